Background: an optimization exercise with open tools, aiming at small area. Do not read the settings as production practice. Where RTL was checked, it was by simulation tests only, not by an equivalence proof against the original. The runs stand in the order in which they began. Some may have run side by side, so a run need not build on the results above it, and the first need not be the original design. Some runs may be left out. An edit can pass the tests and still lose a function that they never use. For run 3, only the layout was checked, not whether the RTL still works. The clock cells of runs 10 and 11 come from the design's own scripts or RTL, not from TritonCTS. The flow treats the clock pin as an ideal source. Dropping or thinning the clock tree relies on that and would not hold on a real chip. No activity file was given, so power comes from the tool's default toggle rates.

`design/flow/config.mk`:
```
export PLATFORM = sky130hd
export DESIGN_NAME = Fitbit
export DESIGN_NICKNAME = Fitbit
export VERILOG_FILES = /design/flow/design.v
export SDC_FILE = /design/flow/constraint.sdc
export NUM_CORES = 4
export LEC_CHECK = 0
export CAP_MARGIN = 20
export CORE_MARGIN = 2
export CORE_UTILIZATION = 40
export SLEW_MARGIN = 20
```
`design/flow/run.sh`:
```
#!/bin/bash
# synth_recipe.tcl (not shown) runs the flow's synth.tcl, then flattens the netlist and writes it again
# the make line also repeats each setting of config.mk as NAME=value (left out here)
make -C /OpenROAD-flow-scripts/flow DESIGN_CONFIG=/design/flow/config.mk WORK_HOME=/design/flow/orfs CLKGATE_MAP_FILE= SYNTH_SCRIPT=/design/flow/synth_recipe.tcl finish
```
`design/flow/design.v`:
```
`timescale 1ns / 1ps
module Seconds(pulseBase, reset, seconds, tick);
    input pulseBase, reset;
    output seconds;
    output tick;
    localparam [12:0] countSec = 13'd5000;
    reg [12:0] count;
    reg pulseIt;
    assign seconds = pulseIt;
    assign tick = (count == countSec) & ~pulseIt;
    always@(posedge pulseBase) begin
        if (reset) begin
            count <= 0;
            pulseIt <= 0;
        end
        else if (count == countSec) begin
            pulseIt <= ~pulseIt;
            count <= 1;
        end
        else count <= count + 1;
    end
endmodule
`timescale 1ns / 1ps
module Full_Pulse(start, select, pulseBase, reset, pulseOut);
    input start, pulseBase, reset;
    output pulseOut;
    input [1:0] select;
    reg [8:0] count, countComp, prevComp;
    reg [9:0] clock;
    reg pulseIt;
    wire sec, sec_tick;
    Seconds t1 (pulseBase, reset, sec, sec_tick);
    assign pulseOut = pulseIt;
    always@(posedge pulseBase) begin
        if (reset)
            clock <= 0;
        else if (sec_tick) begin
            if ((select == 2'b11) & start)
                clock <= clock + 1;
            else
                clock <= 0;
        end
    end
    always@(clock, select) begin
            if (select == 2'b00)
                countComp = 9'd156; 
            else begin
            if (select == 2'b01)
                countComp = 9'd78; 
            else begin
            if (select == 2'b10)
                countComp = 9'd39; 
            else begin
            if ((select == 2'b11) & (clock == 0))
                countComp = 9'd250; 
            else begin
            if ((select == 2'b11) & (clock == 1))
                countComp = 9'd152; 
            else begin
            if ((select == 2'b11) & ((clock == 2)|(clock == 8)))
                countComp = 9'd76; 
            else begin
            if ((select == 2'b11) & (clock == 3))
                countComp = 9'd185; 
            else begin
            if ((select == 2'b11) & (clock == 4))
                countComp = 9'd71; 
            else begin
            if ((select == 2'b11) & ((clock == 5)|(clock == 7)))
                countComp = 9'd167; 
            else begin
            if ((select == 2'b11) & (clock == 6))
                countComp = 9'd263; 
            else begin
            if ((select == 2'b11) & (8 < clock) & (clock < 74))
                countComp = 9'd72; 
            else begin
            if ((select == 2'b11) & (73 < clock) & (clock < 80))
                countComp = 9'd147; 
            else begin
            if ((select == 2'b11) & (79 < clock) & (clock < 145))
                countComp = 9'd40; 
            else begin
                countComp = 0;
            end end end end end end end end end end end end end
    end
    always@(posedge pulseBase) begin
        if (reset) begin
            count <= 0;
            prevComp <= 0;
            pulseIt <= 0;
        end
        else if(countComp != prevComp) begin
            count <= 2;
            prevComp <= countComp;
        end else begin
        if(start && (countComp != 0)) begin
            if ((count == countComp) ) begin
                pulseIt <= ~pulseIt;
                count <= 1;
            end
            else count <= count + 1;
        end
        end
    end
endmodule
`timescale 1ns / 1ps
module FitbitTracker(clk,pulse,reset,display,is_miles,SI);
input clk, pulse, reset;
output [15:0] display;  
output is_miles, SI;
reg second;
reg over60;
reg pulse_d;
reg [15:0] display_reg;
reg is_miles_reg;
reg SI_reg;
reg [12:0] second_divider;
reg display_change;
reg [1:0] display_mode;
reg [3:0] nine_seconds_counter;
reg [7:0] steps_per_sec;
reg [31:0] total_steps;
reg [15:0] high_activity_counter;
reg [15:0] displayed_high_activity_counter;
reg [15:0] distance_traveled;
reg [15:0] over32_highest_time;
wire sec_tick;
wire step;
assign display = display_reg;
assign is_miles = is_miles_reg;
assign SI = SI_reg;
assign sec_tick = (second_divider == 13'd5000) & ~second;
always @(posedge clk) 
begin
    if (reset) begin
        second <= 0;
        second_divider <= 0;
    end
    else if(second_divider == 13'd5000) begin 
        second <= ~second;
        second_divider <= 0;
    end
    else
    second_divider <= second_divider + 1;
end
always @(posedge clk) begin
    if (reset)
        pulse_d <= 0;
    else
        pulse_d <= pulse;
end
assign step = pulse & ~pulse_d;
always @(posedge clk) 
begin
    if(reset) 
        total_steps <= 0;
    else if (step)
        total_steps <= total_steps + 1;
end
always @(*) begin
    distance_traveled = total_steps[25:10];
end
always@(posedge clk) begin
    if (reset)
        steps_per_sec <= 0;
    else if (sec_tick)
        steps_per_sec <= {7'd0, step};
    else if (step)
        steps_per_sec <= steps_per_sec + 1;
end
always@(posedge clk) begin
    if (reset) begin
        nine_seconds_counter <= 0;
        over32_highest_time <= 0;
    end else if (sec_tick) begin
        if(nine_seconds_counter < 9) begin
            if(steps_per_sec > 8'd32)
                over32_highest_time <= over32_highest_time + 1;
            nine_seconds_counter <= nine_seconds_counter + 1;
        end
    end
end    
always @(posedge clk) 
begin
    if (reset) begin
        high_activity_counter <= 0;
        displayed_high_activity_counter <= 0;
        over60 <= 0;
    end
    else if (sec_tick) begin
        if(high_activity_counter < 60) begin
            if(steps_per_sec >= 64)
                high_activity_counter <= high_activity_counter + 1;
            else
                high_activity_counter <= 0;
        end
        else begin
            if(steps_per_sec >= 64) begin
                if(over60) 
                    displayed_high_activity_counter <= displayed_high_activity_counter + 1; 
                else
                displayed_high_activity_counter <= displayed_high_activity_counter + high_activity_counter;
                over60 <= 1;
            end
            else begin
                high_activity_counter <= 0;
                over60 <= 0;
            end
        end
    end
end
always @(posedge clk) begin
    if (reset) begin
        display_change <= 0;
        display_mode <= 0;
    end
    else if (sec_tick) begin
        if(display_change)
            display_mode <= display_mode + 1;
        display_change <= ~display_change;
    end
end
always @(*) 
begin
    case (display_mode)
        0: begin
            if(total_steps > 9999) begin
                display_reg = 9999;
                SI_reg = 1;
            end
            else begin
                display_reg = total_steps[15:0];
                SI_reg = 0;
            end
            is_miles_reg = 0;
        end
        1: begin
            display_reg = distance_traveled;
            is_miles_reg = 1;
            SI_reg = 0;
        end
        2: begin    
            display_reg = over32_highest_time;
            is_miles_reg = 0;
            SI_reg = 0;
        end
        default: begin
            display_reg = displayed_high_activity_counter;
            is_miles_reg = 0;
            SI_reg = 0;
        end
    endcase
end
endmodule
`timescale 1ns / 1ps
module bin2BCD(
    input [15:0] bin_value,
    input is_miles,
    output reg [15:0] BCD_value 
    );
    localparam [3:0] UNDERLINE = 4'd15;
    reg [15:0] temp;
    reg dec_flag;
    always @ (*) begin
        temp = bin_value;
        if(is_miles) begin
            dec_flag = temp[0];
            if(dec_flag) BCD_value[3:0] = 5;
            else BCD_value[3:0] = 0;
            temp = temp >> 1;
            BCD_value[7:4] = UNDERLINE;
            BCD_value[11:8] = temp % 10;
            temp = temp/10;
            BCD_value[15:12] = temp % 10; 
        end
        else begin
            dec_flag = 0;
            BCD_value [3:0] = temp % 10;
            temp = temp/10;
            BCD_value [7:4] = temp % 10;
            temp = temp/10;
            BCD_value [11:8] = temp % 10;
            temp = temp/10;
            BCD_value [15:12] = temp % 10;
        end
    end    
endmodule
`timescale 1ns / 1ps
module hexto7segment(
    input [3:0] x,
    output reg [6:0] r
    );
    always @ (*)
        case (x)
            4'b0000: r = 7'b0000001;
            4'b0001: r = 7'b1001111;
            4'b0010: r = 7'b0010010;
            4'b0011: r = 7'b0000110;
            4'b0100: r = 7'b1001100;
            4'b0101: r = 7'b0100100;
            4'b0110: r = 7'b0100000;
            4'b0111: r = 7'b0001111;
            4'b1000: r = 7'b0000000;
            4'b1001: r = 7'b0000100;
            4'd15: r = 7'b1110111;  
            default: r = 7'b1111111;
        endcase
endmodule
`timescale 1ns / 1ps
module SSEGClkDivider(
    input clk,
    input reset,
    output slow_clk,
    output tick
);
reg [4:0] COUNT;
assign slow_clk = COUNT[4];
assign tick = (COUNT == 5'b01111);
always @(posedge clk) begin
    if (reset)
        COUNT <= 0;
    else
        COUNT <= COUNT + 1;
end
endmodule
`timescale 1ns / 1ps
module StopwatchDisplay(
    input clk,
    input reset,
    input tick,
    input [27:0] sev_seg_data,
    output reg [3:0] an,
    output reg [6:0] sseg
    );
    reg [1:0] state;
    reg [1:0] next_state;
    always @ (*) begin
        case (state)
            2'b00: begin
                an = 4'b0111;
                sseg = sev_seg_data[27:21];
                next_state = 2'b01;
            end
            2'b01: begin
                an = 4'b1011;
                sseg = sev_seg_data[20:14];
                next_state = 2'b10;
            end
            2'b10: begin
                an = 4'b1101; 
                sseg = sev_seg_data[13:7];
                next_state = 2'b11;
            end
            default: begin
                an = 4'b1110; 
                sseg = sev_seg_data[6:0];
                next_state = 2'b00;
            end
        endcase
    end
    always @(posedge clk) begin
        if (reset)
            state <= 2'b00;
        else if (tick)
            state <= next_state;
    end
endmodule
`timescale 1ns / 1ps
module DisplayController(
    input clk,
    input reset,
    input [15:0] fitbit_data,
    input is_miles,
    output [3:0] an,
    output [6:0] sseg
);
wire [15:0] digits; 
wire [27:0] sev_seg_data;
wire slow_clk;
wire scan_tick;
SSEGClkDivider div1 (.clk(clk), .reset(reset), .slow_clk(slow_clk), .tick(scan_tick));
bin2BCD b1 (.bin_value(fitbit_data),.is_miles(is_miles),.BCD_value(digits));
hexto7segment left (.x(digits[15:12]),.r(sev_seg_data[27:21]));
hexto7segment mid_left (.x(digits[11:8]),.r(sev_seg_data[20:14]));
hexto7segment mid_right (.x(digits[7:4]),.r(sev_seg_data[13:7]));
hexto7segment right (.x(digits[3:0]),.r(sev_seg_data[6:0]));
StopwatchDisplay d1 (.clk(clk),.reset(reset),.tick(scan_tick),.sev_seg_data(sev_seg_data),.an(an),.sseg(sseg));
endmodule
`timescale 1ns / 1ps
module Fitbit(
    input CLK,
    input start,
    input reset,
    input [1:0] select,
    output [6:0] sseg,
    output [3:0] an,
    output SI,
    output dp
    );
assign dp = 1;
wire pulseOut;
wire [15:0] display;
wire is_miles;
Full_Pulse pulse (.start(start), .select(select),
    .pulseBase(CLK), .reset(reset), .pulseOut(pulseOut));
FitbitTracker fit (.clk(CLK), .pulse(pulseOut), .reset(reset),
    .display(display), .is_miles(is_miles),.SI(SI));
DisplayController dis (.clk(CLK), .reset(reset), .fitbit_data(display), 
    .is_miles(is_miles), .an(an), .sseg(sseg));
endmodule
```
`design/flow/constraint.sdc`:
```
create_clock -name core_clock -period 25.0 [get_ports {CLK}]
set_input_delay 5.0000 -clock core_clock [delete_from_list [all_inputs] [get_ports {CLK}]]
set_output_delay 5.0000 -clock core_clock [all_outputs]
set_load 0.01 [all_outputs]
```
==> impl_metrics.env, run 1 <==
export IMPL_ys_warn_count=7
export IMPL_synth_edf_count=0
export IMPL_clock_sinks=161
export IMPL_critPathMaxFanout=23
export IMPL_cts_setup_buffers=0
export IMPL_grt_pass1_vias=17503
export IMPL_vias=19069
export IMPL_num_io_pins=18
export IMPL_status="no timing/DRC/antenna violations"
export IMPL_skew_ns=0.009760
export IMPL_cts_max_level=4
export IMPL_antenna_found_initial=0
export IMPL_layout_nets=2602
export IMPL_cp_common_cell="ha_1"
export IMPL_drive_gt1_share_pct=6.653
export IMPL_grt_pass1_wl_mm=86.63
export IMPL_synth_avg_cell_area_um2=7.151
export IMPL_routabilityCongestion=0.9078
export IMPL_overflow=0
export IMPL_yosys_area_top_type="dfxtp_1"
export IMPL_grtUsageTotal_pct=21.41
export IMPL_drtIter0Drc=1557
export IMPL_yosys_top_cells_area="dfxtp_1 (17%), nor2_1 (6.3%), nand2_1 (5.8%)"
export IMPL_setup_violations=0
export IMPL_maxCapViolations=0
export IMPL_worstSetupPathType="flop to primary output"
export IMPL_path_clk_slew_ns=0.06
export IMPL_ys_flop_type="dfxtp_1"
export IMPL_drcViolationCount=0
export IMPL_cts_root_buf="clkbuf_16"
export IMPL_syn_area_um2=18430
export IMPL_wl_per_cell_um=16.72
export IMPL_num_rows=78
export IMPL_grt_max_degree=106
export IMPL_die_width_um=218.6
export IMPL_io_buffer_count=16
export IMPL_slowest_delay_ns=0.75
export IMPL_cp_slowest_cell="o21ai_2"
export IMPL_synth_top_cell_area_share_pct=17.49
export IMPL_finalMaxSlewViolations=0
export IMPL_die_area_um2=47800
export IMPL_worst_setup_path_start_kind="flop"
export IMPL_firstDrtPassIters=6
export IMPL_ant_nets=0
export IMPL_multiInputGateArea_um2=14450
export IMPL_max_slew_worst_pin_slew_ns=1.155
export IMPL_avgViaCountPerCell=6.102
export IMPL_cts_tree="done"
export IMPL_fillerInstances=4657
export IMPL_ff_latch_area_um2=3223
export IMPL_hp_class="flop to flop"
export IMPL_fin_crit_sh_pct=93.45
export IMPL_slew_limit_headroom_pct=22.65
export IMPL_worstPathRequired_ns=20.00
export IMPL_rsz0062_at_grt="false"
export IMPL_wl_mm=52.26
export IMPL_async_reset_ff_share_pct=0
export IMPL_hpwl_mm=39.72
export IMPL_synth_yosys_seq_area_share_pct=17.49
export IMPL_mappedNetlistNets=2666
export IMPL_synth_seq_cells=161
export IMPL_max_clock_path_buffers=2
export IMPL_postSynthCellCount=2577
export IMPL_fmax_ghz=0.04281
export IMPL_coreArea_um2=45380
export IMPL_hold_buffers=0
export IMPL_n_antenna_cell=0
export IMPL_clock_latency_ns=0.43
export IMPL_syn_to_final_growth_pct=6.355
export IMPL_initial_core_util_pct=40.61
export IMPL_arrival_ns=18.36
export IMPL_report_final_hold_viol_count=0
export IMPL_crit_path_end_kind="primary output"
export IMPL_period_needed_ns=23.36
export IMPL_dieHeight_um=218.6
export IMPL_yosys_cell_types_count=125
export IMPL_cts_made_buffers=17
export IMPL_fin_tns_setup_ns=0
-- logic make-up after synthesis --
family	after synthesis	synth area share, %
AOI/OAI and AO/OA	829	31.65
xor gates and xnor gates	178	8.643
adders and majority gates	94	6.294
buffers and inverters	195	4.332
DFF	161	17.49
muxes	41	2.322
other	1	0.02035
and+or+nand+nor	1078	29.25
-- final timing paths --
kind              cells past startpoint  slack, ns                                      end           startpoint
setup / recovery                     51       1.64                                  sseg[0]  fit.display_mode[0]
hold / removal                        1       0.45                        dis.div1.COUNT[0]    dis.div1.COUNT[0]
hold reg to reg                       1       0.45                        dis.div1.COUNT[0]    dis.div1.COUNT[0]
setup reg to reg                     20      20.79  fit.displayed_high_activity_counter[15]           fit.over60
-- routing by layer --
metal / vias up / GRT usage, % / wire length, um
met3: 78 / 1.726 / 2017
met2: 499 / 37.01 / 24930
li1: 9425 / - / -
met4: 0 / 6.395 / 1111
met1: 9067 / 28.24 / 24210
met5: - / 0 / 0
-- critical path, delay by kind of cell (launching register included) --
| kind | cells | cell delay (ns) |
|---|---|---|
| AO/OA/AOI/OAI | 22 | 7.93 |
| XOR/XNOR | 1 | 0.27 |
| adder cells (fa/ha/maj) | 6 | 2.16 |
| buffers and inverters | 4 | 0.82 |
| flip-flops | 1 | 0.36 |
| multiplexers | 2 | 0.75 |
| AND/OR/NAND/NOR | 16 | 5.56 |
-- registers in the layout (all words and copies together) (netlist names) --
register	cells
pulse.clock	10
fit.over60	1
fit.steps_per_sec	8
fit.nine_seconds_counter	4
pulse.t1.count	13
dis.d1.state	2
fit.high_activity_counter	16
fit.second_divider	13
fit.displayed_high_activity_counter	16
fit.display_mode	2
fit.display_change	1
fit.over32_highest_time	16
fit.pulse_d	1
fit.total_steps	32
pulse.t1.pulseIt	1
fit.second	1
dis.div1.COUNT	5
pulse.count	9
pulse.pulseIt	1
pulse.prevComp	9
-- cell usage in the layout (no fill, tap or decap), drive strengths merged, types with 15 or more instances in the layout --
master | netlist | routed
buf | 34 | 23
a21o | 23 | 23
xor2 | 82 | 82
a22oi | 22 | 22
a21oi | 189 | 189
o22ai | 18 | 18
nor2 | 312 | 312
a31oi | 39 | 39
o31ai | 21 | 21
dfxtp | 161 | 161
o211ai | 47 | 47
clkbuf | 87 | 19
nor3 | 72 | 72
o21a | 33 | 33
o31a | 20 | 20
clkdlybuf4s50 | 0 | 15
and3 | 40 | 40
nand4 | 39 | 39
or3 | 42 | 42
inv | 73 | 74
or2 | 22 | 22
o21ai | 181 | 181
a211oi | 40 | 40
nor2b | 33 | 33
o2111ai | 17 | 17
a221oi | 15 | 15
xnor2 | 96 | 96
and2 | 33 | 33
ha | 83 | 83
nand2 | 287 | 287
mux2i | 30 | 30
nand2b | 27 | 27
nand3 | 88 | 88
nor4 | 34 | 34
-- final cells by class --
type                       instances  area share [%]
sequential                       161           16.45
inverter                          74           1.417
multi-input combinational       2221           73.73
clock buffer                      19           2.311
tap                              600           3.830
clock inverter                    12          0.5682
timing repair buffer              38           1.698
-- synthesized netlist by cell type, types with 17 or more instances --
| master | n |
|---|---|
| o31a_1 | 20 |
| inv_1 | 72 |
| o2111ai_1 | 17 |
| xnor2_1 | 93 |
| a22oi_1 | 22 |
| o22ai_1 | 18 |
| nand3_1 | 85 |
| clkbuf_1 | 87 |
| o21a_1 | 32 |
| nand2_1 | 285 |
| o21ai_1 | 29 |
| nor3_1 | 65 |
| nor2_1 | 311 |
| o21ai_0 | 151 |
| o211ai_1 | 45 |
| o31ai_1 | 18 |
| ha_1 | 83 |
| mux2i_1 | 30 |
| or3_1 | 39 |
| nor4_1 | 23 |
| and2_1 | 33 |
| a21oi_1 | 188 |
| nor2b_1 | 33 |
| a31oi_1 | 36 |
| nand2b_1 | 26 |
| and3_1 | 40 |
| xor2_1 | 82 |
| nand4_1 | 37 |
| a21o_1 | 23 |
| dfxtp_1 | 161 |
| a211oi_1 | 32 |
-- repair_timing --
item	4_1_cts	5_1_grt
resized for setup	0	1
endpoints found under the hold margin	0	0
setup endpoints to repair	0	4
-- stage by stage --
step	hold WS [ns]	setup WS, ns	std cells	instance area, um2	util (%)
floorplan	0.4176	5.904	2577	18430	-
global placement	0.4329	2.672	3092	18980	41.83
detailed placement	0.4416	2.024	3092	18980	41.83
CTS	0.4513	1.441	3123	19550	43.08
global route	0.4902	0.2291	3125	19600	43.19
finish	0.4504	1.638	3125	19600	43.19
Power of run 1 is not shown: the default activity estimate is doubtful for this run.
==> run 2, diff against run 1 <==
==> design/flow/design.v (replaced) <==
`timescale 1ns / 1ps
module Fitbit(
    input CLK,
    input start,
    input reset,
    input [1:0] select,
    output [6:0] sseg,
    output [3:0] an,
    output SI,
    output dp
    );
assign dp = 1'b1;
reg [12:0] g_cnt;
reg        g_sec;
wire g_end  = (g_cnt[12] & g_cnt[9] & g_cnt[8] & g_cnt[7] & g_cnt[3]);  
wire g_tick = g_end & ~g_sec;
always @(posedge CLK) begin
    if (reset) begin
        g_cnt <= 13'd0;
        g_sec <= 1'b0;
    end else if (g_end) begin
        g_cnt <= 13'd1;
        g_sec <= ~g_sec;
    end else
        g_cnt <= g_cnt + 13'd1;
end
reg [9:0] hclk;
always @(posedge CLK) begin
    if (reset)
        hclk <= 10'd0;
    else if (g_tick) begin
        if ((select == 2'b11) & start)
            hclk <= hclk + 10'd1;
        else
            hclk <= 10'd0;
    end
end
reg [3:0] code;
always @(*) begin
    case (select)
        2'b00: code = 4'd1;
        2'b01: code = 4'd2;
        2'b10: code = 4'd3;
        default: begin
            if (hclk == 10'd0)                       code = 4'd4;
            else if (hclk == 10'd1)                  code = 4'd5;
            else if (hclk == 10'd2 || hclk == 10'd8) code = 4'd6;
            else if (hclk == 10'd3)                  code = 4'd7;
            else if (hclk == 10'd4)                  code = 4'd8;
            else if (hclk == 10'd5 || hclk == 10'd7) code = 4'd9;
            else if (hclk == 10'd6)                  code = 4'd10;
            else if (hclk < 10'd74)                  code = 4'd11;
            else if (hclk < 10'd80)                  code = 4'd12;
            else if (hclk < 10'd145)                 code = 4'd13;
            else                                     code = 4'd0;
        end
    endcase
end
reg [8:0] half;
always @(*) begin
    case (code)
        4'd1:  half = 9'd156;
        4'd2:  half = 9'd78;
        4'd3:  half = 9'd39;
        4'd4:  half = 9'd250;
        4'd5:  half = 9'd152;
        4'd6:  half = 9'd76;
        4'd7:  half = 9'd185;
        4'd8:  half = 9'd71;
        4'd9:  half = 9'd167;
        4'd10: half = 9'd263;
        4'd11: half = 9'd72;
        4'd12: half = 9'd147;
        4'd13: half = 9'd40;
        default: half = 9'bxxxxxxxxx;
    endcase
end
reg [3:0] prev_code;
reg [8:0] p_cnt;
reg       pulse;
reg       step;           
wire p_toggle = (code == prev_code) & start & (code != 4'd0) & (p_cnt == half);
always @(posedge CLK) begin
    if (reset)
        prev_code <= 4'd0;
    else
        prev_code <= code;
end
always @(posedge CLK) begin
    if (code != prev_code)
        p_cnt <= 9'd2;
    else if (start & (code != 4'd0)) begin
        if (p_toggle)
            p_cnt <= 9'd1;
        else
            p_cnt <= p_cnt + 9'd1;
    end
end
always @(posedge CLK) begin
    if (reset) begin
        pulse <= 1'b0;
        step  <= 1'b0;
    end else begin
        pulse <= pulse ^ (p_toggle & ~reset);
        step  <= p_toggle & ~pulse;
    end
end
reg [12:0] t_cnt;
reg        t_sec;
wire t_end  = (t_cnt[12] & t_cnt[9] & t_cnt[8] & t_cnt[7] & t_cnt[3]);  
wire tick   = t_end & ~t_sec;
always @(posedge CLK) begin
    if (reset) begin
        t_cnt <= 13'd0;
        t_sec <= 1'b0;
    end else if (t_end) begin
        t_cnt <= 13'd0;
        t_sec <= ~t_sec;
    end else
        t_cnt <= t_cnt + 13'd1;
end
reg [6:0] sps;
wire over32 = sps[6] | (sps[5] & (|sps[4:0]));
wire high   = sps[6];
always @(posedge CLK) begin
    if (reset)
        sps <= 7'd0;
    else if (tick)
        sps <= {6'd0, step};
    else if (step & ~sps[6])
        sps <= sps + 7'd1;
end
reg [3:0] nine;
reg [3:0] o32;
always @(posedge CLK) begin
    if (reset) begin
        nine <= 4'd0;
        o32  <= 4'd0;
    end else if (tick & ~(nine[3] & nine[0])) begin
        nine <= nine + 4'd1;
        if (over32)
            o32 <= o32 + 4'd1;
    end
end
reg [5:0] hac;
reg       over60;
wire hac60 = hac[5] & hac[4] & hac[3] & hac[2];
wire ha_add = tick & hac60 & high;
always @(posedge CLK) begin
    if (reset) begin
        hac    <= 6'd0;
        over60 <= 1'b0;
    end else if (tick) begin
        if (~high) begin
            hac    <= 6'd0;
            over60 <= 1'b0;
        end else if (~hac60)
            hac <= hac + 6'd1;
        else
            over60 <= 1'b1;
    end
end
reg [3:0] ha0, ha1, ha2, ha3;
wire add1  = ha_add & over60;
wire add60 = ha_add & ~over60;
wire c0 = add1 & (ha0 == 4'd9);
wire [4:0] t1 = {1'b0, ha1} + (add60 ? 5'd6 : {4'd0, c0});
wire c1 = (t1 > 5'd9);
wire c2 = c1 & (ha2 == 4'd9);
always @(posedge CLK) begin
    if (reset) begin
        ha0 <= 4'd0; ha1 <= 4'd0; ha2 <= 4'd0; ha3 <= 4'd0;
    end else begin
        if (add1) ha0 <= c0 ? 4'd0 : ha0 + 4'd1;
        ha1 <= c1 ? t1[3:0] - 4'd10 : t1[3:0];
        if (c1) ha2 <= c2 ? 4'd0 : ha2 + 4'd1;
        if (c2) ha3 <= (ha3 == 4'd9) ? 4'd0 : ha3 + 4'd1;
    end
end
reg [3:0] s0, s1, s2, s3;
reg       sat;
wire all9 = s0[3] & s0[0] & s1[3] & s1[0] & s2[3] & s2[0] & s3[3] & s3[0];
wire sinc = step & ~all9;
wire sc0 = sinc & s0[3] & s0[0];
wire sc1 = sc0 & s1[3] & s1[0];
wire sc2 = sc1 & s2[3] & s2[0];
always @(posedge CLK) begin
    if (reset) begin
        s0 <= 4'd0; s1 <= 4'd0; s2 <= 4'd0; s3 <= 4'd0;
        sat <= 1'b0;
    end else begin
        if (step & all9) sat <= 1'b1;
        if (sinc) s0 <= sc0 ? 4'd0 : s0 + 4'd1;
        if (sc0)  s1 <= sc1 ? 4'd0 : s1 + 4'd1;
        if (sc1)  s2 <= sc2 ? 4'd0 : s2 + 4'd1;
        if (sc2)  s3 <= s3 + 4'd1;
    end
end
reg [10:0] pre;
reg [3:0]  m0, m1;
wire minc = step & (&pre);
wire mc0  = minc & m0[3] & m0[0];
always @(posedge CLK) begin
    if (reset) begin
        pre <= 11'd0;
        m0  <= 4'd0;
        m1  <= 4'd0;
    end else begin
        if (step) pre <= pre + 11'd1;
        if (minc) m0 <= mc0 ? 4'd0 : m0 + 4'd1;
        if (mc0)  m1 <= (m1[3] & m1[0]) ? 4'd0 : m1 + 4'd1;
    end
end
reg [2:0] rot;
always @(posedge CLK) begin
    if (reset)
        rot <= 3'd0;
    else if (tick)
        rot <= rot + 3'd1;
end
wire [1:0] mode = rot[2:1];
assign SI = (mode == 2'd0) & sat;
reg [6:0] scan;
always @(posedge CLK) begin
    if (reset)
        scan <= 7'd16;
    else
        scan <= scan + 7'd1;
end
wire [1:0] dig = scan[6:5];
assign an = ~(4'b1000 >> dig);
reg [3:0] d;
always @(*) begin
    case (mode)
        2'd0: case (dig)
                2'd0: d = s3;
                2'd1: d = s2;
                2'd2: d = s1;
                default: d = s0;
              endcase
        2'd1: case (dig)
                2'd0: d = m1;
                2'd1: d = m0;
                2'd2: d = 4'd15;
                default: d = pre[10] ? 4'd5 : 4'd0;
              endcase
        2'd2: d = (dig == 2'd3) ? o32 : 4'd0;
        default: case (dig)
                2'd0: d = ha3;
                2'd1: d = ha2;
                2'd2: d = ha1;
                default: d = ha0;
              endcase
    endcase
end
reg [6:0] seg;
always @(*) begin
    case (d)
        4'd0: seg = 7'b0000001;
        4'd1: seg = 7'b1001111;
        4'd2: seg = 7'b0010010;
        4'd3: seg = 7'b0000110;
        4'd4: seg = 7'b1001100;
        4'd5: seg = 7'b0100100;
        4'd6: seg = 7'b0100000;
        4'd7: seg = 7'b0001111;
        4'd8: seg = 7'b0000000;
        4'd9: seg = 7'b0000100;
        4'd15: seg = 7'b1110111;
        default: seg = 7'bxxxxxxx;
    endcase
end
assign sseg = seg;
endmodule
==> run 2 against run 1 <==
Against the previous run: still clean on timing, DRC and antenna; hold slack got worse by 0.0091 ns; synthesized cell count fell by 67%; die area fell by 59%; critical endpoint is now p_cnt[4]; register-to-register slack improved by 0.04 ns; critical path type is now input pin to flop; cell area fell by 57%; sequential share of layout area rose by 16 points; first-iteration DRC count fell by 84%; routed wire length fell by 73%; worst setup slack improved by 15 ns; area after synthesis fell by 60%.
==> impl_metrics.env, run 2 <==
export IMPL_status="no timing/DRC/antenna violations"
export IMPL_routabilityCongestion=0.8852
export IMPL_clock_latency_ns=0.42
export IMPL_holdWs_ns=0.4413
export IMPL_fin_ws_ns=16.17
export IMPL_cts_made_buffers=17
export IMPL_cts_resized=0
export IMPL_grt_pass1_wl_mm=25.07
export IMPL_crit_path_end_kind="flop"
export IMPL_async_reset_ff_share_pct=0
export IMPL_dr_wl_met3_um=449
export IMPL_critPathMaxFanout=11
export IMPL_rr_worst_depth=15
export IMPL_grt_max_degree=73
export IMPL_power_frac_seq_pct=43.8
export IMPL_num_io_pins=18
export IMPL_top_regs="g_cnt x13, t_cnt x13, pre x11"
export IMPL_report_final_hold_viol_count=0
export IMPL_arrival_ns=9.12
export IMPL_grtUsageTotal_pct=15.22
export IMPL_yosys_cell_types_count=73
export IMPL_reg2reg_slack_ns=20.83
export IMPL_skew_ns=0.007946
export IMPL_drtIter0Drc=248
export IMPL_syn_to_final_growth_pct=12.89
export IMPL_io_buffer_count=16
export IMPL_layout_nets=914
export IMPL_power_density_nw_per_um2=60.67
export IMPL_fmax_ghz=0.1133
export IMPL_cts_max_level=4
export IMPL_final_cell_mix="dfxtp_1 (137), nor2_1 (130), nand2_1 (75), xor2_1 (48), ha_1 (46)"
export IMPL_slew_limit_headroom_pct=36.66
export IMPL_initial_core_util_pct=41.00
export IMPL_antenna_found_initial=0
export IMPL_vias=5690
export IMPL_synth_yosys_seq_area_share_pct=36.99
export IMPL_fillerInstances=1736
export IMPL_wl_mm=14.16
export IMPL_switching_share_pct=21.25
export IMPL_routed_top_layer="met4"
export IMPL_dieHeight_um=140.2
export IMPL_wl_per_cell_um=12.82
export IMPL_pre_cts_slack_ns=15.76
export IMPL_wl_met1_mm=7.327
export IMPL_overflow=0
export IMPL_mappedNetlistNets=909
export IMPL_worstSetupPathType="input pin to flop"
export IMPL_hold_buffers=0
export IMPL_setup_violations=0
export IMPL_syn_area_um2=7415
export IMPL_synth_top_cell_area_share_pct=36.99
export IMPL_ant_nets=0
export IMPL_max_clock_path_buffers=2
export IMPL_hpwl_mm=9.888
export IMPL_yosys_top_cells_area="dfxtp_1 (37%), ha_1 (7.8%), nor2_1 (6.6%)"
export IMPL_drcViolationCount=0
export IMPL_maxCapViolations=0
export IMPL_p_int_w=0.0003999
export IMPL_finalMaxSlewViolations=0
export IMPL_fin_crit_sh_pct=35.30
export IMPL_yosysMostFrequentCell="dfxtp_1"
export IMPL_num_rows=49
export IMPL_switchingPower_w=0.0001079
export IMPL_fin_tns_setup_ns=0
export IMPL_clkPwrFrac_pct=52.0
export IMPL_synth_edf_count=0
export IMPL_ys_top_cells_by_count="dfxtp_1 (137), nor2_1 (130), nand2_1 (75), xor2_1 (48), ha_1 (46)"
export IMPL_firstDrtPassIters=20
export IMPL_hold_path_cell_count=1
export IMPL_worstPathRequired_ns=25.29
export IMPL_cts_setup_buffers=0
export IMPL_synth_seq_cells=137
export IMPL_utilization_pct=46.28
export IMPL_cts_root_buf="clkbuf_16"
export IMPL_drive_gt1_share_pct=7.200
export IMPL_worst_setup_path_start_kind="input pin"
export IMPL_clock_sinks=137
export IMPL_postSynthCellCount=857
export IMPL_leakagePower_nw=3.218
export IMPL_cts_tree="done"
export IMPL_ys_flop_type="dfxtp_1"
export IMPL_grt_pass1_vias=5408
export IMPL_path_clk_slew_ns=0.06
export IMPL_avgViaCountPerCell=5.154
export IMPL_synth_avg_cell_area_um2=8.652
export IMPL_ir_worst_vdd_v=0.00005123
export IMPL_die_width_um=140.2
export IMPL_rsz0062_at_grt="false"
export IMPL_final_common_cell="dfxtp_1"
export IMPL_ys_warn_count=1
export IMPL_p_total_w=0.0005079
export IMPL_period_needed_ns=8.826
export IMPL_coreArea_um2=18090
export IMPL_yosys_area_top_type="dfxtp_1"
export IMPL_combPwrFrac_pct=4.2
export IMPL_max_slew_worst_pin_slew_ns=0.9466
export IMPL_hp_class="flop to flop"
export IMPL_n_antenna_cell=0
export IMPL_die_area_um2=19640
export IMPL_wl_met2_mm=6.112
run 2: worst max-delay path, stage by stage:
cell	delay [ns]
clkdlybuf4s50_1	0.50
ha_1	0.41
nor3b_2	0.28
o211ai_2	0.21
o31ai_2	0.50
inv_1	0.17
ha_1	0.34
nand3b_1	0.08
o32ai_1	0.42
a311oi_1	0.13
a211oi_1	0.24
nand4_1	0.20
o31ai_2	0.53
nor2_1	0.10
run 2: cells by family after synthesis:
| logic type | share of synthesized area [%] |
|---|---|
| compound gates | 12.12 |
| xor+xnor | 10.75 |
| fa+ha+maj | 8.032 |
| buf+inv | 3.172 |
| flops | 36.99 |
| mux | 4.590 |
| other cells | 0.05058 |
| simple gates | 24.30 |
run 2: metal layers:
| layer | GRT usage, % | up-vias |
|---|---|---|
| li1 | - | 2997 |
| met1 | 20.98 | 2594 |
| met2 | 23.14 | 74 |
| met3 | 3.897 | 25 |
| met4 | 5.369 | 0 |
| met5 | 0 | - |
run 2: power groups by stage:
stage	clock network, W	registers, W	logic (W)
6_report	0.000264	0.000222	0.0000214
3_5_place_dp	0	0.000227	0.0000212
3_3_place_gp	0	0.000227	0.0000215
5_1_grt	0.000282	0.000223	0.0000240
4_1_cts	0.000271	0.000222	0.0000214
2_1_floorplan	0	0.000227	0.0000166
run 2: cell type report:
type | instances | area, um2 | area share (%)
inverter | 26 | 97.59 | 1.166
multi-input combinational | 661 | 4437 | 53.00
sequential | 137 | 2743 | 32.77
clock inverter | 12 | 172.7 | 2.063
timing repair buffer | 19 | 177.7 | 2.123
tap | 229 | 286.5 | 3.423
clock buffer | 20 | 456.7 | 5.456
run 2: per-stage QoR:
stage / cell area [um2] / std cells
2_1_floorplan: 7415 / 857
3_3_place_gp: 7741 / 1072
3_5_place_dp: 7741 / 1072
4_1_cts: 8371 / 1104
5_1_grt: 8371 / 1104
6_report: 8371 / 1104
run 2: worst paths after layout:
check                   to       from
setup reg to reg    ha3[1]   t_cnt[8]
hold / removal     scan[0]    scan[0]
setup / recovery  p_cnt[4]  select[1]
hold reg to reg    scan[0]    scan[0]
==> run 3, diff against run 2 <==
--- a/design/flow/design.v
+++ b/design/flow/design.v
@@ -11,2 +11,49 @@
     );
+function [15:0] inc;
+    input [15:0] x;
+    integer i;
+    reg c;
+    begin
+        c = 1'b1;
+        for (i = 0; i < 16; i = i + 1) begin
+            inc[i] = x[i] ^ c;
+            c = c & x[i];
+        end
+    end
+endfunction
+function lt10;
+    input [9:0] x;
+    input [9:0] k;
+    integer i;
+    reg r, e;
+    begin
+        r = 1'b0;
+        e = 1'b1;
+        for (i = 9; i >= 0; i = i - 1) begin
+            r = r | (e & ~x[i] & k[i]);
+            e = e & ~(x[i] ^ k[i]);
+        end
+        lt10 = r;
+    end
+endfunction
+function [3:0] dinc;
+    input [3:0] d;
+    begin
+        dinc[0] = ~d[0];
+        dinc[1] = (d[1] ^ d[0]) & ~d[3];
+        dinc[2] = d[2] ^ (d[1] & d[0]);
+        dinc[3] = (d[3] & ~d[0]) | (d[2] & d[1] & d[0]);
+    end
+endfunction
+function [3:0] dadd6;
+    input [3:0] d;
+    reg lo;
+    begin
+        lo = ~d[3] & ~d[2];
+        dadd6[0] = d[0];
+        dadd6[1] = lo ? ~d[1] : (d[1] & ~d[3]);
+        dadd6[2] = lo ? ~d[1] : d[3];
+        dadd6[3] = lo & d[1];
+    end
+endfunction
 assign dp = 1'b1;
@@ -14,3 +61,4 @@
 reg        g_sec;
-wire g_end  = (g_cnt[12] & g_cnt[9] & g_cnt[8] & g_cnt[7] & g_cnt[3]);  
+wire [15:0] g_inc = inc({3'd0, g_cnt});
+wire g_end  = g_cnt[12] & g_cnt[9] & g_cnt[8] & g_cnt[7] & g_cnt[3];  
 wire g_tick = g_end & ~g_sec;
@@ -24,5 +72,6 @@
     end else
-        g_cnt <= g_cnt + 13'd1;
+        g_cnt <= g_inc[12:0];
 end
 reg [9:0] hclk;
+wire [15:0] h_inc = inc({6'd0, hclk});
 always @(posedge CLK) begin
@@ -32,3 +81,3 @@
         if ((select == 2'b11) & start)
-            hclk <= hclk + 10'd1;
+            hclk <= h_inc[9:0];
         else
@@ -51,5 +100,5 @@
             else if (hclk == 10'd6)                  code = 4'd10;
-            else if (hclk < 10'd74)                  code = 4'd11;
-            else if (hclk < 10'd80)                  code = 4'd12;
-            else if (hclk < 10'd145)                 code = 4'd13;
+            else if (lt10(hclk, 10'd74))             code = 4'd11;
+            else if (lt10(hclk, 10'd80))             code = 4'd12;
+            else if (lt10(hclk, 10'd145))            code = 4'd13;
             else                                     code = 4'd0;
@@ -81,3 +130,6 @@
 reg       step;           
-wire p_toggle = (code == prev_code) & start & (code != 4'd0) & (p_cnt == half);
+wire same     = (code == prev_code);
+wire p_run    = start & (code != 4'd0);
+wire p_toggle = same & p_run & (p_cnt == half);
+wire [15:0] p_inc = inc({7'd0, p_cnt});
 always @(posedge CLK) begin
@@ -89,5 +141,5 @@
 always @(posedge CLK) begin
-    if (code != prev_code)
+    if (~same)
         p_cnt <= 9'd2;
-    else if (start & (code != 4'd0)) begin
+    else if (p_run) begin
         if (p_toggle)
@@ -95,3 +147,3 @@
         else
-            p_cnt <= p_cnt + 9'd1;
+            p_cnt <= p_inc[8:0];
     end
@@ -103,3 +155,3 @@
     end else begin
-        pulse <= pulse ^ (p_toggle & ~reset);
+        pulse <= pulse ^ p_toggle;
         step  <= p_toggle & ~pulse;
@@ -109,3 +161,4 @@
 reg        t_sec;
-wire t_end  = (t_cnt[12] & t_cnt[9] & t_cnt[8] & t_cnt[7] & t_cnt[3]);  
+wire [15:0] t_inc = inc({3'd0, t_cnt});
+wire t_end  = t_cnt[12] & t_cnt[9] & t_cnt[8] & t_cnt[7] & t_cnt[3];  
 wire tick   = t_end & ~t_sec;
@@ -119,5 +172,6 @@
     end else
-        t_cnt <= t_cnt + 13'd1;
+        t_cnt <= t_inc[12:0];
 end
 reg [6:0] sps;
+wire [15:0] sps_inc = inc({9'd0, sps});
 wire over32 = sps[6] | (sps[5] & (|sps[4:0]));
@@ -130,3 +184,3 @@
     else if (step & ~sps[6])
-        sps <= sps + 7'd1;
+        sps <= sps_inc[6:0];
 end
@@ -139,5 +193,5 @@
     end else if (tick & ~(nine[3] & nine[0])) begin
-        nine <= nine + 4'd1;
+        nine <= dinc(nine);
         if (over32)
-            o32 <= o32 + 4'd1;
+            o32 <= dinc(o32);
     end
@@ -145,17 +199,14 @@
 reg [5:0] hac;
-reg       over60;
-wire hac60 = hac[5] & hac[4] & hac[3] & hac[2];
+wire [15:0] hac_inc = inc({10'd0, hac});
+wire hac60  = hac[5] & hac[4] & hac[3] & hac[2];
+wire over60 = hac[0];
 wire ha_add = tick & hac60 & high;
 always @(posedge CLK) begin
-    if (reset) begin
-        hac    <= 6'd0;
-        over60 <= 1'b0;
-    end else if (tick) begin
-        if (~high) begin
-            hac    <= 6'd0;
-            over60 <= 1'b0;
-        end else if (~hac60)
-            hac <= hac + 6'd1;
-        else
-            over60 <= 1'b1;
+    if (reset)
+        hac <= 6'd0;
+    else if (tick) begin
+        if (~high)
+            hac <= 6'd0;
+        else if (~(hac60 & hac[0]))
+            hac <= hac_inc[5:0];
     end
@@ -165,6 +216,5 @@
 wire add60 = ha_add & ~over60;
-wire c0 = add1 & (ha0 == 4'd9);
-wire [4:0] t1 = {1'b0, ha1} + (add60 ? 5'd6 : {4'd0, c0});
-wire c1 = (t1 > 5'd9);
-wire c2 = c1 & (ha2 == 4'd9);
+wire c0 = add1 & ha0[3] & ha0[0];
+wire c1 = (add60 & (ha1[3] | ha1[2])) | (c0 & ha1[3] & ha1[0]);
+wire c2 = c1 & ha2[3] & ha2[0];
 always @(posedge CLK) begin
@@ -173,6 +223,7 @@
     end else begin
-        if (add1) ha0 <= c0 ? 4'd0 : ha0 + 4'd1;
-        ha1 <= c1 ? t1[3:0] - 4'd10 : t1[3:0];
-        if (c1) ha2 <= c2 ? 4'd0 : ha2 + 4'd1;
-        if (c2) ha3 <= (ha3 == 4'd9) ? 4'd0 : ha3 + 4'd1;
+        if (add1)  ha0 <= dinc(ha0);
+        if (add60) ha1 <= dadd6(ha1);
+        else if (c0) ha1 <= dinc(ha1);
+        if (c1) ha2 <= dinc(ha2);
+        if (c2) ha3 <= dinc(ha3);
     end
@@ -180,3 +231,3 @@
 reg [3:0] s0, s1, s2, s3;
-reg       sat;
+wire sat  = s0[3] & s0[1];
 wire all9 = s0[3] & s0[0] & s1[3] & s1[0] & s2[3] & s2[0] & s3[3] & s3[0];
@@ -189,9 +240,8 @@
         s0 <= 4'd0; s1 <= 4'd0; s2 <= 4'd0; s3 <= 4'd0;
-        sat <= 1'b0;
     end else begin
-        if (step & all9) sat <= 1'b1;
-        if (sinc) s0 <= sc0 ? 4'd0 : s0 + 4'd1;
-        if (sc0)  s1 <= sc1 ? 4'd0 : s1 + 4'd1;
-        if (sc1)  s2 <= sc2 ? 4'd0 : s2 + 4'd1;
-        if (sc2)  s3 <= s3 + 4'd1;
+        if (step & all9) s0 <= 4'b1011;
+        else if (sinc) s0 <= dinc(s0);
+        if (sc0)  s1 <= dinc(s1);
+        if (sc1)  s2 <= dinc(s2);
+        if (sc2)  s3 <= dinc(s3);
     end
@@ -200,2 +250,3 @@
 reg [3:0]  m0, m1;
+wire [15:0] pre_inc = inc({5'd0, pre});
 wire minc = step & (&pre);
@@ -208,5 +259,5 @@
     end else begin
-        if (step) pre <= pre + 11'd1;
-        if (minc) m0 <= mc0 ? 4'd0 : m0 + 4'd1;
-        if (mc0)  m1 <= (m1[3] & m1[0]) ? 4'd0 : m1 + 4'd1;
+        if (step) pre <= pre_inc[10:0];
+        if (minc) m0 <= dinc(m0);
+        if (mc0)  m1 <= dinc(m1);
     end
@@ -214,2 +265,3 @@
 reg [2:0] rot;
+wire [15:0] rot_inc = inc({13'd0, rot});
 always @(posedge CLK) begin
@@ -218,3 +270,3 @@
     else if (tick)
-        rot <= rot + 3'd1;
+        rot <= rot_inc[2:0];
 end
@@ -223,2 +275,3 @@
 reg [6:0] scan;
+wire [15:0] scan_inc = inc({9'd0, scan});
 always @(posedge CLK) begin
@@ -227,6 +280,6 @@
     else
-        scan <= scan + 7'd1;
+        scan <= scan_inc[6:0];
 end
 wire [1:0] dig = scan[6:5];
-assign an = ~(4'b1000 >> dig);
+assign an = {~(dig == 2'd0), ~(dig == 2'd1), ~(dig == 2'd2), ~(dig == 2'd3)};
 reg [3:0] d;
@@ -244,3 +297,3 @@
                 2'd2: d = 4'd15;
-                default: d = pre[10] ? 4'd5 : 4'd0;
+                default: d = {1'b0, pre[10], 1'b0, pre[10]};
               endcase
@@ -268,2 +321,3 @@
         4'd9: seg = 7'b0000100;
+        4'd11: seg = 7'b0000100;
         4'd15: seg = 7'b1110111;
==> design/flow/flow/run.sh (new file) <==
#!/bin/bash
# Own layout flow: the standard synthesis, then an area-oriented re-mapping of
# its combinational logic (the registers, their names and cells are kept as
# the standard synthesis made them), then the standard ORFS layout steps with
# a small clock tree and small port buffers.
set -euo pipefail
W=$(pwd)
F=$W/flow
R=$W/orfs/results/$FLOW_PLATFORM/Fitbit/base
LIB=$FLOW_HOME/platforms/sky130hd/lib/sky130_fd_sc_hd__tt_025C_1v80.lib

bash standard.sh synth > $W/log_1_standard_synth.txt 2>&1

cp $R/1_2_yosys.v $W/standard_synth.v
LIB=$LIB IN=$W/standard_synth.v OUT=$W/resynth.v ABC=$F/area.abc \
  yosys -c $F/resynth.tcl > $W/log_2_resynth.txt 2>&1
cp $W/resynth.v $R/1_2_yosys.v
rm -f $R/1_synth.odb $R/1_synth.sdc

CTS="-sink_clustering_enable -repair_clock_nets -buf_list sky130_fd_sc_hd__clkbuf_4 -root_buf sky130_fd_sc_hd__clkbuf_8 -sink_clustering_size 16 -sink_clustering_max_diameter 60 -dont_use_dummy_load"
bash standard.sh finish \
  "CTS_ARGS=$CTS" \
  "BUFFER_PORTS_ARGS=-buffer_cell sky130_fd_sc_hd__buf_1" \
  > $W/log_3_standard_finish.txt 2>&1
test -f $W/out/final.def
==> design/flow/flow/area.abc (new file) <==
strash
balance -l
 resub -K 6 -l
 rewrite -l
 resub -K 6 -N 2 -l
 refactor -l
 resub -K 8 -l
 balance -l
 resub -K 8 -N 2 -l
 rewrite -l
 resub -K 10 -l
 rewrite -z -l
 resub -K 10 -N 2 -l
 balance -l
 resub -K 12 -l
 refactor -z -l
 resub -K 12 -N 2 -l
 rewrite -z -l
 balance -l
dch -f
map -a
strash
balance -l
 resub -K 6 -l
 rewrite -l
 resub -K 6 -N 2 -l
 refactor -l
 resub -K 8 -l
 balance -l
 resub -K 8 -N 2 -l
 rewrite -l
 resub -K 10 -l
 rewrite -z -l
 resub -K 10 -N 2 -l
 balance -l
 resub -K 12 -l
 refactor -z -l
 resub -K 12 -N 2 -l
 rewrite -z -l
 balance -l
dch -f
map -a
==> design/flow/flow/resynth.tcl (new file) <==
# Re-map the combinational logic of the standard synthesis for area.
# Flip-flops and tie cells stay as they are (same instances, names, cells).
yosys read_liberty -ignore_miss_func $::env(LIB)
yosys read_verilog $::env(IN)
yosys hierarchy -top Fitbit
yosys setattr -mod -set keep_hierarchy 1 sky130_fd_sc_hd__dfxtp_1 sky130_fd_sc_hd__conb_1
yosys flatten
yosys opt_clean
yosys abc -liberty $::env(LIB) -script $::env(ABC) -dont_use *lpflow* -dont_use *probe*
yosys opt_clean -purge
yosys hilomap -singleton -hicell sky130_fd_sc_hd__conb_1 HI -locell sky130_fd_sc_hd__conb_1 LO
yosys opt_clean -purge
yosys stat -liberty $::env(LIB)
yosys select Fitbit
yosys write_verilog -selected -noattr -nohex -nodec $::env(OUT)
==> design/flow/standard.sh (new file) <==
#!/bin/bash
# synth_recipe.tcl (not shown) runs the flow's synth.tcl, then flattens the netlist and writes it again
# the make line also repeats each setting of config.mk as NAME=value (left out here)
make -C /OpenROAD-flow-scripts/flow DESIGN_CONFIG=/design/flow/config.mk WORK_HOME=/design/flow/orfs CLKGATE_MAP_FILE= SYNTH_SCRIPT=/design/flow/synth_recipe.tcl "${@:-finish}"
removed: design/flow/run.sh
==> run 3 against run 2 <==
Against the previous run: still clean on timing, DRC and antenna; core utilization fell by 2.5 points; routed wire length fell by 6.9%; count of clock-buffer cells in the layout fell by 3; register-to-register slack improved by 0.02 ns; critical path type is now flop to primary output.
==> impl_metrics.env, run 3 <==
export IMPL_wl_mm=13.18
export IMPL_max_clock_path_buffers=2
export IMPL_maxCapViolations=0
export IMPL_final_cell_mix="nor2_1 (199), clkinv_1 (162), dfxtp_1 (135), o21ai_0 (105), nand2_1 (102)"
export IMPL_coreArea_um2=15200
export IMPL_hp_class="flop to flop"
export IMPL_antenna_found_initial=0
export IMPL_slew_limit_headroom_pct=55.20
export IMPL_grt_pass1_vias=5164
export IMPL_dieHeight_um=128.6
export IMPL_arrival_ns=3.67
export IMPL_min_from="scan[0]"
export IMPL_place_inst=1111
export IMPL_synth_avg_cell_area_um2=6.862
export IMPL_n_antenna_cell=0
export IMPL_hpwl_mm=9.563
export IMPL_grtUsageTotal_pct=17.13
export IMPL_path_clk_slew_ns=0.10
export IMPL_overflow=0
export IMPL_die_area_um2=16540
export IMPL_critPathMaxFanout=8
export IMPL_busiest_layer="met2"
export IMPL_p_int_w=0.0002551
export IMPL_switchingPower_w=0.00007740
export IMPL_fin_crit_sh_pct=34.68
export IMPL_rr_worst_depth=20
export IMPL_syn_to_final_growth_pct=7.173
export IMPL_ys_warn_count=1
export IMPL_num_io_pins=18
export IMPL_switching_share_pct=23.28
export IMPL_finalMaxSlewViolations=0
export IMPL_final_common_cell="nor2_1"
export IMPL_routabilityCongestion=0.9584
export IMPL_clock_sinks=135
export IMPL_utilization_pct=43.78
export IMPL_cts_tree="done"
export IMPL_initial_core_util_pct=40.85
export IMPL_skew_ns=0.04015
export IMPL_grt_pass1_wl_mm=23.16
export IMPL_mappedNetlistNets=910
export IMPL_worstSetupPathType="flop to primary output"
export IMPL_setup_violations=0
export IMPL_num_rows=45
export IMPL_top_regs="g_cnt x13, t_cnt x13, pre x11"
export IMPL_cts_root_buf="clkbuf_8"
export IMPL_layout_nets=947
export IMPL_period_needed_ns=8.671
export IMPL_drtIter0Drc=351
export IMPL_die_width_um=128.6
export IMPL_pre_cts_slack_ns=16.26
export IMPL_leakagePower_nw=2.283
export IMPL_clock_latency_ns=0.42
export IMPL_io_buffer_count=16
export IMPL_crit_path_end_kind="primary output"
export IMPL_r2r_end="p_cnt[3]"
export IMPL_cts_resized=0
export IMPL_grt_max_degree=50
export IMPL_grt_use_met3_pct=5.281
export IMPL_ant_nets=0
export IMPL_hold_buffers=0
export IMPL_finish_instance_area_um2=6655
export IMPL_hold_path_end="scan[0]"
export IMPL_power_frac_seq_pct=65.6
export IMPL_report_final_hold_viol_count=0
export IMPL_fin_tns_setup_ns=0
export IMPL_ir_worst_vdd_v=0.00002599
export IMPL_timing_rr_start="hclk[8]"
export IMPL_power_density_nw_per_um2=49.96
export IMPL_rsz0062_at_grt="false"
export IMPL_vias=5715
export IMPL_hold_path_cell_count=1
export IMPL_worst_setup_path_start_kind="flop"
export IMPL_max_slew_worst_pin_slew_ns=0.6650
export IMPL_reg2reg_slack_ns=20.85
export IMPL_firstDrtPassIters=5
export IMPL_cts_max_level=4
export IMPL_wl_per_cell_um=11.69
export IMPL_status="no timing/DRC/antenna violations"
export IMPL_cts_setup_buffers=0
export IMPL_drcViolationCount=0
export IMPL_avgViaCountPerCell=5.066
export IMPL_cts_made_buffers=17
export IMPL_clkPwrFrac_pct=29.4
export IMPL_syn_area_um2=6210
export IMPL_fin_cells=1128
export IMPL_postSynthCellCount=905
export IMPL_placed_area_um2=6521
export IMPL_grtUsageMet2_pct=27.38
export IMPL_grtUsageMet1_pct=21.76
export IMPL_drive_gt1_share_pct=2.660
export IMPL_combPwrFrac_pct=5.0
export IMPL_worstPathRequired_ns=20.00
export IMPL_fmax_ghz=0.1153
export IMPL_cp_startpoint="scan[6]"
export IMPL_fin_ws_ns=16.33
==> run 3: changes by cell type in the layout (fill, tap and decap cells not counted), sizes merged, moves of 16 or more <==
cell / previous run / this run
ha: 46 / 0
o21ai: 21 / 105
and3: 25 / 0
a21oi: 38 / 63
clkinv: 6 / 162
nor2: 130 / 199
inv: 26 / 0
nand2: 75 / 102
nand3: 35 / 19
xnor2: 43 / 0
nand4: 20 / 4
xor2: 48 / 5
mux2i: 16 / 0
==> run 3: cell type report <==
type | count | area, um2
Clock buffer | 17 | 133.9
Fill cell | 1612 | 8547
Inverter | 162 | 608.1
Multi-Input combinational cell | 608 | 2899
Sequential cell | 135 | 2703
Tap cell | 188 | 235.2
Timing Repair Buffer | 18 | 76.32
==> run 3: through the flow <==
| stage | power, W | hold slack (ns) |
|---|---|---|
| after global routing | 0.0003506 | 0.4693 |
| after detailed placement | 0.0002394 | 0.4237 |
| after global placement | 0.0002395 | 0.4207 |
| after floorplan | 0.0002341 | 0.4044 |
| after CTS | 0.0003385 | 0.4389 |
| final | 0.0003325 | 0.4362 |
==> run 3: worst max-delay path by stage <==
| stage | end | slack, ns |
|---|---|---|
| finish | sseg[6] | 16.33 |
| global route | sseg[6] | 15.79 |
| CTS | sseg[6] | 16.32 |
| detailed placement | p_cnt[6] | 16.26 |
| global placement | p_cnt[6] | 16.38 |
| floorplan | p_cnt[2] | 16.99 |
==> run 3: power groups by stage <==
stage	sequential, W	combinational, W	clock (W)
6_report	0.000218	0.0000165	0.0000979
5_1_grt	0.000218	0.0000187	0.000113
4_1_cts	0.000218	0.0000164	0.000104
3_5_place_dp	0.000223	0.0000164	0
3_3_place_gp	0.000223	0.0000164	0
2_1_floorplan	0.000223	0.0000114	0
==> run 3: critical path: stages (launching register included) <==
cell and delay, ns:
dfxtp_1 0.40, clkinv_1 0.17, nor2_1 0.45, clkinv_1 0.37, nor2_1 0.17, clkinv_1 0.09
o221ai_1 0.10, o22ai_1 0.10, a211oi_1 0.32, nand2_1 0.16, a2111oi_0 0.61, nand2_1 0.10
nand2_1 0.08, buf_1 0.14
==> run 3: per-layer routing <==
layer	wire length [um]	share of wire, %	vias up
li1	-	-	3090
met1	6476	49	2470
met2	5798	44	129
met3	641	4.9	26
met4	266	2.0	0
met5	0	0	-
==> run 4, diff against run 3 <==
--- a/design/flow/design.v
+++ b/design/flow/design.v
@@ -59,6 +59,13 @@
 assign dp = 1'b1;
+function [12:0] lfsr;
+    input [12:0] q;
+    lfsr = {q[11:0], ~(q[12] ^ q[11] ^ q[1] ^ q[0])};
+endfunction
+function lfsr_end;
+    input [12:0] q;
+    lfsr_end = ~q[10] & ~q[9] & ~q[8] & ~q[7] & q[6] & q[4] & ~q[3] & q[2] & ~q[1] & ~q[0];
+endfunction
 reg [12:0] g_cnt;
 reg        g_sec;
-wire [15:0] g_inc = inc({3'd0, g_cnt});
-wire g_end  = g_cnt[12] & g_cnt[9] & g_cnt[8] & g_cnt[7] & g_cnt[3];  
+wire g_end  = lfsr_end(g_cnt);
 wire g_tick = g_end & ~g_sec;
@@ -69,6 +76,6 @@
     end else if (g_end) begin
-        g_cnt <= 13'd1;
+        g_cnt <= 13'd1;           
         g_sec <= ~g_sec;
     end else
-        g_cnt <= g_inc[12:0];
+        g_cnt <= lfsr(g_cnt);
 end
@@ -161,4 +168,3 @@
 reg        t_sec;
-wire [15:0] t_inc = inc({3'd0, t_cnt});
-wire t_end  = t_cnt[12] & t_cnt[9] & t_cnt[8] & t_cnt[7] & t_cnt[3];  
+wire t_end  = lfsr_end(t_cnt);
 wire tick   = t_end & ~t_sec;
@@ -172,3 +178,3 @@
     end else
-        t_cnt <= t_inc[12:0];
+        t_cnt <= lfsr(t_cnt);
 end
--- a/design/flow/flow/run.sh
+++ b/design/flow/flow/run.sh
@@ -19,3 +19,3 @@
 
-CTS="-sink_clustering_enable -repair_clock_nets -buf_list sky130_fd_sc_hd__clkbuf_4 -root_buf sky130_fd_sc_hd__clkbuf_8 -sink_clustering_size 16 -sink_clustering_max_diameter 60 -dont_use_dummy_load"
+CTS="-sink_clustering_enable -repair_clock_nets -dont_use_dummy_load $(cat $F/cts_args.txt)"
 bash standard.sh finish \
--- a/design/flow/flow/area.abc
+++ b/design/flow/flow/area.abc
@@ -19,5 +19,6 @@
  balance -l
-dch -f
-map -a
-strash
+
+&get -n
+&deepsyn -J 100 -T 400 -v
+&put
 balance -l
@@ -40,3 +41,6 @@
  balance -l
-dch -f
-map -a
+
+&get -n
+&dch -f
+&nf -R 1000
+&put
==> design/flow/flow/cts_args.txt (new file) <==
-buf_list sky130_fd_sc_hd__clkbuf_8 -root_buf sky130_fd_sc_hd__clkbuf_8 -sink_clustering_size 30 -sink_clustering_max_diameter 100
==> run 4 against run 3 <==
Against the previous run: still clean; core utilization rose by 0.85 points; hold slack worse by 0.011 ns; count of clock-buffer cells in the layout stayed put; critical path type unchanged; largest power group unchanged.
==> impl_metrics.env, run 4 <==
export IMPL_firstDrtPassIters=4
export IMPL_fin_tns_setup_ns=0
export IMPL_grt_pass1_wl_mm=20.15
export IMPL_overflow=0
export IMPL_max_slew_worst_pin_slew_ns=0.7471
export IMPL_clkPwrFrac_pct=35.8
export IMPL_p_total_w=0.0003623
export IMPL_postSynthCellCount=660
export IMPL_drive_gt1_share_pct=2.878
export IMPL_fmax_ghz=0.1192
export IMPL_final_cell_mix="dfxtp_1 (135), nor2_1 (90), a21oi_1 (68), nor3_1 (46), nand2_1 (37)"
export IMPL_syn_to_final_growth_pct=9.503
export IMPL_wl_per_cell_um=13.31
export IMPL_critPathMaxFanout=10
export IMPL_drtIter0Drc=234
export IMPL_die_area_um2=15050
export IMPL_hpwl_mm=8.285
export IMPL_switching_share_pct=22.12
export IMPL_combPwrFrac_pct=3.7
export IMPL_status="no timing/DRC/antenna violations"
export IMPL_io_buffer_count=16
export IMPL_power_frac_seq_pct=60.5
export IMPL_finalMaxSlewViolations=0
export IMPL_fin_ws_ns=16.61
export IMPL_antenna_found_initial=0
export IMPL_worstPathRequired_ns=20.00
export IMPL_wl_mm=11.65
export IMPL_slew_limit_headroom_pct=49.66
export IMPL_ys_warn_count=1
export IMPL_n_antenna_cell=0
export IMPL_worst_setup_path_start_kind="flop"
export IMPL_cts_tree="done"
export IMPL_clock_latency_ns=0.43
export IMPL_crit_path_end_kind="primary output"
export IMPL_arrival_ns=3.39
export IMPL_drcViolationCount=0
export IMPL_num_io_pins=18
export IMPL_max_clock_path_buffers=2
export IMPL_report_final_hold_viol_count=0
export IMPL_path_clk_slew_ns=0.06
export IMPL_avgViaCountPerCell=5.459
export IMPL_cts_root_buf="clkbuf_8"
export IMPL_cts_made_buffers=17
export IMPL_coreArea_um2=13830
export IMPL_hold_buffers=0
export IMPL_switchingPower_w=0.00008015
export IMPL_grt_max_degree=60
export IMPL_skew_ns=0.01783
export IMPL_vias=4777
export IMPL_utilization_pct=44.63
export IMPL_hp_class="flop to flop"
export IMPL_maxCapViolations=0
export IMPL_syn_area_um2=5635
export IMPL_ir_worst_vdd_v=0.00003148
export IMPL_num_rows=43
export IMPL_fin_crit_sh_pct=33.56
export IMPL_period_needed_ns=8.389
export IMPL_layout_nets=702
export IMPL_leakagePower_nw=2.305
export IMPL_top_regs="g_cnt x13, t_cnt x13, pre x11"
export IMPL_synth_avg_cell_area_um2=8.538
export IMPL_routabilityCongestion=0.8460
export IMPL_clock_sinks=135
export IMPL_die_width_um=122.7
export IMPL_p_int_w=0.0002821
export IMPL_final_common_cell="dfxtp_1"
export IMPL_rsz0062_at_grt="false"
export IMPL_grtUsageTotal_pct=16.73
export IMPL_power_density_nw_per_um2=58.71
export IMPL_grt_pass1_vias=4482
export IMPL_worstSetupPathType="flop to primary output"
export IMPL_cts_resized=0
export IMPL_fin_cells=875
export IMPL_ant_nets=0
export IMPL_initial_core_util_pct=40.76
export IMPL_cts_max_level=4
export IMPL_pre_cts_slack_ns=16.85
export IMPL_setup_violations=0
export IMPL_place_inst=858
export IMPL_dieHeight_um=122.7
export IMPL_cts_setup_buffers=0
export IMPL_mappedNetlistNets=665
## run 4: cell types whose count changed in the layout (fill, tap and decap cells not counted), moves of 18 or more
cell / change
nor2_1: -109
and3_1: +30
nand2_1: -65
clkinv_1: -154
o21ai_0: -74
o21a_1: +22
nor3_1: +18
nor2b_1: +28
and2_0: +32
## run 4: power groups by stage
stage	sequential, W	combinational [W]	clock (W)
CTS	0.000219	0.0000135	0.000134
floorplan	0.000224	0.00000898	0
global route	0.000220	0.0000153	0.000143
detailed placement	0.000224	0.0000135	0
finish	0.000219	0.0000134	0.000130
global placement	0.000224	0.0000129	0
## run 4: worst paths after layout
| kind | startpoint | endpoint | slack (ns) | depth (start not counted) |
|---|---|---|---|---|
| hold reg to reg | t_cnt[12] | t_cnt[0] | 0.42 | 1 |
| hold / removal | t_cnt[12] | t_cnt[0] | 0.42 | 1 |
| setup / recovery | scan[5] | sseg[5] | 16.61 | 14 |
| setup reg to reg | t_cnt[3] | ha3[2] | 20.74 | 15 |
## run 4: worst max-delay path, stage by stage (launching register included)
cell	delay (ns)
dfxtp_1	0.49
clkinv_1	0.17
nor2_1	0.28
clkinv_1	0.33
o22ai_1	0.25
nor3_1	0.08
a211oi_1	0.22
o21ai_0	0.23
nor2b_1	0.24
o22ai_1	0.13
a21oi_1	0.21
nor2_1	0.06
nor2_1	0.11
nor2_1	0.05
buf_1	0.12
## run 4: final cells by class
class	count	area [um2]
clock buffer	17	234.0
fill	1352	7656
inverter	8	30.03
multi-input combinational	517	2903
sequential	135	2703
tap	180	225.2
timing repair buffer	18	76.32
## run 4: metrics by stage
stage          hold WS (ns)  instance area (um2)
2_1_floorplan        0.4000                 5635
3_3_place_gp         0.4105                 5937
3_5_place_dp         0.4130                 5937
4_1_cts              0.4280                 6171
5_1_grt              0.4592                 6171
6_report             0.4249                 6171
## run 4: metal layers
metal,track usage (%),wire length (um),vias to the layer above
li1,-,-,2452
met1,19.74,5425,2243
met2,28.94,5681,70
met3,5.297,409,12
met4,4.957,128,0
met5,0,0,-
==> run 5, diff against run 4 <==
==> design/flow/flow/cts_args.txt (replaced) <==
-buf_list sky130_fd_sc_hd__clkbuf_4 -root_buf sky130_fd_sc_hd__clkbuf_8 -sink_clustering_size 16 -sink_clustering_max_diameter 60
==> run 5 against run 4 <==
Against the previous run: still clean on timing, DRC and antenna; sequential share of layout area increased by 0.72 points; global-route usage about the same; hold slack improved by 0.0040 ns; fmax about the same; cell area decreased by 1.6%; combinational power about the same; non-clock buffer count unchanged; power decreased by 8.8%; core utilization decreased by 0.72 points; register-to-register slack got worse by 0.03 ns; highest routed layer unchanged.
==> impl_metrics.env, run 5 <==
export IMPL_worst_setup_path_start_kind="flop"
export IMPL_antenna_found_initial=0
export IMPL_cts_setup_buffers=0
export IMPL_hold_path_cell_count=1
export IMPL_finalMaxSlewViolations=0
export IMPL_grt_pass1_vias=4473
export IMPL_die_width_um=122.7
export IMPL_utilization_pct=43.91
export IMPL_grt_max_degree=60
export IMPL_drtIter0Drc=264
export IMPL_ys_warn_count=1
export IMPL_max_slew_worst_pin_slew_ns=0.7272
export IMPL_power_frac_seq_pct=66.3
export IMPL_io_buffer_count=16
export IMPL_cts_resized=0
export IMPL_coreArea_um2=13830
export IMPL_final_common_cell="dfxtp_1"
export IMPL_drive_gt1_share_pct=2.878
export IMPL_skew_ns=0.02689
export IMPL_mappedNetlistNets=665
export IMPL_layout_nets=702
export IMPL_setup_violations=0
export IMPL_switchingPower_w=0.00007475
export IMPL_clkPwrFrac_pct=29.6
export IMPL_ir_worst_vdd_v=0.00003166
export IMPL_rsz0062_at_grt="false"
export IMPL_worstSetupPathType="flop to primary output"
export IMPL_num_rows=43
export IMPL_combPwrFrac_pct=4.1
export IMPL_dieHeight_um=122.7
export IMPL_vias=4798
export IMPL_wl_mm=11.66
export IMPL_fin_cells=875
export IMPL_ant_nets=0
export IMPL_arrival_ns=3.39
export IMPL_hold_buffers=0
export IMPL_worstPathRequired_ns=20.00
export IMPL_die_area_um2=15050
export IMPL_crit_path_end_kind="primary output"
export IMPL_p_int_w=0.0002555
export IMPL_maxCapViolations=0
export IMPL_period_needed_ns=8.391
export IMPL_max_clock_path_buffers=2
export IMPL_n_antenna_cell=0
export IMPL_fillerInstances=1367
export IMPL_grtUsageTotal_pct=16.77
export IMPL_hpwl_mm=8.285
export IMPL_clock_latency_ns=0.41
export IMPL_slew_limit_headroom_pct=51.01
export IMPL_overflow=0
export IMPL_fin_crit_sh_pct=33.56
export IMPL_switching_share_pct=22.63
export IMPL_syn_area_um2=5635
export IMPL_routabilityCongestion=0.8460
export IMPL_syn_to_final_growth_pct=7.726
export IMPL_top_regs="g_cnt x13, t_cnt x13, pre x11"
export IMPL_r2r_end="ha3[2]"
export IMPL_min_from="t_cnt[12]"
export IMPL_power_density_nw_per_um2=54.40
export IMPL_timing_rr_start="t_cnt[3]"
export IMPL_cts_root_buf="clkbuf_8"
export IMPL_initial_core_util_pct=40.76
export IMPL_cts_made_buffers=17
export IMPL_report_final_hold_viol_count=0
export IMPL_drcViolationCount=0
export IMPL_synth_avg_cell_area_um2=8.538
export IMPL_hold_path_end="t_cnt[0]"
export IMPL_postSynthCellCount=660
export IMPL_status="no timing/DRC/antenna violations"
export IMPL_fmax_ghz=0.1192
export IMPL_firstDrtPassIters=4
export IMPL_wl_per_cell_um=13.33
export IMPL_grt_pass1_wl_mm=20.13
export IMPL_final_cell_mix="dfxtp_1 (135), nor2_1 (90), a21oi_1 (68), nor3_1 (46), nand2_1 (37)"
export IMPL_rr_worst_depth=15
export IMPL_place_inst=858
export IMPL_clock_sinks=135
export IMPL_fin_tns_setup_ns=0
export IMPL_cts_max_level=4
export IMPL_avgViaCountPerCell=5.483
export IMPL_path_clk_slew_ns=0.09
export IMPL_reg2reg_slack_ns=20.71
export IMPL_hp_class="flop to flop"
export IMPL_critPathMaxFanout=10
export IMPL_cts_tree="done"
export IMPL_num_io_pins=18
export IMPL_leakagePower_nw=2.264
[run 5: through the flow]
stage,setup WS [ns],cell area (um2),total power [W],hold WS [ns]
2_1_floorplan,17.40,5635,0.0002325,0.4000
3_3_place_gp,17.05,5937,0.0002369,0.4105
3_5_place_dp,16.85,5937,0.0002375,0.4130
4_1_cts,16.64,6071,0.0003357,0.4329
5_1_grt,16.14,6071,0.0003472,0.4605
6_report,16.61,6071,0.0003303,0.4289
[run 5: cell type report]
class                   count  area [um2]  share of cell area (%)
clock buffers              17       133.9                   2.205
multi-input cells         517        2903                   47.82
repair buffers             18       76.32                   1.257
well taps                 180       225.2                   3.710
flip-flops and latches    135        2703                   44.52
inverters                   8       30.03                  0.4946
[run 5: worst max-delay path by stage]
| stage | start | endpoint | slack [ns] | cells after the start |
|---|---|---|---|---|
| finish | scan[5] | sseg[5] | 16.61 | 14 |
| global route | scan[5] | sseg[3] | 16.14 | 13 |
| CTS | scan[5] | sseg[5] | 16.64 | 14 |
| detailed placement | select[0] | step | 16.85 | 14 |
| global placement | select[0] | step | 17.05 | 14 |
| floorplan | scan[5] | sseg[5] | 17.40 | 13 |
[run 5: layer usage]
metal | global-route usage [%] | vias to the layer above | part of all wire (%)
met5 | 0 | - | 0
met1 | 19.77 | 2247 | 45
li1 | - | 2457 | -
met4 | 5.316 | 0 | 0.93
met2 | 28.80 | 82 | 49
met3 | 5.437 | 12 | 4.3
[run 5: power groups by stage]
stage,clock network (W),registers (W),logic (W)
final,0.0000978,0.000219,0.0000134
after CTS,0.000103,0.000219,0.0000135
after global routing,0.000112,0.000220,0.0000153
after floorplan,0,0.000224,0.00000898
after detailed placement,0,0.000224,0.0000135
after global placement,0,0.000224,0.0000129
[run 5: worst max-delay path, stage by stage (launching register included)]
cell,delay (ns)
dfxtp_1,0.50
clkinv_1,0.17
nor2_1,0.28
clkinv_1,0.32
o22ai_1,0.25
nor3_1,0.07
a211oi_1,0.23
o21ai_0,0.23
nor2b_1,0.24
o22ai_1,0.13
a21oi_1,0.21
nor2_1,0.06
nor2_1,0.11
nor2_1,0.05
buf_1,0.12
==> run 6, diff against run 5 <==
--- a/design/flow/design.v
+++ b/design/flow/design.v
@@ -139,3 +139,3 @@
 wire p_run    = start & (code != 4'd0);
-wire p_toggle = same & p_run & (p_cnt == half);
+wire p_toggle = same & p_run & (&(p_cnt | ~half));
 wire [15:0] p_inc = inc({7'd0, p_cnt});
@@ -143,6 +143,7 @@
     if (reset)
-        prev_code <= 4'd0;
+        prev_code[3] <= 1'b1;
     else
-        prev_code <= code;
+        prev_code[3] <= code[3];
 end
+always @(posedge CLK) prev_code[2:0] <= code[2:0];
 always @(posedge CLK) begin
@@ -316,16 +317,13 @@
 always @(*) begin
-    case (d)
-        4'd0: seg = 7'b0000001;
-        4'd1: seg = 7'b1001111;
-        4'd2: seg = 7'b0010010;
-        4'd3: seg = 7'b0000110;
-        4'd4: seg = 7'b1001100;
-        4'd5: seg = 7'b0100100;
-        4'd6: seg = 7'b0100000;
-        4'd7: seg = 7'b0001111;
-        4'd8: seg = 7'b0000000;
-        4'd9: seg = 7'b0000100;
-        4'd11: seg = 7'b0000100;
-        4'd15: seg = 7'b1110111;
-        default: seg = 7'bxxxxxxx;
+    if (d[3])
+        seg = d[2] ? 7'b1110111 : (d[0] ? 7'b0000100 : 7'b0000000);
+    else case (d[2:0])
+        3'd0: seg = 7'b0000001;
+        3'd1: seg = 7'b1001111;
+        3'd2: seg = 7'b0010010;
+        3'd3: seg = 7'b0000110;
+        3'd4: seg = 7'b1001100;
+        3'd5: seg = 7'b0100100;
+        3'd6: seg = 7'b0100000;
+        default: seg = 7'b0001111;
     endcase
==> run 6 against run 5 <==
Against the previous run: routed wire length down 4.3%; cell area down 3.5%; first-iteration DRC count down 14%; count of clock-buffer cells in the layout unchanged; area after synthesis down 3.6%; critical path depth down 4; synthesized cell count down 4.4%; global-route usage down 0.48 points; core utilization up 0.32 points; clock power down 0.5%; sequential power about the same; critical endpoint is now sseg[3]; highest routed layer unchanged.
==> impl_metrics.env, run 6 <==
export IMPL_status="no timing/DRC/antenna violations"
export IMPL_hpwl_mm=7.728
export IMPL_worstSetupPathType="flop to primary output"
export IMPL_rr_worst_depth=15
export IMPL_finalMaxSlewViolations=0
export IMPL_final_common_cell="dfxtp_1"
export IMPL_dieHeight_um=120.5
export IMPL_clock_sinks=135
export IMPL_fillerInstances=1322
export IMPL_drcViolationCount=0
export IMPL_num_io_pins=18
export IMPL_hold_path_cell_count=1
export IMPL_grt_pass1_wl_mm=19.30
export IMPL_path_buf_inv=1
export IMPL_postSynthCellCount=631
export IMPL_path_clk_slew_ns=0.08
export IMPL_firstDrtPassIters=5
export IMPL_critPathMaxFanout=12
export IMPL_grt_pass1_vias=4268
export IMPL_arrival_ns=3.19
export IMPL_max_clock_path_buffers=2
export IMPL_wl_per_cell_um=13.27
export IMPL_synth_avg_cell_area_um2=8.610
export IMPL_initial_core_util_pct=41.02
export IMPL_worstPathCellList="or2_0, o22ai_1, nor2_1, a2111oi_1, and2_0, nor2_1, nor2_1, nand2_1, o21ai_0, buf_1"
export IMPL_cts_max_level=4
export IMPL_avgViaCountPerCell=5.422
export IMPL_ys_warn_count=1
export IMPL_wl_mm=11.16
export IMPL_hold_buffers=0
export IMPL_ir_worst_vdd_v=0.00003721
export IMPL_place_inst=824
export IMPL_worstPathRequired_ns=20.00
export IMPL_max_slew_worst_pin_slew_ns=0.8118
export IMPL_clock_latency_ns=0.42
export IMPL_die_area_um2=14530
export IMPL_fin_crit_sh_pct=32.76
export IMPL_drive_gt1_share_pct=2.857
export IMPL_period_needed_ns=8.191
export IMPL_fin_tns_setup_ns=0
export IMPL_leakagePower_nw=2.113
export IMPL_skew_ns=0.03856
export IMPL_holdWs_ns=0.4307
export IMPL_die_width_um=120.5
export IMPL_ant_nets=0
export IMPL_grtUsageTotal_pct=16.30
export IMPL_coreArea_um2=13240
export IMPL_cts_resized=0
export IMPL_cts_tree="done"
export IMPL_cp_num_cells=10
export IMPL_maxCapViolations=0
export IMPL_antenna_found_initial=0
export IMPL_cp_common_cell="nor2_1"
export IMPL_mappedNetlistNets=636
export IMPL_crit_path_end_kind="primary output"
export IMPL_setup_violations=0
export IMPL_cts_setup_buffers=0
export IMPL_layout_nets=672
export IMPL_slew_limit_headroom_pct=45.74
export IMPL_cp_slowest_cell="a2111oi_1"
export IMPL_utilization_pct=44.23
export IMPL_grt_max_degree=79
export IMPL_worst_setup_path_start_kind="flop"
export IMPL_report_final_hold_viol_count=0
export IMPL_final_cell_mix="dfxtp_1 (135), nor2_1 (81), a21oi_1 (74), nor3_1 (49), and3_1 (39)"
export IMPL_io_buffer_count=16
export IMPL_cts_made_buffers=17
export IMPL_power_density_nw_per_um2=55.74
export IMPL_fmax_ghz=0.1221
export IMPL_cts_root_buf="clkbuf_8"
export IMPL_syn_to_final_growth_pct=7.808
export IMPL_overflow=0
export IMPL_routabilityCongestion=0.8914
export IMPL_drtIter0Drc=226
export IMPL_num_rows=42
export IMPL_n_antenna_cell=0
export IMPL_slowest_delay_ns=0.75
export IMPL_syn_area_um2=5433
export IMPL_top_regs="g_cnt x13, t_cnt x13, pre x11"
export IMPL_fin_cells=841
export IMPL_rsz0062_at_grt="false"
export IMPL_vias=4560
export IMPL_critical_path_top_delay_family="simple AND/OR/NAND/NOR gates"
export IMPL_hp_class="flop to flop"
export IMPL_p_total_w=0.0003265
[run 6: where the power goes]
group | switching, W | internal, W
Clock | 0.0000639 | 0.0000334
Sequential | 0.00000145 | 0.000217
Combinational | 0.00000696 | 0.00000376
Total | 0.0000723 | 0.000254
[run 6: area by class of cell]
cell class	count	area, um2	area share, %
Clock buffer	17	133.9	2.286
Inverter	13	48.80	0.8332
Tap cell	176	220.2	3.760
Timing Repair Buffer	17	68.82	1.175
Multi-Input combinational cell	483	2683	45.80
Sequential cell	135	2703	46.14
[run 6: worst register-to-register path: stages, from the launching register on]
cell and delay [ns]:
dfxtp_1 0.48, o21a_1 0.21, o211ai_1 0.10, a21oi_1 0.27
or2_0 0.19, nor2b_1 0.21, clkinv_1 0.08, o21ai_0 0.61
or2_0 0.19, a31oi_1 0.08, o31ai_1 0.26, o2111ai_1 0.20
nor2b_1 0.30, xnor2_1 0.16, nor2_1 0.06, and2_0 0.18
[run 6: layer usage]
layer	part of all wire (%)	routed length (um)	global-route usage (%)	up-vias
li1	-	-	-	2357
met1	49	5443	20.44	2131
met2	46	5188	26.52	64
met3	3.8	429	5.189	8
met4	0.90	101	5.451	0
met5	0	0	0	-
[run 6: worst paths after layout]
| path | startpoint | to | slack, ns |
|---|---|---|---|
| setup / recovery | scan[5] | sseg[3] | 16.81 |
| hold / removal | t_cnt[5] | t_cnt[6] | 0.43 |
| setup reg to reg | hclk[2] | step | 21.32 |
| hold reg to reg | t_cnt[5] | t_cnt[6] | 0.43 |
[run 6: through the flow]
stage,setup slack (ns),instance area (um2)
6_report,16.81,5857
5_1_grt,16.50,5857
4_1_cts,16.61,5856
3_5_place_dp,17.08,5722
3_3_place_gp,17.29,5722
2_1_floorplan,17.61,5433
==> run 7, diff against run 6 <==
--- a/design/flow/flow/area.abc
+++ b/design/flow/flow/area.abc
@@ -21,3 +21,3 @@
 &get -n
-&deepsyn -J 100 -T 400 -v
+&deepsyn -J 100 -T 500
 &put
@@ -46 +46,4 @@
 &put
+mfs3 -ar
+mfs3 -a
+mfs3 -ar
--- a/design/flow/config.mk
+++ b/design/flow/config.mk
@@ -9,3 +9,3 @@
 export CORE_MARGIN = 2
-export CORE_UTILIZATION = 40
+export CORE_UTILIZATION = 55
 export SLEW_MARGIN = 20
==> run 7 against run 6 <==
Against the previous run: cell area down 2.0%; highest routed layer unchanged; power decreased by 0.58%; routed wire length is 4.6% lower; hold slack better by 0.010 ns; clock power fell by 0.9%; global-route usage rose by 5.4 points; die area down 27%; first-iteration DRC count decreased by 12%; sequential cell count unchanged; fmax fell by 1.5%.
==> impl_metrics.env, run 7 <==
export IMPL_rr_worst_depth=12
export IMPL_final_cell_mix="dfxtp_1 (135), nor2_1 (83), a21oi_1 (80), nor3_1 (49), o21ai_0 (38)"
export IMPL_layout_nets=666
export IMPL_ir_worst_vdd_v=0.00004361
export IMPL_cts_resized=0
export IMPL_fmax_ghz=0.1203
export IMPL_wl_mm=10.65
export IMPL_max_clock_path_buffers=2
export IMPL_grt_pass1_wl_mm=18.01
export IMPL_fin_crit_sh_pct=33.25
export IMPL_worst_setup_path_start_kind="flop"
export IMPL_period_needed_ns=8.314
export IMPL_crit_path_end_kind="primary output"
export IMPL_routabilityCongestion=0.8830
export IMPL_drive_gt1_share_pct=3.035
export IMPL_ant_nets=0
export IMPL_vias=4464
export IMPL_n_antenna_cell=0
export IMPL_maxCapViolations=0
export IMPL_wl_per_cell_um=13.45
export IMPL_postSynthCellCount=624
export IMPL_initial_core_util_pct=55.63
export IMPL_finalMaxSlewViolations=0
export IMPL_mappedNetlistNets=629
export IMPL_path_clk_slew_ns=0.11
export IMPL_cts_setup_buffers=0
export IMPL_worstSetupPathType="flop to primary output"
export IMPL_dieHeight_um=102.7
export IMPL_skew_ns=0.03655
export IMPL_final_common_cell="dfxtp_1"
export IMPL_clock_latency_ns=0.42
export IMPL_ys_warn_count=1
export IMPL_drcViolationCount=0
export IMPL_synth_avg_cell_area_um2=8.594
export IMPL_antenna_found_initial=0
export IMPL_syn_area_um2=5363
export IMPL_max_slew_worst_pin_slew_ns=1.065
export IMPL_grtUsageTotal_pct=21.66
export IMPL_cts_root_buf="clkbuf_8"
export IMPL_place_inst=775
export IMPL_arrival_ns=3.31
export IMPL_leakagePower_nw=2.060
export IMPL_cts_tree="done"
export IMPL_fin_tns_setup_ns=0
export IMPL_setup_violations=0
export IMPL_cts_made_buffers=17
export IMPL_report_final_hold_viol_count=0
export IMPL_firstDrtPassIters=4
export IMPL_grtUsageMet2_pct=34.59
export IMPL_overflow=0
export IMPL_grt_max_degree=52
export IMPL_syn_to_final_growth_pct=7.023
export IMPL_power_density_nw_per_um2=56.55
export IMPL_rsz0062_at_grt="false"
export IMPL_drtIter0Drc=199
export IMPL_critPathMaxFanout=12
export IMPL_io_buffer_count=16
export IMPL_hold_buffers=0
export IMPL_die_width_um=102.7
export IMPL_slew_limit_headroom_pct=27.18
export IMPL_coreArea_um2=9639
export IMPL_utilization_pct=59.54
export IMPL_hp_class="flop to flop"
export IMPL_num_rows=36
export IMPL_hold_path_cell_count=1
export IMPL_status="no timing/DRC/antenna violations"
export IMPL_cts_max_level=4
export IMPL_worstPathRequired_ns=20.00
export IMPL_hpwl_mm=7.412
export IMPL_die_area_um2=10560
export IMPL_grt_use_met3_pct=7.254
export IMPL_avgViaCountPerCell=5.636
export IMPL_grt_pass1_vias=3998
export IMPL_grtUsageMet1_pct=27.87
export IMPL_top_regs="g_cnt x13, t_cnt x13, pre x11"
export IMPL_fin_cells=792
export IMPL_busiest_layer="met2"
export IMPL_num_io_pins=18
export IMPL_clock_sinks=135
==> run 7: stage by stage <==
stage / worst slack, ns / total power [W] / instance area [um2] / hold slack, ns
after floorplan: 17.61 / 0.0002289 / 5363 / 0.3999
after global placement: 17.30 / 0.0002329 / 5605 / 0.4061
after detailed placement: 17.15 / 0.0002332 / 5605 / 0.4211
after CTS: 16.69 / 0.0003291 / 5739 / 0.4406
after global routing: 16.45 / 0.0003399 / 5739 / 0.4649
final: 16.69 / 0.0003246 / 5739 / 0.4407
==> run 7: final timing paths <==
| path | slack [ns] | endpoint | start |
|---|---|---|---|
| min reg2reg | 0.44 | t_cnt[0] | t_cnt[12] |
| min | 0.44 | t_cnt[0] | t_cnt[12] |
| max reg2reg | 21.10 | ha3[2] | t_cnt[3] |
| max | 16.69 | sseg[3] | scan[5] |
==> run 7: layout make-up <==
cell class,instances,area (um2)
well taps,133,166.4
repair buffers,18,76.32
flip-flops and latches,135,2703
clock buffers,17,133.9
fillers,879,3900
inverters,11,41.29
multi-input cells,478,2619
==> run 7: per-layer routing <==
layer / vias to the layer above / routed length, um / part of all wire (%)
met4: 0 / 138 / 1.3
met5: - / 0 / 0
met3: 15 / 341 / 3.2
li1: 2333 / - / -
met1: 2052 / 5229 / 49
met2: 64 / 4942 / 46
==> run 7: worst max-delay path, stage by stage, from the launching register on <==
cell and delay, ns:
dfxtp_1 0.38, or2_0 0.48, o22ai_1 0.26, nor2_1 0.07, a2111oi_0 0.91, and2_0 0.29
nor2_1 0.06, nor2_1 0.15, nand2_1 0.08, o21ai_0 0.08, buf_1 0.17
==> run 7: power by group <==
group	switching, W	internal (W)	total (W)
registers	0.00000127	0.000217	0.000218
logic	0.00000665	0.00000352	0.0000102
clock network	0.0000630	0.0000333	0.0000964
==> run 8, diff against run 7 <==
--- a/design/flow/flow/run.sh
+++ b/design/flow/flow/run.sh
@@ -23,2 +23,3 @@
   "BUFFER_PORTS_ARGS=-buffer_cell sky130_fd_sc_hd__buf_1" \
+  "POST_CTS_TCL=$F/post_cts.tcl" \
   > $W/log_3_standard_finish.txt 2>&1
==> design/flow/flow/post_cts.tcl (new file) <==
estimate_parasitics -placement
set limit 0.095
foreach inst [get_cells -filter "ref_name == sky130_fd_sc_hd__clkbuf_4"] {
  set net [get_nets -of_objects [get_pins [get_full_name $inst]/X]]
  set worst 0
  foreach pin [get_pins -of_objects $net -filter "direction == input"] {
    set s [get_property $pin slew_max]
    if {$s > $worst} { set worst $s }
  }
  if {$worst > $limit} {
    puts "post_cts: [get_full_name $inst] worst sink slew $worst, upsizing"
    replace_cell $inst sky130_fd_sc_hd__clkbuf_8
  }
}
detailed_placement
estimate_parasitics -placement
==> run 8 against run 7 <==
Against the previous run: still clean; largest power group unchanged; sequential share of layout area shrank 0.20 points; final cell count is the same; highest routed layer unchanged; routed wire length grew 0.19%; largest cell class unchanged.
==> impl_metrics.env, run 8 <==
export IMPL_critPathMaxFanout=12
export IMPL_path_clk_slew_ns=0.08
export IMPL_top_regs="g_cnt x13, t_cnt x13, pre x11"
export IMPL_grt_pass1_wl_mm=18.07
export IMPL_wl_per_cell_um=13.47
export IMPL_syn_to_final_growth_pct=7.490
export IMPL_power_density_nw_per_um2=57.63
export IMPL_cts_tree="done"
export IMPL_fillerInstances=879
export IMPL_fin_ws_ns=16.64
export IMPL_arrival_ns=3.36
export IMPL_maxCapViolations=0
export IMPL_grt_max_degree=52
export IMPL_dieHeight_um=102.7
export IMPL_max_slew_worst_pin_slew_ns=1.090
export IMPL_grtUsageTotal_pct=21.74
export IMPL_hold_path_end="t_cnt[6]"
export IMPL_avgViaCountPerCell=5.645
export IMPL_postSynthCellCount=624
export IMPL_cp_common_cell="nor2_1"
export IMPL_antenna_found_initial=0
export IMPL_fin_tns_setup_ns=0
export IMPL_final_common_cell="dfxtp_1"
export IMPL_overflow=0
export IMPL_clock_latency_ns=0.41
export IMPL_timing_rr_start="t_cnt[3]"
export IMPL_ys_warn_count=1
export IMPL_hp_class="flop to flop"
export IMPL_drive_gt1_share_pct=3.035
export IMPL_io_buffer_count=16
export IMPL_mappedNetlistNets=629
export IMPL_pre_cts_slack_ns=17.15
export IMPL_routabilityCongestion=0.8830
export IMPL_grt_pass1_vias=4003
export IMPL_drcViolationCount=0
export IMPL_skew_ns=0.02164
export IMPL_hpwl_mm=7.412
export IMPL_status="no timing/DRC/antenna violations"
export IMPL_coreArea_um2=9639
export IMPL_report_final_hold_viol_count=0
export IMPL_slowest_delay_ns=0.92
export IMPL_cp_slowest_cell="a2111oi_0"
export IMPL_finalMaxSlewViolations=0
export IMPL_num_io_pins=18
export IMPL_rsz0062_at_grt="false"
export IMPL_clock_sinks=135
export IMPL_rr_worst_depth=12
export IMPL_ant_nets=0
export IMPL_fin_crit_sh_pct=33.42
export IMPL_wl_mm=10.67
export IMPL_layout_nets=666
export IMPL_slew_limit_headroom_pct=25.46
export IMPL_n_antenna_cell=0
export IMPL_drtIter0Drc=234
export IMPL_die_area_um2=10560
export IMPL_syn_area_um2=5363
export IMPL_reg2reg_slack_ns=21.15
export IMPL_hold_path_cell_count=1
export IMPL_crit_path_end_kind="primary output"
export IMPL_min_from="t_cnt[5]"
export IMPL_vias=4471
export IMPL_setup_violations=0
export IMPL_ir_worst_vdd_v=0.00004722
export IMPL_fmax_ghz=0.1197
export IMPL_initial_core_util_pct=55.63
export IMPL_period_needed_ns=8.356
export IMPL_num_rows=36
export IMPL_worstPathCellList="or2_0, o22ai_1, nor2_1, a2111oi_0, and2_0, nor2_1, nor2_1, nand2_1, o21ai_0, buf_1"
export IMPL_synth_avg_cell_area_um2=8.594
export IMPL_die_width_um=102.7
export IMPL_worstPathRequired_ns=20.00
export IMPL_r2r_end="ha3[2]"
export IMPL_firstDrtPassIters=5
export IMPL_worstSetupPathType="flop to primary output"
export IMPL_leakagePower_nw=2.070
export IMPL_worst_setup_path_start_kind="flop"
export IMPL_final_cell_mix="dfxtp_1 (135), nor2_1 (83), a21oi_1 (80), nor3_1 (49), o21ai_0 (38)"
run 8: worst max-delay path by stage:
stage,start,end
global route,scan[5],sseg[3]
floorplan,scan[5],sseg[3]
finish,scan[5],sseg[3]
global placement,scan[5],sseg[3]
detailed placement,scan[5],sseg[3]
run 8: layer usage:
metal	track usage, %	vias up	routed length [um]
met1	27.99	2049	5169
met5	0	-	0
li1	-	2329	-
met3	6.983	10	404
met4	7.186	0	101
met2	34.79	83	4995
run 8: per-stage QoR:
stage	std cells	cell area (um2)	hold slack (ns)	total power (W)	util, %
floorplan	624	5363	0.3999	0.0002289	-
global placement	775	5605	0.4061	0.0002329	58.15
detailed placement	775	5605	0.4211	0.0002332	58.15
global route	792	5764	0.4541	0.0003474	59.80
finish	792	5764	0.4315	0.0003322	59.80
run 8: critical path, delay by kind of cell, from the launching register on:
kind            cells  cell delay [ns]
flops               1             0.38
buf+inv             1             0.17
simple gates        6             1.13
compound gates      3             1.26
run 8: cell type report:
type / count / area [um2] / share of cell area, %
sequential: 135 / 2703 / 46.89
multi-input combinational: 478 / 2619 / 45.43
tap: 133 / 166.4 / 2.887
clock buffer: 17 / 158.9 / 2.757
timing repair buffer: 18 / 76.32 / 1.324
inverter: 11 / 41.29 / 0.7163
run 8: power breakdown:
group          internal, W  switching, W
Clock            0.0000400     0.0000640
Combinational   0.00000352    0.00000664
Sequential        0.000217    0.00000127
Total             0.000260     0.0000719
==> run 9, diff against run 8 <==
--- a/design/flow/flow/run.sh
+++ b/design/flow/flow/run.sh
@@ -14,5 +14,23 @@
 cp $R/1_2_yosys.v $W/standard_synth.v
-LIB=$LIB IN=$W/standard_synth.v OUT=$W/resynth.v ABC=$F/area.abc \
-  yosys -c $F/resynth.tcl > $W/log_2_resynth.txt 2>&1
-cp $W/resynth.v $R/1_2_yosys.v
+# Three ABC scripts run side by side; the smallest netlist that comes out
+# is kept. ABC's don't-care pass can crash on some netlists, hence more than
+# one; if all fail, the standard synthesis is kept unchanged.
+best=""; best_area=""
+for k in 1 2 3; do
+  ( LIB=$LIB IN=$W/standard_synth.v OUT=$W/resynth_$k.v ABC=$F/area$k.abc \
+      timeout 1200 yosys -c $F/resynth.tcl > $W/log_2_resynth_$k.txt 2>&1 || true ) &
+done
+wait
+for k in 1 2 3; do
+  a=$(grep "Chip area for top module" $W/log_2_resynth_$k.txt 2>/dev/null | awk '{print $NF}' || true)
+  if [[ -n "$a" && -s $W/resynth_$k.v ]] && grep -q "^endmodule" $W/resynth_$k.v; then
+    if [[ -z "$best" ]] || awk -v a="$a" -v b="$best_area" 'BEGIN{exit !(a<b)}'; then
+      best=$k; best_area=$a
+    fi
+  fi
+done
+echo "resynth choice: ${best:-none} area ${best_area:-n/a}" > $W/log_2_resynth_choice.txt
+if [[ -n "$best" ]]; then
+  cp $W/resynth_$best.v $R/1_2_yosys.v
+fi
 rm -f $R/1_synth.odb $R/1_synth.sdc
==> design/flow/flow/area1.abc (new file) <==
strash
balance -l
 resub -K 6 -l
 rewrite -l
 resub -K 6 -N 2 -l
 refactor -l
 resub -K 8 -l
 balance -l
 resub -K 8 -N 2 -l
 rewrite -l
 resub -K 10 -l
 rewrite -z -l
 resub -K 10 -N 2 -l
 balance -l
 resub -K 12 -l
 refactor -z -l
 resub -K 12 -N 2 -l
 rewrite -z -l
 balance -l

&get -n
&deepsyn -J 100 -T 500
&put
balance -l
 resub -K 6 -l
 rewrite -l
 resub -K 6 -N 2 -l
 refactor -l
 resub -K 8 -l
 balance -l
 resub -K 8 -N 2 -l
 rewrite -l
 resub -K 10 -l
 rewrite -z -l
 resub -K 10 -N 2 -l
 balance -l
 resub -K 12 -l
 refactor -z -l
 resub -K 12 -N 2 -l
 rewrite -z -l
 balance -l

&get -n
&dch -f
&nf -R 1000
&put
mfs3 -ar
mfs3 -a
mfs3 -ar
==> design/flow/flow/area2.abc (new file) <==
strash
balance -l
 resub -K 6 -l
 rewrite -l
 resub -K 6 -N 2 -l
 refactor -l
 resub -K 8 -l
 balance -l
 resub -K 8 -N 2 -l
 rewrite -l
 resub -K 10 -l
 rewrite -z -l
 resub -K 10 -N 2 -l
 balance -l
 resub -K 12 -l
 refactor -z -l
 resub -K 12 -N 2 -l
 rewrite -z -l
 balance -l

&get -n
&deepsyn -J 100 -T 500
&put
balance -l
 resub -K 6 -l
 rewrite -l
 resub -K 6 -N 2 -l
 refactor -l
 resub -K 8 -l
 balance -l
 resub -K 8 -N 2 -l
 rewrite -l
 resub -K 10 -l
 rewrite -z -l
 resub -K 10 -N 2 -l
 balance -l
 resub -K 12 -l
 refactor -z -l
 resub -K 12 -N 2 -l
 rewrite -z -l
 balance -l

&get -n
&dch -f
&nf -R 1000
&put
mfs3 -a
mfs3 -a
==> design/flow/flow/area3.abc (new file) <==
strash
balance -l
 resub -K 6 -l
 rewrite -l
 resub -K 6 -N 2 -l
 refactor -l
 resub -K 8 -l
 balance -l
 resub -K 8 -N 2 -l
 rewrite -l
 resub -K 10 -l
 rewrite -z -l
 resub -K 10 -N 2 -l
 balance -l
 resub -K 12 -l
 refactor -z -l
 resub -K 12 -N 2 -l
 rewrite -z -l
 balance -l

&get -n
&deepsyn -J 100 -T 400 -v
&put
balance -l
 resub -K 6 -l
 rewrite -l
 resub -K 6 -N 2 -l
 refactor -l
 resub -K 8 -l
 balance -l
 resub -K 8 -N 2 -l
 rewrite -l
 resub -K 10 -l
 rewrite -z -l
 resub -K 10 -N 2 -l
 balance -l
 resub -K 12 -l
 refactor -z -l
 resub -K 12 -N 2 -l
 rewrite -z -l
 balance -l

&get -n
&dch -f
&nf -R 1000
&put
removed: design/flow/flow/area.abc
==> run 9 against run 8 <==
Against the previous run: combinational power is essentially flat; sequential share of layout area is the same; first-iteration DRC count is the same; cell area is the same; core utilization is the same; synthesized cell count is the same; largest cell class unchanged.
==> impl_metrics.env, run 9 <==
export IMPL_path_clk_slew_ns=0.08
export IMPL_placed_area_um2=5605
export IMPL_cp_startpoint="scan[5]"
export IMPL_drtIter0Drc=234
export IMPL_grt_pass1_vias=4003
export IMPL_layout_nets=666
export IMPL_leakagePower_nw=2.070
export IMPL_n_antenna_cell=0
export IMPL_worst_setup_path_start_kind="flop"
export IMPL_slew_limit_headroom_pct=25.46
export IMPL_setup_violations=0
export IMPL_overflow=0
export IMPL_mappedNetlistNets=629
export IMPL_worstPathRequired_ns=20.00
export IMPL_ir_worst_vdd_v=0.00004722
export IMPL_num_rows=36
export IMPL_routabilityCongestion=0.8830
export IMPL_finalMaxSlewViolations=0
export IMPL_min_from="t_cnt[5]"
export IMPL_final_cell_mix="dfxtp_1 (135), nor2_1 (83), a21oi_1 (80), nor3_1 (49), o21ai_0 (38)"
export IMPL_dieHeight_um=102.7
export IMPL_hp_class="flop to flop"
export IMPL_report_final_hold_viol_count=0
export IMPL_coreArea_um2=9639
export IMPL_holdWs_ns=0.4315
export IMPL_initial_core_util_pct=55.63
export IMPL_period_needed_ns=8.356
export IMPL_drcViolationCount=0
export IMPL_clock_sinks=135
export IMPL_firstDrtPassIters=5
export IMPL_die_width_um=102.7
export IMPL_arrival_ns=3.36
export IMPL_grt_max_degree=52
export IMPL_crit_path_end_kind="primary output"
export IMPL_timing_rr_start="t_cnt[3]"
export IMPL_vias=4471
export IMPL_grtUsageTotal_pct=21.74
export IMPL_clock_latency_ns=0.41
export IMPL_power_density_nw_per_um2=57.63
export IMPL_p_total_w=0.0003322
export IMPL_hpwl_mm=7.412
export IMPL_io_buffer_count=16
export IMPL_rsz0062_at_grt="false"
export IMPL_wl_mm=10.67
export IMPL_num_io_pins=18
export IMPL_grt_pass1_wl_mm=18.07
export IMPL_worstSetupPathType="flop to primary output"
export IMPL_ys_warn_count=1
export IMPL_skew_ns=0.02164
export IMPL_avgViaCountPerCell=5.645
export IMPL_reg2reg_slack_ns=21.15
export IMPL_antenna_found_initial=0
export IMPL_fin_crit_sh_pct=33.42
export IMPL_fin_tns_setup_ns=0
export IMPL_cts_tree="done"
export IMPL_fmax_ghz=0.1197
export IMPL_utilization_pct=59.80
export IMPL_ant_nets=0
export IMPL_syn_area_um2=5363
export IMPL_drive_gt1_share_pct=3.035
export IMPL_finish_instance_area_um2=5764
export IMPL_final_common_cell="dfxtp_1"
export IMPL_syn_to_final_growth_pct=7.490
export IMPL_max_slew_worst_pin_slew_ns=1.090
export IMPL_wl_per_cell_um=13.47
export IMPL_maxCapViolations=0
export IMPL_die_area_um2=10560
export IMPL_top_regs="g_cnt x13, t_cnt x13, pre x11"
export IMPL_critPathMaxFanout=12
export IMPL_status="no timing/DRC/antenna violations"
export IMPL_postSynthCellCount=624
export IMPL_synth_avg_cell_area_um2=8.594
-- run 9: cell counts in the layout (fill, tap and decap cells not counted) --
No cell type changed its count.
-- run 9: power by group --
group | internal (W) | switching, W
clock | 0.0000400 | 0.0000640
combinational | 0.00000352 | 0.00000664
sequential | 0.000217 | 0.00000127
-- run 9: path summary, 6_finish.rpt --
path | endpoint | depth (start not counted)
worst max-delay path | sseg[3] | 10
worst min register to register | t_cnt[6] | 1
worst min-delay path | t_cnt[6] | 1
worst max register to register | ha3[2] | 12
-- run 9: routing by layer --
metal  GRT usage [%]  share of wire (%)  vias to the layer above
met5               0                  0                        -
met4           7.186               0.95                        0
met3           6.983                3.8                       10
met2           34.79                 47                       83
met1           27.99                 48                     2049
li1                -                  -                     2329
-- run 9: worst max-delay path: stages (launching register included) --
cell and delay [ns]:
dfxtp_1 0.38, or2_0 0.48, o22ai_1 0.26, nor2_1 0.07, a2111oi_0 0.92, and2_0 0.29, nor2_1 0.06, nor2_1 0.15
nand2_1 0.08, o21ai_0 0.08, buf_1 0.17
-- run 9: through the flow --
| step | std cells | setup WS (ns) |
|---|---|---|
| final | 792 | 16.64 |
| after global routing | 792 | 16.44 |
| after detailed placement | 775 | 17.15 |
| after global placement | 775 | 17.30 |
| after floorplan | 624 | 17.61 |
-- run 9: layout make-up --
cell class	instances	area, um2
Inverter	11	41.29
Clock buffer	17	158.9
Fill cell	879	3875
Sequential cell	135	2703
Timing Repair Buffer	18	76.32
Tap cell	133	166.4
Multi-Input combinational cell	478	2619
==> run 10, diff against run 9 <==
--- a/design/flow/flow/run.sh
+++ b/design/flow/flow/run.sh
@@ -4,3 +4,3 @@
 # the standard synthesis made them), then the standard ORFS layout steps with
-# a small clock tree and small port buffers.
+# small port buffers and a clock tree built by hand (flow/manual_cts.tcl).
 set -euo pipefail
@@ -37,8 +37,15 @@
 
-CTS="-sink_clustering_enable -repair_clock_nets -dont_use_dummy_load $(cat $F/cts_args.txt)"
+bash standard.sh place \
+  "BUFFER_PORTS_ARGS=-buffer_cell sky130_fd_sc_hd__buf_1" \
+  > $W/log_3_standard_place.txt 2>&1
+
+PLATFORM_DIR=$FLOW_HOME/platforms/sky130hd IN_ODB=$R/3_place.odb IN_SDC=$R/3_place.sdc \
+  NCLUS=8 CBUF=sky130_fd_sc_hd__inv_8 CBUF_BIG=sky130_fd_sc_hd__inv_12 \
+  ROOTBUF=sky130_fd_sc_hd__inv_8 SLEW_LIMIT=0.095 \
+  OUT_ODB=$R/4_1_cts.odb OUT_SDC=$R/4_cts.sdc \
+  openroad -no_init -exit $F/manual_cts.tcl > $W/log_4_manual_cts.txt 2>&1
+
 bash standard.sh finish \
-  "CTS_ARGS=$CTS" \
   "BUFFER_PORTS_ARGS=-buffer_cell sky130_fd_sc_hd__buf_1" \
-  "POST_CTS_TCL=$F/post_cts.tcl" \
-  > $W/log_3_standard_finish.txt 2>&1
+  > $W/log_5_standard_finish.txt 2>&1
 test -f $W/out/final.def
==> design/flow/flow/manual_cts.tcl (new file) <==
# Clock tree by hand: the flip-flops are split into NCLUS groups by position
# (balanced k-means); each group gets one inverter at its centre, and one
# root inverter next to the clock port drives them all, so every flip-flop
# sees the clock through exactly two inverters (the port feeds one pin).
set P $::env(PLATFORM_DIR)
read_liberty $P/lib/sky130_fd_sc_hd__tt_025C_1v80.lib
read_db $::env(IN_ODB)
read_sdc $::env(IN_SDC)
source $P/setRC.tcl
set_dont_use {*lpflow* *probe*}
set K $::env(NCLUS)
set BUF $::env(CBUF)
set db [ord::get_db]
set block [ord::get_db_block]
set clk [$block findNet CLK]
set sinks {}
foreach it [$clk getITerms] {
  lappend sinks $it
}
set n [llength $sinks]
set xs {}; set ys {}
foreach it $sinks {
  set inst [$it getInst]
  set b [$inst getBBox]
  lappend xs [expr {([$b xMin] + [$b xMax]) / 2.0}]
  lappend ys [expr {([$b yMin] + [$b yMax]) / 2.0}]
}
# k-means, deterministic start: sinks sorted by x, evenly spaced picks
set order [lsort -indices -real $xs]
set cx {}; set cy {}
for {set k 0} {$k < $K} {incr k} {
  set i [lindex $order [expr {int(($k + 0.5) * $n / $K)}]]
  lappend cx [lindex $xs $i]; lappend cy [lindex $ys $i]
}
set cap [expr {int(ceil(double($n) / $K)) + 2}]
for {set iter 0} {$iter < 50} {incr iter} {
  # balanced assignment: greedy by distance with a size cap
  set pairs {}
  for {set i 0} {$i < $n} {incr i} {
    for {set k 0} {$k < $K} {incr k} {
      set d [expr {abs([lindex $xs $i] - [lindex $cx $k]) + abs([lindex $ys $i] - [lindex $cy $k])}]
      lappend pairs [list $d $i $k]
    }
  }
  set pairs [lsort -real -index 0 $pairs]
  array unset asg; array unset cnt
  for {set k 0} {$k < $K} {incr k} { set cnt($k) 0 }
  foreach p $pairs {
    lassign $p d i k
    if {[info exists asg($i)]} continue
    if {$cnt($k) >= $cap} continue
    set asg($i) $k; incr cnt($k)
  }
  set nx {}; set ny {}
  for {set k 0} {$k < $K} {incr k} {
    set sx 0; set sy 0; set c 0
    for {set i 0} {$i < $n} {incr i} {
      if {$asg($i) == $k} { set sx [expr {$sx + [lindex $xs $i]}]; set sy [expr {$sy + [lindex $ys $i]}]; incr c }
    }
    if {$c > 0} { lappend nx [expr {$sx / $c}]; lappend ny [expr {$sy / $c}] } else { lappend nx [lindex $cx $k]; lappend ny [lindex $cy $k] }
  }
  set cx $nx; set cy $ny
}
proc outterm {inst} {
  set t [$inst findITerm X]
  if {$t eq "NULL" || $t eq ""} { set t [$inst findITerm Y] }
  return $t
}
set master [$db findMaster $BUF]
set src $clk
if {[info exists ::env(ROOTBUF)] && $::env(ROOTBUF) ne ""} {
  set rinst [odb::dbInst_create $block [$db findMaster $::env(ROOTBUF)] "clkbuf_m_root"]
  set src [odb::dbNet_create $block "clknet_m_root"]
  $src setSigType CLOCK
  [$rinst findITerm A] connect $clk
  [outterm $rinst] connect $src
  set sx 0; set sy 0
  foreach x $cx y $cy { set sx [expr {$sx + $x}]; set sy [expr {$sy + $y}] }
  $rinst setLocation [expr {int($sx / $K)}] [expr {int($sy / $K)}]
  $rinst setPlacementStatus PLACED
}
for {set k 0} {$k < $K} {incr k} {
  set inst [odb::dbInst_create $block $master "clkbuf_m_$k"]
  set net [odb::dbNet_create $block "clknet_m_$k"]
  $net setSigType CLOCK
  [$inst findITerm A] connect $src
  [outterm $inst] connect $net
  $inst setLocation [expr {int([lindex $cx $k])}] [expr {int([lindex $cy $k])}]
  $inst setPlacementStatus PLACED
  set newnet($k) $net
  puts "cluster $k: $cnt($k) sinks"
}
for {set i 0} {$i < $n} {incr i} {
  set it [lindex $sinks $i]
  $it disconnect
  $it connect $newnet($asg($i))
}
global_connect
detailed_placement
set_propagated_clock [all_clocks]
estimate_parasitics -placement
# a leaf whose flip-flops see a slow clock slew gets the next larger inverter
foreach k [array names newnet] {
  set net $newnet($k)
  set worst 0
  foreach it [$net getITerms] {
    set i [$it getInst]
    if {[[$i getMaster] getName] eq $BUF} continue
    set s [get_property [get_pins [$i getName]/CLK] slew_max]
    if {$s > $worst} {set worst $s}
  }
  puts "leaf $k worst slew $worst"
  if {$worst > $::env(SLEW_LIMIT)} {
    puts "upsizing clkbuf_m_$k"
    replace_cell [get_cells clkbuf_m_$k] $::env(CBUF_BIG)
  }
}
detailed_placement
check_placement -verbose
set_propagated_clock [all_clocks]
estimate_parasitics -placement
set worst 0
foreach pin [get_pins -hierarchical */CLK] {
  set s [get_property $pin slew_max]
  if {$s > $worst} {set worst $s}
}
puts "RESULT worst_ck_slew=$worst"
report_clock_skew
report_worst_slack -min
report_worst_slack -max
write_db $::env(OUT_ODB)
write_sdc -no_timestamp $::env(OUT_SDC)
removed: design/flow/flow/cts_args.txt
removed: design/flow/flow/post_cts.tcl
==> run 10 against run 9 <==
Against the previous run: power fell by 4.3%; sequential share of layout area grew 0.43 points; sequential cell count unchanged; largest power group unchanged; routed wire length decreased by 1.8%; via count shrank 1.5%; critical endpoint unchanged; die area is the same; hold slack gained 0.0062 ns; final cell count is 1.0% lower.
==> impl_metrics.env, run 10 <==
export IMPL_status="no timing/DRC/antenna violations"
export IMPL_grt_pass1_wl_mm=17.86
export IMPL_power_frac_seq_pct=68.6
export IMPL_coreArea_um2=9639
export IMPL_initial_core_util_pct=55.63
export IMPL_wl_per_cell_um=13.37
export IMPL_crit_path_end_kind="primary output"
export IMPL_wl_mm=10.48
export IMPL_fin_crit_sh_pct=32.50
export IMPL_hpwl_mm=7.412
export IMPL_postSynthCellCount=624
export IMPL_pre_cts_slack_ns=17.15
export IMPL_n_antenna_cell=0
export IMPL_grtUsageTotal_pct=19.92
export IMPL_drive_gt1_share_pct=1.843
export IMPL_slew_limit_headroom_pct=27.61
export IMPL_drcViolationCount=0
export IMPL_finalMaxSlewViolations=0
export IMPL_finish_instance_area_um2=5712
export IMPL_layout_nets=658
export IMPL_final_cell_mix="dfxtp_1 (135), nor2_1 (83), a21oi_1 (80), nor3_1 (49), o21ai_0 (38)"
export IMPL_clock_latency_ns=0.21
export IMPL_p_int_w=0.0002336
export IMPL_placed_area_um2=5605
export IMPL_hold_path_cell_count=1
export IMPL_rsz0062_at_grt="false"
export IMPL_antenna_found_initial=0
export IMPL_firstDrtPassIters=4
export IMPL_synth_avg_cell_area_um2=8.594
export IMPL_power_density_nw_per_um2=55.64
export IMPL_die_area_um2=10560
export IMPL_drtIter0Drc=216
export IMPL_rr_worst_depth=12
export IMPL_period_needed_ns=8.126
export IMPL_worstPathRequired_ns=20.00
export IMPL_setup_violations=0
export IMPL_worstSetupPathType="flop to primary output"
export IMPL_routabilityCongestion=0.8830
export IMPL_switching_share_pct=26.48
export IMPL_report_final_hold_viol_count=0
export IMPL_p_total_w=0.0003178
export IMPL_hp_class="flop to flop"
export IMPL_fin_ws_ns=16.87
export IMPL_path_clk_slew_ns=0.09
export IMPL_die_width_um=102.7
export IMPL_dieHeight_um=102.7
export IMPL_clkPwrFrac_pct=28.2
export IMPL_final_common_cell="dfxtp_1"
export IMPL_mappedNetlistNets=629
export IMPL_syn_to_final_growth_pct=6.510
export IMPL_grt_max_degree=52
export IMPL_fin_cells=784
export IMPL_num_rows=36
export IMPL_arrival_ns=3.13
export IMPL_ys_warn_count=1
export IMPL_avgViaCountPerCell=5.619
export IMPL_overflow=0
export IMPL_skew_ns=0.01466
export IMPL_top_regs="g_cnt x13, t_cnt x13, pre x11"
export IMPL_worst_setup_path_start_kind="flop"
export IMPL_place_inst=775
export IMPL_io_buffer_count=16
export IMPL_grt_pass1_vias=3929
export IMPL_critPathMaxFanout=12
export IMPL_switchingPower_w=0.00008415
export IMPL_leakagePower_nw=2.034
export IMPL_combPwrFrac_pct=3.2
export IMPL_maxCapViolations=0
export IMPL_fmax_ghz=0.1231
export IMPL_max_slew_worst_pin_slew_ns=1.059
export IMPL_ant_nets=0
export IMPL_ir_worst_vdd_v=0.00004134
export IMPL_vias=4405
export IMPL_fin_tns_setup_ns=0
export IMPL_syn_area_um2=5363
export IMPL_fillerInstances=888
export IMPL_num_io_pins=18
## run 10: metal layers
metal	global-route usage [%]	vias up	wire length, um
met5	0	-	0
met4	2.530	0	155
met3	2.034	12	303
met2	34.89	52	4888
met1	27.57	2023	5136
li1	-	2318	-
## run 10: critical path, cell delays in order (launching register included)
cell,delay [ns]
dfxtp_1,0.38
or2_0,0.48
o22ai_1,0.26
nor2_1,0.07
a2111oi_0,0.90
and2_0,0.28
nor2_1,0.06
nor2_1,0.15
nand2_1,0.08
o21ai_0,0.08
buf_1,0.17
## run 10: power groups by stage
| stage | sequential, W | clock [W] | combinational, W |
|---|---|---|---|
| 2_1_floorplan | 0.000223 | 0 | 0.00000615 |
| 3_3_place_gp | 0.000223 | 0 | 0.00000993 |
| 3_5_place_dp | 0.000223 | 0 | 0.0000102 |
| 5_1_grt | 0.000219 | 0.000103 | 0.0000115 |
| 6_report | 0.000218 | 0.0000896 | 0.0000101 |
## run 10: worst paths after layout
kind                 start       end  slack, ns
setup / recovery   scan[5]   sseg[3]      16.87
hold / removal    t_cnt[5]  t_cnt[6]       0.44
setup reg to reg  t_cnt[3]    ha3[2]      21.11
hold reg to reg   t_cnt[5]  t_cnt[6]       0.44
## run 10: layout make-up
class | instances | area [um2] | area share (%)
multi-input combinational | 478 | 2619 | 45.85
inverter | 20 | 147.6 | 2.585
timing repair buffer | 18 | 76.32 | 1.336
sequential | 135 | 2703 | 47.32
tap | 133 | 166.4 | 2.913
## run 10: through the flow
| step | utilization, % | hold WS (ns) |
|---|---|---|
| 6_report | 59.25 | 0.4377 |
| 5_1_grt | 59.25 | 0.4590 |
| 3_5_place_dp | 58.15 | 0.4211 |
| 3_3_place_gp | 58.15 | 0.4061 |
| 2_1_floorplan | - | 0.3999 |
==> run 11, diff against run 10 <==
--- a/design/flow/config.mk
+++ b/design/flow/config.mk
@@ -9,3 +9,3 @@
 export CORE_MARGIN = 2
-export CORE_UTILIZATION = 55
+export CORE_UTILIZATION = 70
 export SLEW_MARGIN = 20
==> run 11 against run 10 <==
Against the previous run: still clean on timing, DRC and antenna; worst setup slack better by 0.085 ns; first-iteration DRC count up 9.7%; routed wire length rose by 2.3%; critical path depth did not move; synthesized cell count unchanged; cell area shrank 0.94%; power decreased by 0.66%; clock skew up 0.0024 ns; final cell count fell by 4.5%; hold slack got worse by 0.0048 ns; global-route usage is 5.9 points higher; critical endpoint unchanged.
==> impl_metrics.env, run 11 <==
export IMPL_status="no timing/DRC/antenna violations"
export IMPL_overflow=0
export IMPL_mappedNetlistNets=629
export IMPL_rsz0062_at_grt="false"
export IMPL_ir_worst_vdd_v=0.00004932
export IMPL_ant_nets=0
export IMPL_initial_core_util_pct=73.15
export IMPL_critPathCapture="sseg[3]"
export IMPL_drcViolationCount=0
export IMPL_worst_setup_path_start_kind="flop"
export IMPL_syn_to_final_growth_pct=5.506
export IMPL_io_buffer_count=16
export IMPL_worstPathRequired_ns=20.00
export IMPL_wl_per_cell_um=14.32
export IMPL_grt_pass1_vias=4313
export IMPL_layout_nets=657
export IMPL_slowest_delay_ns=0.80
export IMPL_skew_ns=0.01702
export IMPL_grtUsageTotal_pct=25.86
export IMPL_finalMaxSlewViolations=0
export IMPL_path_clk_slew_ns=0.09
export IMPL_routabilityCongestion=0.9009
export IMPL_hp_class="flop to flop"
export IMPL_p_total_w=0.0003157
export IMPL_power_density_nw_per_um2=55.80
export IMPL_cp_common_cell="nor2_1"
export IMPL_coreArea_um2=7331
export IMPL_synth_avg_cell_area_um2=8.594
export IMPL_grt_pass1_wl_mm=18.80
export IMPL_maxCapViolations=0
export IMPL_grt_max_degree=82
export IMPL_critical_path_top_delay_family="compound AO/OA/AOI/OAI gates"
export IMPL_arrival_ns=3.04
export IMPL_r2r_end="ha3[2]"
export IMPL_vias=4560
export IMPL_fin_crit_sh_pct=32.16
export IMPL_die_area_um2=8377
export IMPL_firstDrtPassIters=5
export IMPL_cp_startpoint="scan[5]"
export IMPL_top_regs="g_cnt x13, t_cnt x13, pre x11"
export IMPL_final_cell_mix="dfxtp_1 (135), nor2_1 (83), a21oi_1 (80), nor3_1 (49), o21ai_0 (38)"
export IMPL_fmax_ghz=0.1244
export IMPL_critPathMaxFanout=12
export IMPL_path_buf_inv=1
export IMPL_worstPathCellList="or2_0, o22ai_1, nor2_1, a2111oi_1, and2_0, nor2_1, nor2_1, nand2_1, o21ai_0, buf_1"
export IMPL_ys_warn_count=1
export IMPL_utilization_pct=77.18
export IMPL_num_io_pins=18
export IMPL_drive_gt1_share_pct=1.692
export IMPL_rr_worst_depth=12
export IMPL_syn_area_um2=5363
export IMPL_slew_limit_headroom_pct=40.70
export IMPL_leakagePower_nw=2.029
export IMPL_report_final_hold_viol_count=0
export IMPL_crit_path_end_kind="primary output"
export IMPL_hold_path_cell_count=1
export IMPL_period_needed_ns=8.041
export IMPL_die_width_um=91.53
export IMPL_dieHeight_um=91.53
export IMPL_cp_num_cells=10
export IMPL_worstSetupPathType="flop to primary output"
export IMPL_cp_slowest_cell="a2111oi_1"
export IMPL_num_rows=31
export IMPL_avgViaCountPerCell=6.088
export IMPL_max_slew_worst_pin_slew_ns=0.8872
export IMPL_fin_tns_setup_ns=0
export IMPL_reg2reg_slack_ns=21.16
export IMPL_n_antenna_cell=0
export IMPL_clock_latency_ns=0.21
export IMPL_final_common_cell="dfxtp_1"
export IMPL_drtIter0Drc=237
export IMPL_timing_rr_start="t_cnt[3]"
export IMPL_wl_mm=10.73
export IMPL_hpwl_mm=7.511
export IMPL_setup_violations=0
export IMPL_antenna_found_initial=0
export IMPL_postSynthCellCount=624
run 11: metrics by stage:
| stage | setup slack (ns) | hold slack, ns | std cells | area, um2 |
|---|---|---|---|---|
| detailed placement | 17.10 | 0.4150 | 740 | 5555 |
| finish | 16.96 | 0.4330 | 749 | 5658 |
| global route | 16.70 | 0.4659 | 749 | 5658 |
| global placement | 17.35 | 0.4087 | 740 | 5555 |
| floorplan | 17.61 | 0.3999 | 624 | 5363 |
run 11: worst min-delay path by stage:
| stage | from | endpoint | slack, ns |
|---|---|---|---|
| after floorplan | t_cnt[12] | t_cnt[0] | 0.40 |
| after global routing | t_cnt[5] | t_cnt[6] | 0.47 |
| final | t_cnt[12] | t_cnt[0] | 0.43 |
| after detailed placement | t_cnt[5] | t_cnt[6] | 0.41 |
| after global placement | t_cnt[12] | t_cnt[0] | 0.41 |
run 11: routing by layer:
layer  global-route usage, %  share of wire, %  up-vias
met3                   2.324               4.6       22
li1                        -                 -     2319
met2                   47.98                49      120
met5                       0                 0        -
met4                   5.429               1.9        0
met1                   32.52                44     2099
run 11: report_power, final:
group / total (W) / switching [W] / internal (W)
logic: 0.0000100 / 0.00000660 / 0.00000342
clock network: 0.0000875 / 0.0000749 / 0.0000127
registers: 0.000218 / 0.00000132 / 0.000217
total: 0.000316 / 0.0000828 / 0.000233
run 11: worst register-to-register path: stages, from the launching register on:
cell and delay [ns]:
dfxtp_1 0.32, nor4_1 0.44, nand3_1 0.17, nor2_1 0.40, clkinv_1 0.34, nor3_1 0.45, clkinv_1 0.16, a21oi_1 0.31
and2_0 0.40, and3_1 0.28, and2_0 0.25, o21ai_0 0.11, a21oi_1 0.13
run 11: area by class of cell:
| class | instances | area, um2 |
|---|---|---|
| timing repair buffer | 17 | 68.82 |
| tap | 99 | 123.9 |
| multi-input combinational | 478 | 2620 |
| fill | 526 | 1673 |
| inverter | 20 | 142.6 |
| sequential | 135 | 2703 |

## what the ideal ports hide
The flow's constraints put no driver on any port. The routed layouts listed below were extracted and timed again, unchanged, in two steps.
Step 1 sets driving cells, clkbuf_16 on the clock port and buf_2 on the other inputs (assumed; they add their load-dependent delay and slew).
Step 2 also shifts input and output timing later by t, the mid clock arrival at the registers, as if the neighbouring blocks saw the same clock.
Three values: ideal, step 1, step 2; two values: the first two.
| run | t (ns) | slack for setup (ns) | clock arrival spread, ns | worst register clock-pin slew, ns |
|---|---|---|---|---|
| run 1 | 0.474 | 1.638 / 1.593 / 2.067 | 0.012 / 0.012 | 0.07 / 0.07 |
| run 2 | 0.455 | 16.174 / 16.192 / 15.737 | 0.009 / 0.009 | 0.06 / 0.06 |
| run 3 | 0.440 | 16.329 / 16.292 / 16.187 | 0.041 / 0.041 | 0.12 / 0.12 |
| run 4 | 0.460 | 16.611 / 16.577 / 16.850 | 0.018 / 0.018 | 0.07 / 0.07 |
| run 5 | 0.430 | 16.609 / 16.575 / 16.863 | 0.027 / 0.027 | 0.11 / 0.11 |
| run 6 | 0.431 | 16.810 / 16.776 / 17.207 | 0.039 / 0.040 | 0.12 / 0.12 |
| run 7 | 0.436 | 16.686 / 16.654 / 17.090 | 0.046 / 0.046 | 0.12 / 0.12 |
| run 8 | 0.436 | 16.644 / 16.612 / 17.048 | 0.022 / 0.022 | 0.09 / 0.09 |
| run 9 | 0.436 | 16.644 / 16.612 / 17.048 | 0.022 / 0.022 | 0.09 / 0.09 |
| run 10 | 0.253 | 16.874 / 16.825 / 17.078 | 0.015 / 0.015 | 0.09 / 0.09 |
| run 11 | 0.253 | 16.959 / 16.910 / 17.163 | 0.018 / 0.018 | 0.09 / 0.09 |
After both steps every run listed still meets setup and hold. The setup slack of run 2, which loses most, moves by +0.018 ns with the drivers and by -0.437 ns with both steps.
